Background: an optimization exercise with open tools, aiming at small area. Do not read the settings as production practice. Only simulation tests tie the RTL to the original design; equivalence was not proved. Order is by start time. A run may have started before the one above it ended, and the first run may already hold edits. Some runs may be left out. An edit can pass the tests and still lose a function that they never use. No driver is modelled on the clock port, so clocking that relies on it looks cheaper here than on a real chip. Power figures rest on the tool's default switching activity, not on a simulated workload.

==> flow/design.v <==
`timescale 1ns / 1ns
module VendMachine(
    input wire clk, rst, btnU, btnL, btnR, btnD, btnC,
    input wire [3:1] sw,
    output reg [3:0] an,
    output reg [0:7] seg,
    output wire [15:0] led
    );
    localparam IDLE = 2'd0, COIN = 2'd1, VEND = 2'd2, REFUND = 2'd3;
    reg [6:0] c;
    always @(posedge clk)
        if (rst || c == 7'd99) c <= 0;
        else c <= c + 1'b1;
    wire tick1 = (c == 7'd0);
    wire tick2 = (c == 7'd0) || (c == 7'd50);
    reg [1:0] mod4;
    always @(posedge clk)
        if (rst) mod4 <= 0;
        else if (c[1:0] == 2'd1) mod4 <= mod4 + 1'b1;
    reg [3:0] b1;
    reg [2:0] e1, ev;
    wire [3:0] btn = {btnD, btnR, btnL, btnC};
    wire [3:0] rise = btn & ~b1;
    always @(posedge clk)
        if (rst) begin
            b1 <= 0; e1 <= 0; ev <= 0;
        end else begin
            b1 <= btn;
            e1 <= {rise[0], rise[1] ? 2'd1 : rise[2] ? 2'd2 : rise[3] ? 2'd3 : 2'd0};
            ev <= e1;
        end
    reg [1:0] st;
    reg k;               
    reg [3:0] timer;
    reg [4:0] r;         
    reg [4:0] M;         
    reg [1:0] P;         
    reg [2:0] swr;
    reg p;               
    wire [4:0] inc = (P == 2'd1) ? 5'd2 : (P == 2'd2) ? 5'd5 : (P == 2'd3) ? 5'd10 : 5'd0;
    wire [4:0] price = swr[0] ? 5'd3 : swr[1] ? 5'd7 : 5'd11;
    wire vend_end = (st == VEND) && tick1 && (r == 5'd1);
    wire [4:0] money = M + (vend_end ? -price : inc);
    wire ge3 = money[4] | money[3] | money[2] | (money[1] & money[0]);
    wire ge7 = money[4] | money[3] | (money[2] & money[1] & money[0]);
    wire ge11 = money[4] | (money[3] & (money[2] | (money[1] & money[0])));
    wire reached = swr[0] ? ge3 : swr[1] ? ge7 : ge11;
    wire t10 = timer[3] & timer[1];                  
    wire tlt2 = ~|timer[3:1];
    wire t2 = (timer == 4'd2);
    wire swany = |sw;
    reg [1:0] st_n;
    reg [3:0] timer_n;
    reg [4:0] r_n, M_n;
    reg [1:0] P_n;
    reg p_n;
    always @(*) begin
        st_n = st; timer_n = timer; r_n = 5'd21; M_n = money; P_n = 0; p_n = p;
        case (st)
            IDLE: begin
                M_n = 0;
                p_n = p ^ (tick2 | swany);
                if (swany) st_n = COIN;
            end
            COIN: begin
                p_n = ~p;
                if (reached) begin
                    st_n = VEND; timer_n = 0;
                end else if (ev[2]) begin
                    st_n = REFUND; timer_n = 0;
                end else if (ev[1:0] != 0) begin
                    P_n = ev[1:0]; timer_n = 0;
                end
                if (tick1 && !t10) timer_n = timer + 1'b1;
                if (t10) begin
                    st_n = REFUND; timer_n = 0;
                end
            end
            VEND: begin
                r_n = tick1 ? r - 1'b1 : r;
                if (vend_end) st_n = REFUND;
            end
            REFUND: begin
                r_n = r;
                p_n = 0;
                if (tick1 && tlt2) timer_n = timer + 1'b1;
                if (t2 && !swany) st_n = IDLE;
            end
        endcase
    end
    always @(posedge clk)
        if (rst) begin
            st <= IDLE; k <= 0; timer <= 0; r <= 5'd21; M <= 0; P <= 0; p <= 0;
        end else begin
            st <= st_n; k <= (st_n != st); timer <= timer_n; r <= r_n; M <= M_n; P <= P_n; p <= p_n;
        end
    always @(posedge clk) if (st == IDLE) swr <= sw;
    wire L = (st == COIN) || (st == VEND && k) || (st == REFUND && r != 0);
    wire full = (st == IDLE) || (st == COIN && k);
    wire [2:0] base = {3{p}} & (full ? 3'b111 : swr);
    wire vr = (st == VEND) || (st == REFUND);
    wire bl = (r == 5'd21) ? p : (r == 5'd19);
    wire [2:0] sel = swr[0] ? 3'b001 : swr[1] ? 3'b010 : 3'b100;
    wire [2:0] sv = {3{vr}} & sel;
    wire [2:0] l3 = (sv & {3{bl}}) | (~sv & base);
    assign led = {{12{L}}, l3, L};
    reg dash, cnt, usr;
    always @(*) begin
        dash = 0; cnt = 0; usr = 0;
        case (st)
            IDLE:   begin dash = k; cnt = ~k; end
            COIN:   cnt = k;
            VEND:   begin cnt = (r != 5'd21); usr = cnt; end
            REFUND: if (k && r == 0) begin cnt = 1; usr = 1; end
                    else dash = ~k;
        endcase
    end
    wire [4:0] v = usr ? r : M;
    reg [1:0] tens;
    reg [3:0] ones;
    always @(*) begin
        case (v)
            5'd10: {tens, ones} = cnt ? {2'd0, 4'd1} : {2'd1, 4'd0};
            5'd11: {tens, ones} = {2'd1, 4'd1};
            5'd12: {tens, ones} = {2'd1, 4'd2};
            5'd13: {tens, ones} = {2'd1, 4'd3};
            5'd14: {tens, ones} = {2'd1, 4'd4};
            5'd15: {tens, ones} = {2'd1, 4'd5};
            5'd16: {tens, ones} = {2'd1, 4'd6};
            5'd17: {tens, ones} = {2'd1, 4'd7};
            5'd18: {tens, ones} = {2'd1, 4'd8};
            5'd19: {tens, ones} = {2'd1, 4'd9};
            5'd20: {tens, ones} = {2'd2, 4'd0};
            default: {tens, ones} = {2'd0, v[3:0]};
        endcase
    end
    reg [3:0] dig;
    always @(*) begin
        case (mod4)
            2'd3: begin an = 4'b0111; dig = dash ? 4'hA : 4'hF; end
            2'd2: begin an = 4'b1011; dig = (tens == 0 && !cnt) ? 4'hF : {2'b00, tens}; end
            2'd1: begin an = 4'b1101; dig = ones; end
            default: begin an = 4'b1110; dig = 4'h0; end
        endcase
        case (dig)
            4'd0: seg = 8'b0000_0011;
            4'd1: seg = 8'b1001_1111;
            4'd2: seg = 8'b0010_0101;
            4'd3: seg = 8'b0000_1101;
            4'd4: seg = 8'b1001_1001;
            4'd5: seg = 8'b0100_1001;
            4'd6: seg = 8'b0100_0001;
            4'd7: seg = 8'b0001_1111;
            4'd8: seg = 8'b0000_0001;
            4'd9: seg = 8'b0000_1001;
            4'hA: seg = 8'b1111_1101;
            default: seg = 8'b1111_1111;
        endcase
        if (mod4 == 2'd1) seg[7] = 1'b0;
    end
endmodule
==> flow/run.sh <==
#!/bin/bash
# synth_recipe.tcl (not shown) runs the flow's synth.tcl, then flattens the netlist and writes it again
# the make line also repeats each setting of config.mk as NAME=value (left out here)
make -C /OpenROAD-flow-scripts/flow DESIGN_CONFIG=/design/flow/config.mk WORK_HOME=/design/flow/orfs CLKGATE_MAP_FILE= SYNTH_SCRIPT=/design/flow/synth_recipe.tcl finish
==> flow/config.mk <==
export PLATFORM = sky130hd
export DESIGN_NAME = VendMachine
export DESIGN_NICKNAME = VendMachine
export VERILOG_FILES = /design/flow/design.v
export SDC_FILE = /design/flow/constraint.sdc
export NUM_CORES = 4
export LEC_CHECK = 0
export CAP_MARGIN = 20
export CORE_MARGIN = 2
export CORE_UTILIZATION = 40
export SLEW_MARGIN = 20
==> flow/constraint.sdc <==
create_clock -name core_clock -period 20.0 [get_ports {clk}]
set_input_delay 4.0000 -clock core_clock [delete_from_list [all_inputs] [get_ports {clk}]]
set_output_delay 4.0000 -clock core_clock [all_outputs]
set_load 0.01 [all_outputs]
==> flow_metrics.py, run 1 <==
metrics = {
    "cells_and_area": {
        "layout_common_cells": "39 x dfxtp_1, 36 x clkdlybuf4s50_1, 33 x nor2_1, 32 x nand2_1, 28 x inv_1",
        "area_growth_pct": 12.97,
        "multiInputGateArea_um2": 1991,
        "antenna_cells": 0,
        "final_nets": 437,
        "final_core_util": 0.4622,
        "drive_gt1_frac": 0.07731,
        "mostFrequentLayoutCell": "dfxtp_1",
        "seq_area_um2": 870.8,
        "fillers": 801,
    },
    "yosys": {
        "synth_cell_types": 73,
        "yosys.area.top_type_share": 0.2482,
        "synthMuxAreaShare": 0.006364,
        "synth-simple-area-share": 0.2530,
        "synth_area_leaders": "dfxtp_1 25%, ha_1 10%, nor2_1 3.9%",
        "synth_top_family_by_area": "simple AND/OR/NAND/NOR gates",
        "synth_area_per_cell_um2": 8.170,
        "synthAdderAreaFrac": 0.1098,
        "netlist_area_um2": 3146,
        "yosys.area_share.xor_xnor": 0.03580,
        "synth_edf_count": 3,
        "synth_ff_type": "dfxtp_1",
        "async_reset_ff_frac": 0,
        "yosysSeqAreaShare": 0.2768,
        "synth_top_cell_by_area": "dfxtp_1",
        "ys_warn_count": 1,
        "syn_inst": 385,
        "ys_seq_elements": 42,
        "synth_compound_area_frac": 0.2279,
    },
    "clocking": {
        "root_buffer": "clkbuf_8",
        "clock_path_buffers": 2,
        "clkSlewWorstSetupHoldPaths_ns": 0.08,
        "clock-sinks": 42,
        "cts_resized": 0,
        "numCtsBuffers": 5,
        "cts_tree": "done",
        "clock_latency_ns": 0.30,
        "cts_hold_buf": 0,
        "post-cts-setup-buffers": 0,
        "h-tree-depth": 2,
    },
    "critical_path": {
        "r2r-end": "timer[2]",
        "crit_chain": "inv_1 > ha_1 > a311o_1 > nand2_1 > a21oi_1 > o311ai_1 > a211oi_1 > a31oi_1 > ha_1 > nor3_1 > and3_1 > a221oi_1 > clkdlybuf4s50_1",
        "ff2ff_path_depth": 13,
        "r2r_slack_ns": 16.29,
        "critPathLaunchType": "register",
        "path_max_fanout": 12,
        "cp_slowest_cell": "clkdlybuf4s50_1",
        "cp-startpoint": "r[1]",
        "crit_family": "compound AO/OA/AOI/OAI gates",
        "timing_worst_setup_path_type": "reg -> out",
        "crit_path_end": "seg[5]",
        "worstPathArrival_ns": 4.26,
        "cp.depth": 13,
        "crit_path_frequent_cell": "ha_1",
        "required_ns": 16.00,
        "endpoint_kind": "primary output",
        "rr_startpoint": "st[1]",
        "critPathBufInv": 2,
        "cpPeakStageDelay_ns": 0.58,
    },
    "sta": {
        "grt_setup_unrepaired": "false",
        "max_clock_freq_mhz": 121.0,
        "finalSetupTns_ns": 0,
        "skew_ns": 0.01096,
        "setup_viol": 0,
        "slew_viol_final": 0,
        "fin_crit_sh": 0.4131,
        "finalHoldViolCount": 0,
        "period_minus_slack_ns": 8.262,
        "max_slew_margin": 0.4033,
        "tightest_slew_ns": 0.8910,
    },
    "routing": {
        "vias": 2752,
        "wl_mm": 6.868,
        "drc": 0,
        "first_iter_violations": 120,
        "antenna_left": 0,
        "wl_per_cell_um": 13.65,
        "vias_per_cell": 5.471,
        "dr.pass1.iters": 5,
    },
    "floorplan": {
        "io_pins": 38,
        "fp-row-count": 32,
        "coreArea_um2": 7687,
        "die_w_um": 92.68,
        "initial_core_util": 0.4092,
        "design.die.area_um2": 8590,
        "die_y_um": 92.68,
    },
    "hold_path": {
        "hp-class": "reg -> reg",
    },
    "power_and_ir_drop": {
        "ir_drop_v": 0.00003201,
        "p_leak_nw": 1.394,
        "cellPowerDensity_nw_per_um2": 52.72,
    },
    "global_route": {
        "antenna_found_initial": 0,
        "track_usage": 0.1674,
        "grt_pass1_vias": 2539,
        "grt_start_max_net_pins": 22,
        "grt_overflow": 0,
        "grt_first_pass_wirelength_mm": 11.76,
    },
    "status": {
        "outcome": "finished clean",
    },
    "placement": {
        "port_buffers": 36,
        "hpwl_mm": 5.178,
        "gp_congestion": 0.8186,
    },
    "run": {
        "maxCapViolations": 0,
    },
}
kinds of logic after synthesis:
logic type / after synthesis
AND/OR/NAND/NOR: 148
AO/OA/AOI/OAI: 97
buffers and inverters: 57
flip-flops: 42
adder cells (fa/ha/maj): 27
XOR/XNOR: 12
multiplexers: 2
per-layer routing:
metal | track usage | part of all wire | vias to the layer above
met3 | 0.02197 | 0.036 | 9
met2 | 0.2743 | 0.47 | 43
met1 | 0.2250 | 0.48 | 1319
li1 | - | - | 1381
met4 | 0.06250 | 0.015 | 0
met5 | 0 | 0 | -
sequential cells by signal (all words and copies together), names as in the netlist:
| register | cells |
|---|---|
| timer | 4 |
| mod4 | 2 |
| k | 1 |
| b1 | 4 |
| ev | 3 |
| e1 | 3 |
| M | 5 |
| c | 7 |
| p | 1 |
| r | 5 |
| st | 2 |
| swr | 3 |
| P | 2 |
worst min-delay path by stage:
stage                      from     to  slack (ns)  cells past startpoint
after global routing      b1[0]  e1[2]        0.40                      1
after CTS                 b1[0]  e1[2]        0.39                      1
after detailed placement  b1[0]  e1[2]        0.38                      1
final                     b1[0]  e1[2]        0.39                      1
after global placement    b1[0]  e1[2]        0.37                      1
after floorplan           b1[0]  e1[2]        0.37                      1
stage by stage:
step | instances | total power [mW] | cell area (um2) | setup WS [ns] | hold WS, ns
2_1_floorplan | 385 | 0.1198 | 3146 | 13.09 | 0.3674
3_3_place_gp | 495 | 0.1317 | 3462 | 12.11 | 0.3714
3_5_place_dp | 495 | 0.1321 | 3462 | 12.14 | 0.3764
4_1_cts | 503 | 0.1893 | 3553 | 11.77 | 0.3884
5_1_grt | 503 | 0.1971 | 3553 | 11.42 | 0.4012
6_report | 503 | 0.1873 | 3553 | 11.74 | 0.3859
synthesized netlist by cell type, types with 3 or more instances:
library cell / number
buf_4: 16
a21oi_1: 24
or3b_2: 3
inv_1: 28
a31o_2: 4
nand2b_1: 7
ha_1: 26
edfxtp_1: 3
or3_1: 4
nor2b_1: 15
o211ai_1: 3
and2_1: 3
nor3_1: 16
nand2_1: 32
clkbuf_1: 10
nand3_1: 10
dfxtp_1: 39
o31ai_1: 3
a211oi_1: 3
nand4_1: 5
and3_1: 5
xnor2_1: 9
nor2_1: 33
o21ai_0: 15
o221ai_1: 3
a31oi_1: 8
cell type report:
| class | count | share of cell area |
|---|---|---|
| sequential | 42 | 0.2451 |
| timing repair buffer | 37 | 0.1035 |
| clock inverter | 1 | 0.001408 |
| tap | 102 | 0.03592 |
| inverter | 28 | 0.02958 |
| multi-input combinational | 286 | 0.5602 |
| clock buffer | 7 | 0.02430 |
report_power, final:
part / total, mW / switching, mW / internal [mW]
clock network: 0.0573 / 0.0295 / 0.0279
logic: 0.0373 / 0.0195 / 0.0178
registers: 0.0927 / 0.00445 / 0.0883
==> inputs of run 2 (changes only) <==
--- a/flow/config.mk
+++ b/flow/config.mk
@@ -6,4 +6,5 @@
 export NUM_CORES = 4
 export LEC_CHECK = 0
+export ABC_AREA = 1
 export CAP_MARGIN = 20
 export CORE_MARGIN = 2
==> run 2 against run 1 <==
First-iteration DRC count decreased by 13%. Highest routed layer unchanged. Via count shrank 1.1%. Clock skew grew 0.00082 ns. Hold slack better by 0.0058 ns. Synthesized area up 0.20%. Non-clock buffer count fell by 1. Sequential share of layout area down 0.38 points. Fmax is 7.1% higher.
==> flow_metrics.py, run 2 <==
metrics = {
    "global_route": {
        "grt_first_pass_wirelength_mm": 10.48,
        "grt_overflow": 0,
        "track_usage": 0.1483,
        "antenna_found_initial": 0,
        "grt_start_max_net_pins": 17,
        "grt_pass1_vias": 2455,
    },
    "run": {
        "maxCapViolations": 0,
    },
    "clocking": {
        "clock_path_buffers": 2,
        "cts_tree": "done",
        "cts_hold_buf": 0,
        "clkSlewWorstSetupHoldPaths_ns": 0.08,
        "root_buffer": "clkbuf_8",
        "clock-sinks": 42,
        "h-tree-depth": 2,
        "post-cts-setup-buffers": 0,
        "numCtsBuffers": 5,
        "clock_latency_ns": 0.29,
        "cts_resized": 0,
    },
    "floorplan": {
        "io_pins": 38,
        "design.die.area_um2": 8605,
        "die_w_um": 92.77,
        "fp-row-count": 32,
        "coreArea_um2": 7687,
        "initial_core_util": 0.4100,
        "die_y_um": 92.77,
    },
    "yosys": {
        "synth_top_family_by_area": "simple AND/OR/NAND/NOR gates",
        "ys_seq_elements": 42,
        "synth-simple-area-share": 0.3732,
        "yosysSeqAreaShare": 0.2763,
        "synthMuxAreaShare": 0,
        "synth_cell_types": 39,
        "synth_common_cells": "81 x nand2_1, 73 x inv_1, 49 x nor2_1",
        "synth_ff_type": "dfxtp_1",
        "synthAdderAreaFrac": 0.1096,
        "synth_area_leaders": "dfxtp_1 25%, ha_1 10%, nand2_1 9.6%",
        "ys_warn_count": 1,
        "synth.most_common_cell": "nand2_1",
        "async_reset_ff_frac": 0,
        "yosys.area.top_type_share": 0.2477,
        "synth_top_cell_by_area": "dfxtp_1",
        "synth_compound_area_frac": 0.09250,
        "synth_edf_count": 3,
        "synth_area_per_cell_um2": 6.988,
        "yosys.area_share.xor_xnor": 0.01389,
        "netlist_area_um2": 3152,
        "syn_inst": 451,
    },
    "cells_and_area": {
        "drive_gt1_frac": 0.1148,
        "reg_top3": "c: 7 flops, M: 5 flops, r: 5 flops",
        "area_growth_pct": 14.53,
        "finalNonFillerCells": 581,
        "antenna_cells": 0,
        "largest_reg_flops": 7,
        "regMostFlops": "c",
        "final_core_util": 0.4696,
        "mostFrequentLayoutCell": "nand2_1",
        "final_nets": 515,
        "layout_common_cells": "81 x nand2_1, 73 x inv_1, 49 x nor2_1, 39 x dfxtp_1, 38 x nand3_1",
    },
    "sta": {
        "finalHoldViolCount": 0,
        "fin_crit_sh": 0.3857,
        "skew_ns": 0.01178,
        "setup_viol": 0,
        "period_minus_slack_ns": 7.715,
        "slew_viol_final": 0,
        "tightest_slew_ns": 0.9206,
        "max_clock_freq_mhz": 129.6,
        "grt_setup_unrepaired": "false",
        "max_slew_margin": 0.3834,
        "finalSetupTns_ns": 0,
    },
    "power_and_ir_drop": {
        "cellPowerDensity_nw_per_um2": 60.33,
        "power_mw": 0.2178,
        "ir_drop_v": 0.00004035,
        "p_comb_frac": 0.309,
        "seq_power_share": 0.441,
        "switching_share": 0.3363,
        "p_leak_nw": 1.713,
        "p_clk_frac": 0.250,
        "p_switching_mw": 0.07325,
        "p_int_mw": 0.1445,
    },
    "routing": {
        "dr.pass1.iters": 5,
        "wl_per_cell_um": 10.72,
        "vias_per_cell": 4.685,
        "wl_mm": 6.230,
        "antenna_left": 0,
        "vias": 2722,
        "first_iter_violations": 104,
        "drc": 0,
    },
    "critical_path": {
        "cp-startpoint": "r[0]",
        "path_max_fanout": 10,
        "timing_worst_setup_path_type": "reg -> out",
        "critPathLaunchType": "register",
        "r2r_slack_ns": 16.45,
        "endpoint_kind": "primary output",
        "required_ns": 16.00,
        "rr_startpoint": "st[1]",
        "worstPathArrival_ns": 3.71,
    },
    "placement": {
        "port_buffers": 36,
        "hpwl_mm": 4.992,
        "gp_congestion": 0.8472,
        "dp.cells": 573,
    },
    "hold_path": {
        "hp-class": "reg -> reg",
        "hp-start": "b1[0]",
    },
    "status": {
        "outcome": "finished clean",
    },
}
run 2: power by group through the flow:
stage	registers [mW]	clock network (mW)	logic [mW]
2_1_floorplan	0.0954	0	0.0504
3_3_place_gp	0.0979	0	0.0670
3_5_place_dp	0.0980	0	0.0678
4_1_cts	0.0961	0.0561	0.0680
5_1_grt	0.0969	0.0601	0.0754
6_report	0.0961	0.0544	0.0673
run 2: path summary, 6_finish.rpt:
kind / depth (start not counted) / to
max reg2reg: 19 / timer[1]
max: 21 / seg[4]
min: 1 / e1[2]
min reg2reg: 1 / e1[2]
run 2: stage by stage:
stage / hold WS [ns] / setup WS (ns) / instance area [um2]
global route: 0.4135 / 11.89 / 3610
floorplan: 0.3743 / 13.48 / 3152
global placement: 0.3781 / 12.66 / 3516
CTS: 0.3935 / 12.25 / 3602
finish: 0.3917 / 12.29 / 3610
detailed placement: 0.3811 / 12.59 / 3516
run 2: routing by layer:
layer  global-route usage  share of wire
met5                    0              0
met1               0.1936           0.49
met4              0.04044         0.0048
met3              0.02685          0.031
met2               0.2506           0.48
run 2: cell families after synthesis:
| kind of cell | after synthesis |
|---|---|
| simple gates | 228 |
| compound gates | 53 |
| fa+ha+maj | 27 |
| xor+xnor | 5 |
| flops | 42 |
| buf+inv | 96 |
run 2: area by class of cell:
cell class	instances	area, um2
Clock buffer	6	72.57
Multi-Input combinational cell	313	1864
Timing Repair Buffer	36	360.3
Tap cell	102	127.6
Sequential cell	42	870.8
Inverter	80	300.3
Clock inverter	2	13.76
Fill cell	823	4078
run 2: critical path: stages, from the launching register on:
cell and delay [ns]:
dfxtp_1 0.34, inv_1 0.17, ha_1 0.17, inv_1 0.04, nor2_1 0.20, nand3_4 0.17, nand2_4 0.12, nand2_1 0.06
nand2_1 0.13, nand3_2 0.11, nand2_2 0.08, inv_2 0.06, nand3_2 0.08, a21oi_1 0.08, o21ai_1 0.39, inv_1 0.15
ha_1 0.21, nand3b_1 0.15, nand2_1 0.06, nand2_1 0.05, nand2_1 0.07, clkdlybuf4s50_1 0.53
==> inputs of run 3 (changes only) <==
==> flow/flow/run.sh (new file) <==
#!/bin/bash
# Standard ORFS layout; port buffers use the smallest buffer cell.
set -euo pipefail
bash standard.sh finish 'BUFFER_PORTS_ARGS=-buffer_cell sky130_fd_sc_hd__buf_1' > make_finish.log 2>&1
==> flow/standard.sh (new file) <==
#!/bin/bash
# synth_recipe.tcl (not shown) runs the flow's synth.tcl, then flattens the netlist and writes it again
# the make line also repeats each setting of config.mk as NAME=value (left out here)
make -C /OpenROAD-flow-scripts/flow DESIGN_CONFIG=/design/flow/config.mk WORK_HOME=/design/flow/orfs CLKGATE_MAP_FILE= SYNTH_SCRIPT=/design/flow/synth_recipe.tcl "${@:-finish}"
--- a/flow/config.mk
+++ b/flow/config.mk
@@ -6,5 +6,4 @@
 export NUM_CORES = 4
 export LEC_CHECK = 0
-export ABC_AREA = 1
 export CAP_MARGIN = 20
 export CORE_MARGIN = 2
removed: flow/run.sh
==> run 3 against run 2 <==
Still clean on timing, DRC and antenna. Total power is 19% lower. Synthesized cell count shrank 15%. Register-to-register slack got worse by 0.18 ns. Sequential share of layout area rose by 2.1 points. Final cell count down 13%. Clock power down 3.7%. Die area down 0.18%.
==> flow_metrics.py, run 3 <==
metrics = {
    "status": {
        "outcome": "finished clean",
    },
    "clocking": {
        "cts_hold_buf": 0,
        "clkSlewWorstSetupHoldPaths_ns": 0.08,
        "clock_path_buffers": 2,
        "numCtsBuffers": 5,
        "cts_tree": "done",
        "clock-sinks": 42,
        "root_buffer": "clkbuf_8",
        "cts_resized": 0,
        "post-cts-setup-buffers": 0,
        "h-tree-depth": 2,
        "clock_latency_ns": 0.29,
    },
    "critical_path": {
        "r2r_slack_ns": 16.27,
        "r2r-end": "timer[2]",
        "critPathLaunchType": "register",
        "worstPathArrival_ns": 3.85,
        "endpoint_kind": "primary output",
        "required_ns": 16.00,
        "rr_startpoint": "st[1]",
        "path_max_fanout": 12,
        "timing_worst_setup_path_type": "reg -> out",
        "ff2ff_path_depth": 13,
    },
    "yosys": {
        "synth_area_per_cell_um2": 8.170,
        "async_reset_ff_frac": 0,
        "synth_ff_type": "dfxtp_1",
        "ys_warn_count": 1,
        "synth_edf_count": 3,
        "synth_top_cell_by_area": "dfxtp_1",
        "yosys.area.top_type_share": 0.2482,
        "synth_common_cells": "39 x dfxtp_1, 33 x nor2_1, 32 x nand2_1",
        "netlist_area_um2": 3146,
        "synth.most_common_cell": "dfxtp_1",
        "yosysSeqAreaShare": 0.2768,
        "synth_area_leaders": "dfxtp_1 25%, ha_1 10%, nor2_1 3.9%",
        "synthMuxAreaShare": 0.006364,
        "synth-simple-area-share": 0.2530,
        "ys_seq_elements": 42,
        "synth_compound_area_frac": 0.2279,
        "synthAdderAreaFrac": 0.1098,
        "yosys.area_share.xor_xnor": 0.03580,
        "syn_inst": 385,
        "synth_top_family_by_area": "simple AND/OR/NAND/NOR gates",
        "synth_cell_types": 73,
    },
    "cells_and_area": {
        "regMostFlops": "c",
        "antenna_cells": 0,
        "fillers": 816,
        "multiInputGateArea_um2": 1991,
        "largest_reg_flops": 7,
        "layout_common_cells": "39 x dfxtp_1, 36 x buf_1, 33 x nor2_1, 32 x nand2_1, 28 x inv_1",
        "mostFrequentLayoutCell": "dfxtp_1",
        "seq_area_um2": 870.8,
        "drive_gt1_frac": 0.07481,
        "final_core_util": 0.4316,
        "reg_top3": "c: 7 flops, M: 5 flops, r: 5 flops",
        "area_growth_pct": 5.489,
        "final_nets": 437,
    },
    "placement": {
        "gp_congestion": 0.8749,
        "hpwl_mm": 5.045,
        "dp_slack_ns": 12.50,
        "port_buffers": 36,
    },
    "sta": {
        "period_minus_slack_ns": 7.853,
        "finalSetupTns_ns": 0,
        "tightest_slew_ns": 0.8591,
        "max_slew_margin": 0.4246,
        "fin_crit_sh": 0.3927,
        "max_clock_freq_mhz": 127.3,
        "setup_viol": 0,
        "grt_setup_unrepaired": "false",
        "slew_viol_final": 0,
        "fin_ws_ns": 12.15,
        "finalHoldViolCount": 0,
        "skew_ns": 0.008402,
    },
    "routing": {
        "drc": 0,
        "vias_per_cell": 5.366,
        "wl_per_cell_um": 13.29,
        "antenna_left": 0,
        "top_layer": "met4",
        "vias": 2699,
        "wl_met3_um": 229,
        "dr.pass1.iters": 4,
        "wl_mm": 6.685,
        "first_iter_violations": 151,
        "wl_met1_mm": 3.199,
        "met2RoutedLength_mm": 3.203,
    },
    "global_route": {
        "grt_overflow": 0,
        "grt_pass1_vias": 2429,
        "grt_first_pass_wirelength_mm": 11.31,
        "grt_start_max_net_pins": 22,
        "antenna_found_initial": 0,
        "track_usage": 0.1614,
    },
    "floorplan": {
        "fp-row-count": 32,
        "design.die.area_um2": 8590,
        "die_y_um": 92.68,
        "die_w_um": 92.68,
        "io_pins": 38,
        "initial_core_util": 0.4092,
        "coreArea_um2": 7687,
    },
    "power_and_ir_drop": {
        "cellPowerDensity_nw_per_um2": 53.08,
        "p_leak_nw": 1.293,
        "ir_drop_v": 0.00003749,
    },
    "hold_path": {
        "holdPathEnd": "e1[2]",
        "hp-start": "b1[0]",
        "hold_depth": 1,
        "hp-class": "reg -> reg",
    },
    "run": {
        "maxCapViolations": 0,
    },
}
-- run 3: changes by cell type after synthesis, sizes merged, moves of 7 or more --
cell | before | now
nor3 | 5 | 17
nand2b | 0 | 7
nand2 | 100 | 33
nor2 | 62 | 34
nor2b | 0 | 16
inv | 77 | 28
xnor2 | 3 | 10
clkbuf | 1 | 10
o21ai | 23 | 16
nand3 | 44 | 11
-- run 3: routing by layer --
layer	vias up	GRT usage
met5	-	0
met4	0	0.03676
met3	5	0.02685
met2	50	0.2664
met1	1251	0.2215
li1	1393	-
-- run 3: stage by stage --
| step | cells | hold slack [ns] | instance area [um2] | power, mW |
|---|---|---|---|---|
| after floorplan | 385 | 0.3674 | 3146 | 0.1198 |
| after global placement | 495 | 0.3742 | 3237 | 0.1254 |
| after detailed placement | 495 | 0.3820 | 3237 | 0.1259 |
| after CTS | 503 | 0.3925 | 3318 | 0.1787 |
| after global routing | 503 | 0.4092 | 3318 | 0.1877 |
| final | 503 | 0.3920 | 3318 | 0.1761 |
-- run 3: worst max-delay path by stage --
stage,start,to,slack [ns],depth (start not counted)
floorplan,r[1],seg[5],13.09,13
global placement,r[1],seg[5],12.56,13
global route,r[1],seg[5],11.87,13
detailed placement,r[1],seg[5],12.50,13
finish,r[1],seg[5],12.15,13
CTS,r[1],seg[5],12.18,13
-- run 3: critical path: stages, from the launching register on --
cell      delay, ns
dfxtp_1        0.59
inv_1          0.20
ha_1           0.30
a311o_1        0.43
nand2_1        0.21
a21oi_1        0.12
o311ai_1       0.40
a211oi_1       0.16
a31oi_1        0.26
ha_1           0.23
nor3_1         0.08
and3_1         0.19
a221oi_1       0.20
buf_1          0.19
-- run 3: power breakdown --
group | total [mW] | internal, mW | switching (mW)
Clock | 0.0524 | 0.0240 | 0.0284
Sequential | 0.0927 | 0.0883 | 0.00442
Combinational | 0.0310 | 0.0117 | 0.0193
Total | 0.176 | 0.124 | 0.0522
-- run 3: area by class of cell --
class	count	share of cell area
Sequential cell	42	0.2624
Tap cell	102	0.03846
Timing Repair Buffer	37	0.04299
Multi-Input combinational cell	286	0.5999
Clock buffer	6	0.02187
Inverter	28	0.03167
Clock inverter	2	0.002640
-- run 3: cells by family (layout without fill, tap and decap cells) --
family,Yosys count,after routing
compound gates,97,97
xor+xnor,12,12
fa+ha+maj,27,27
buf+inv,57,73
flops,42,42
mux,2,2
simple gates,148,148
==> inputs of run 4 (changes only) <==
==> flow/flow/run.sh (replaced) <==
#!/bin/bash
# Standard ORFS layout without adder-cell extraction, with yosys/abc buffers
# removed at floorplan; port buffers use the smallest buffer cell.
set -euo pipefail
bash standard.sh finish ADDER_MAP_FILE= REMOVE_ABC_BUFFERS=1 'BUFFER_PORTS_ARGS=-buffer_cell sky130_fd_sc_hd__buf_1' > make_finish.log 2>&1
==> run 4 against run 3 <==
Non-clock buffer count unchanged. Die area down 2.4%. Via count up 7.8%. Synthesized area down 2.5%. Hold slack worse by 0.0027 ns. Count of clock-buffer cells in the layout down 1. Register-to-register slack better by 0.10 ns. Final cell count up 1.4%. Sequential power up 1%. Flip-flop and latch count unchanged. First-iteration DRC count down 19%. Largest cell class unchanged. Largest power group unchanged.
==> flow_metrics.py, run 4 <==
metrics = {
    "cells_and_area": {
        "final_area_um2": 3228,
        "final_nets": 420,
        "drive_gt1_frac": 0.06326,
        "area_growth_pct": 5.306,
        "mostFrequentLayoutCell": "nand2_1",
        "largest_reg_flops": 7,
        "regMostFlops": "c",
        "finalNonFillerCells": 510,
        "reg_top3": "c: 7 flops, M: 5 flops, r: 5 flops",
        "final_core_util": 0.4403,
        "fillers": 734,
        "antenna_cells": 0,
        "layout_common_cells": "43 x nand2_1, 42 x nor2_1, 39 x dfxtp_1, 36 x buf_1, 19 x o21ai_0",
    },
    "sta": {
        "period_minus_slack_ns": 7.825,
        "fin_crit_sh": 0.3912,
        "max_slew_margin": 0.4306,
        "holdWs_ns": 0.3894,
        "finalSetupTns_ns": 0,
        "max_clock_freq_mhz": 127.8,
        "skew_ns": 0.006162,
        "slew_viol_final": 0,
        "fin_ws_ns": 12.18,
        "tightest_slew_ns": 0.8502,
        "finalHoldViolCount": 0,
        "setup_viol": 0,
        "grt_setup_unrepaired": "false",
    },
    "clocking": {
        "clock_path_buffers": 2,
        "clkSlewWorstSetupHoldPaths_ns": 0.09,
        "cts_hold_buf": 0,
        "root_buffer": "clkbuf_8",
        "cts_resized": 0,
        "clock-sinks": 42,
        "numCtsBuffers": 5,
        "post-cts-setup-buffers": 0,
        "cts_tree": "done",
        "clock_latency_ns": 0.30,
        "h-tree-depth": 2,
    },
    "global_route": {
        "grt_start_max_net_pins": 27,
        "met1_usage": 0.2295,
        "busiest_layer": "met2",
        "grt.met2_usage": 0.2714,
        "track_usage": 0.1663,
        "grt_pass1_vias": 2549,
        "antenna_found_initial": 0,
        "grt_overflow": 0,
        "use_met3": 0.02324,
        "grt_first_pass_wirelength_mm": 11.77,
    },
    "yosys": {
        "synth_cell_types": 71,
        "ys_warn_count": 1,
        "netlist_area_um2": 3065,
        "synth_edf_count": 3,
        "synth_area_leaders": "dfxtp_1 25%, nand2_1 5.3%, nor2_1 5.1%",
        "syn_inst": 404,
        "synth_top_cell_by_area": "dfxtp_1",
        "synth_area_per_cell_um2": 7.588,
        "synth_ff_type": "dfxtp_1",
        "yosys.area.top_type_share": 0.2547,
        "ys_seq_elements": 42,
        "synth.most_common_cell": "nand2_1",
        "synth_common_cells": "43 x nand2_1, 42 x nor2_1, 39 x dfxtp_1",
        "yosysSeqAreaShare": 0.2841,
        "async_reset_ff_frac": 0,
    },
    "power_and_ir_drop": {
        "power_mw": 0.1873,
        "p_switching_mw": 0.05940,
        "cellPowerDensity_nw_per_um2": 58.02,
        "ir_drop_v": 0.00003942,
        "switching_share": 0.3171,
        "seq_power_share": 0.502,
        "p_clk_frac": 0.321,
        "p_comb_frac": 0.177,
        "p_int_mw": 0.1279,
        "p_leak_nw": 1.190,
    },
    "critical_path": {
        "critPathLaunchType": "register",
        "worstPathArrival_ns": 3.82,
        "endpoint_kind": "primary output",
        "timing_worst_setup_path_type": "reg -> out",
        "required_ns": 16.00,
        "path_max_fanout": 19,
    },
    "placement": {
        "dpl_cell_area_um2": 3131,
        "dp_slack_ns": 12.57,
        "gp_congestion": 0.8392,
        "port_buffers": 36,
        "dp.cells": 502,
        "hpwl_mm": 5.127,
    },
    "routing": {
        "drc": 0,
        "vias_per_cell": 5.704,
        "wl_per_cell_um": 13.35,
        "dr.pass1.iters": 4,
        "antenna_left": 0,
        "wl_mm": 6.808,
        "vias": 2909,
        "first_iter_violations": 122,
    },
    "floorplan": {
        "die_y_um": 91.54,
        "fp-row-count": 31,
        "die_w_um": 91.54,
        "io_pins": 38,
        "design.die.area_um2": 8380,
        "coreArea_um2": 7331,
        "initial_core_util": 0.4182,
    },
    "run": {
        "maxCapViolations": 0,
    },
    "hold_path": {
        "hp-class": "reg -> reg",
    },
    "status": {
        "outcome": "finished clean",
    },
}
-- run 4: cell count changes after synthesis, moves of 5 or more --
cell,delta
nand2_1,+11
inv_1,-16
nor3_1,-5
a211oi_1,+6
nor2_1,+9
a21oi_1,-6
ha_1,-26
clkbuf_1,+11
-- run 4: critical path, stage by stage, from the launching register on --
cell	delay [ns]
dfxtp_1	0.72
nand4bb_1	0.26
o21ai_0	0.55
a21bo_2	0.28
a22oi_1	0.13
o2111a_1	0.31
o41ai_1	0.53
nand2_1	0.22
xor2_1	0.21
a21bo_2	0.22
buf_1	0.12
-- run 4: final timing paths --
check | start | end | slack, ns | cells after the start
worst min-delay path | b1[0] | e1[2] | 0.39 | 1
worst min register to register | b1[0] | e1[2] | 0.39 | 1
worst max-delay path | st[1] | seg[1] | 12.18 | 10
worst max register to register | st[1] | timer[0] | 16.37 | 8
-- run 4: cell families (layout without fill, tap and decap cells) --
logic type                after synthesis  count (layout)  synth area share
and+or+nand+nor                       185             185            0.3220
muxes                                   2               2          0.008162
buffers and inverters                  50              57           0.08041
DFF                                    42              42            0.2841
xor gates and xnor gates               17              17           0.04857
AOI/OAI and AO/OA                     108             108            0.2567
-- run 4: final cells by class --
type | instances | area [um2] | area share
Timing Repair Buffer | 37 | 142.6 | 0.04419
Tap cell | 99 | 123.9 | 0.03837
Inverter | 12 | 45.04 | 0.01395
Clock buffer | 5 | 68.82 | 0.02132
Multi-Input combinational cell | 312 | 1948 | 0.6035
Clock inverter | 3 | 28.78 | 0.008915
Sequential cell | 42 | 870.8 | 0.2698
-- run 4: routing by layer --
layer	up-vias	part of all wire
li1	1466	-
met1	1368	0.48
met2	71	0.48
met3	4	0.037
met4	0	0.0043
met5	-	0
-- run 4: power by group through the flow --
stage          logic [mW]  clock network [mW]  registers [mW]
2_1_floorplan      0.0243                   0          0.0942
3_3_place_gp       0.0331                   0          0.0957
3_5_place_dp       0.0333                   0          0.0959
4_1_cts            0.0335              0.0614          0.0939
5_1_grt            0.0368              0.0646          0.0949
6_report           0.0332              0.0602          0.0940
==> inputs of run 5 (changes only) <==
--- a/flow/config.mk
+++ b/flow/config.mk
@@ -6,4 +6,5 @@
 export NUM_CORES = 4
 export LEC_CHECK = 0
+export ABC_AREA = 1
 export CAP_MARGIN = 20
 export CORE_MARGIN = 2
==> run 5 against run 4 <==
Non-clock buffer count stayed put. Synthesized area is 9.7% lower. Highest routed layer unchanged. Utilization is 0.21 points higher. Final cell count is 2.9% higher. Total power is 2.2% higher. Global-route usage hardly changed. Fmax is 11% higher. Synthesized cell count is 3.7% higher. Sequential power is 2% lower. Critical endpoint is now seg[2]. Register-to-register slack better by 0.98 ns. Clock power is 8.8% higher.
==> flow_metrics.py, run 5 <==
metrics = {
    "status": {
        "outcome": "finished clean",
    },
    "clocking": {
        "clkSlewWorstSetupHoldPaths_ns": 0.08,
        "clock_latency_ns": 0.30,
        "cts_hold_buf": 0,
        "h-tree-depth": 2,
        "numCtsBuffers": 5,
        "clock_path_buffers": 2,
        "post-cts-setup-buffers": 0,
        "cts_tree": "done",
        "cts_resized": 0,
        "clock-sinks": 42,
        "root_buffer": "clkbuf_8",
    },
    "cells_and_area": {
        "regMostFlops": "c",
        "fillers": 739,
        "area_growth_pct": 7.953,
        "multiInputGateArea_um2": 1519,
        "mostFrequentLayoutCell": "nand2_1",
        "antenna_cells": 0,
        "reg_top3": "c: 7 flops, M: 5 flops, r: 5 flops",
        "final_nets": 454,
        "drive_gt1_frac": 0.1326,
        "seq_area_um2": 870.8,
        "layout_common_cells": "85 x nand2_1, 58 x nor2_1, 58 x inv_1, 39 x dfxtp_1, 36 x buf_1",
        "finalNonFillerCells": 525,
        "largest_reg_flops": 7,
    },
    "floorplan": {
        "io_pins": 38,
        "coreArea_um2": 6756,
        "initial_core_util": 0.4098,
        "fp-row-count": 30,
        "die_y_um": 87.20,
        "die_w_um": 87.20,
        "design.die.area_um2": 7604,
    },
    "yosys": {
        "syn_inst": 419,
        "netlist_area_um2": 2769,
        "synth_area_leaders": "dfxtp_1 28%, nand2_1 12%, inv_1 7.9%",
        "synth_top_cell_by_area": "dfxtp_1",
        "synth_cell_types": 45,
        "async_reset_ff_frac": 0,
        "synth_common_cells": "85 x nand2_1, 58 x inv_1, 58 x nor2_1",
        "yosysSeqAreaShare": 0.3145,
        "synth.most_common_cell": "nand2_1",
        "ys_seq_elements": 42,
        "yosys.area.top_type_share": 0.2820,
        "ys_warn_count": 1,
        "synth_ff_type": "dfxtp_1",
        "synth_edf_count": 3,
        "synth_area_per_cell_um2": 6.608,
    },
    "sta": {
        "setup_viol": 0,
        "holdWs_ns": 0.3953,
        "max_clock_freq_mhz": 141.3,
        "finalSetupTns_ns": 0,
        "slew_viol_final": 0,
        "tightest_slew_ns": 0.7792,
        "fin_crit_sh": 0.3539,
        "max_slew_margin": 0.4805,
        "period_minus_slack_ns": 7.078,
        "skew_ns": 0.01102,
        "grt_setup_unrepaired": "false",
        "finalHoldViolCount": 0,
    },
    "power_and_ir_drop": {
        "p_int_mw": 0.1321,
        "seq_power_share": 0.483,
        "power_mw": 0.1914,
        "p_switching_mw": 0.05928,
        "p_leak_nw": 1.333,
        "p_comb_frac": 0.175,
        "ir_drop_v": 0.00004908,
        "switching_share": 0.3097,
        "cellPowerDensity_nw_per_um2": 64.04,
        "p_clk_frac": 0.342,
    },
    "routing": {
        "wl_met1_mm": 2.866,
        "met2RoutedLength_mm": 2.737,
        "dr.pass1.iters": 4,
        "antenna_left": 0,
        "vias_per_cell": 4.895,
        "wl_per_cell_um": 11.28,
        "wl_met3_um": 278,
        "first_iter_violations": 113,
        "drc": 0,
        "vias": 2570,
        "wl_mm": 5.923,
        "top_layer": "met4",
    },
    "critical_path": {
        "critPathLaunchType": "register",
        "crit_family": "simple AND/OR/NAND/NOR gates",
        "required_ns": 16.00,
        "crit_path_frequent_cell": "nand2_1",
        "timing_worst_setup_path_type": "reg -> out",
        "r2r-end": "timer[3]",
        "rr_startpoint": "st[1]",
        "path_max_fanout": 11,
        "ff2ff_path_depth": 18,
        "critPathBufInv": 3,
        "r2r_slack_ns": 17.35,
        "cpPeakStageDelay_ns": 0.60,
        "worstPathArrival_ns": 3.08,
        "crit_chain": "nand2_2 > nor2_1 > nand2_1 > nand2_2 > nand2_1 > o21a_1 > inv_1 > nand3_2 > nand2_4 > nor2_8 > inv_2 > nand2_1 > nand3_2 > nand3_4 > or2_1 > a21oi_1 > buf_1",
        "endpoint_kind": "primary output",
        "cp_slowest_cell": "dfxtp_1",
    },
    "hold_path": {
        "hp-start": "b1[0]",
        "hold_depth": 1,
        "hp-class": "reg -> reg",
        "holdPathEnd": "e1[2]",
    },
    "global_route": {
        "grt_pass1_vias": 2364,
        "antenna_found_initial": 0,
        "grt_start_max_net_pins": 23,
        "track_usage": 0.1661,
        "grt_overflow": 0,
        "grt_first_pass_wirelength_mm": 10.27,
    },
    "placement": {
        "port_buffers": 36,
        "dp.cells": 517,
        "hpwl_mm": 4.669,
        "gp_congestion": 0.8511,
    },
    "run": {
        "maxCapViolations": 0,
    },
}
==> run 5: metal layers <==
metal,up-vias,global-route usage
met5,-,0
met1,1130,0.2214
li1,1374,-
met4,0,0.03357
met2,61,0.2831
met3,5,0.02844
==> run 5: worst max-delay path by stage <==
stage               start     end  cells past startpoint  slack (ns)
floorplan           st[0]  led[0]                      2       13.30
global placement    st[0]  seg[3]                     19       13.29
detailed placement  st[0]  seg[2]                     17       13.24
CTS                 st[0]  seg[2]                     17       12.90
global route        st[0]  seg[0]                     19       12.53
finish              st[0]  seg[2]                     17       12.92
==> run 5: worst register-to-register path, stage by stage (launching register included) <==
cell and delay [ns]:
dfxtp_1 0.53, inv_2 0.17, nor2_8 0.16, nand3_2 0.19, nand2_2 0.17, nand3_2 0.15, nand2_1 0.12, nand2_1 0.06
nand2_1 0.11, nand2_1 0.08, nor2_1 0.10, nand2_1 0.07, nand3_2 0.10, nand4_2 0.11, nand2_2 0.15, nand2_2 0.09
nand3_1 0.10, nand2_1 0.05, nor2_1 0.09
==> run 5: logic make-up (layout without fill, tap and decap cells) <==
kind of cell	count (synthesis)	after routing	synth area share
XOR/XNOR	2	2	0.006327
buffers and inverters	84	110	0.1369
flip-flops	42	42	0.3145
AO/OA/AOI/OAI	52	52	0.1139
AND/OR/NAND/NOR	239	239	0.4284
==> run 5: cell type report <==
class | instances | share of cell area
flip-flops and latches | 42 | 0.2913
repair buffers | 37 | 0.04772
inverters | 65 | 0.08162
well taps | 80 | 0.03349
clock inverters | 2 | 0.006279
clock buffers | 6 | 0.03139
multi-input cells | 293 | 0.5082
==> run 5: power by group through the flow <==
| stage | clock network [mW] | logic (mW) | registers [mW] |
|---|---|---|---|
| finish | 0.0655 | 0.0336 | 0.0924 |
| floorplan | 0 | 0.0232 | 0.0933 |
| CTS | 0.0673 | 0.0338 | 0.0924 |
| global placement | 0 | 0.0332 | 0.0941 |
| detailed placement | 0 | 0.0337 | 0.0943 |
| global route | 0.0708 | 0.0384 | 0.0930 |
==> run 5: metrics by stage <==
| step | utilization | setup WS [ns] | cell area [um2] |
|---|---|---|---|
| finish | 0.4424 | 12.92 | 2989 |
| global route | 0.4424 | 12.53 | 2989 |
| CTS | 0.4424 | 12.90 | 2989 |
| detailed placement | 0.4257 | 13.24 | 2877 |
| global placement | 0.4257 | 13.29 | 2877 |
| floorplan | - | 13.30 | 2634 |
==> inputs of run 6 (changes only) <==
==> flow/flow/run.sh (replaced) <==
#!/bin/bash
# Standard ORFS layout (standard.sh) with:
#  - synthesis: the standard flow's script, ABC area mapping with flow/area.script,
#    no adder-cell extraction;
#  - yosys/abc buffers removed at floorplan;
#  - port buffers of the smallest buffer cell.
set -euo pipefail
W=$(pwd)
export FLOW_SYNTH_TCL=$W/synth_recipe.tcl
export MY_ABC=$W/flow/area.script
bash standard.sh finish SYNTH_SCRIPT=$W/flow/synth_wrap.tcl ADDER_MAP_FILE= REMOVE_ABC_BUFFERS=1 \
  'BUFFER_PORTS_ARGS=-buffer_cell sky130_fd_sc_hd__buf_1' > make_finish.log 2>&1
==> flow/flow/area.script (new file) <==
strash
dch -f
map -a
mfs2
strash
dch -f
map -a
mfs2
strash
dch -f
map -a
topo
dnsize -c
==> flow/flow/synth_wrap.tcl (new file) <==
# Runs the standard flow's synthesis script unchanged, except that the ABC area script
# used for technology mapping is replaced by flow/area.script (several rounds
# of choice-based area mapping with don't-care resubstitution). Only the
# combinational mapping changes; registers come out as in the standard run.
proc abc {args} {
  set i [lsearch -exact $args -script]
  if {$i >= 0 && [string match *abc_area* [lindex $args [expr {$i + 1}]]]} {
    lset args [expr {$i + 1}] $::env(MY_ABC)
  }
  yosys abc {*}$args
}
source $::env(FLOW_SYNTH_TCL)
==> run 6 against run 5 <==
Count of clock-buffer cells in the layout is the same. Sequential power decreased by 0.4%. Final cell count is 13% lower. Routed wire length shrank 17%. Still clean on timing, DRC and antenna. Synthesized cell count is 15% lower.
==> flow_metrics.py, run 6 <==
metrics = {
    "placement": {
        "gp_congestion": 0.8139,
        "dp.cells": 450,
        "port_buffers": 36,
        "hpwl_mm": 3.858,
    },
    "global_route": {
        "grt_first_pass_wirelength_mm": 8.045,
        "grt_start_max_net_pins": 20,
        "track_usage": 0.1585,
        "grt_pass1_vias": 1881,
        "grt_overflow": 0,
        "antenna_found_initial": 0,
    },
    "sta": {
        "finalSetupTns_ns": 0,
        "tightest_slew_ns": 0.7513,
        "holdWs_ns": 0.3910,
        "max_clock_freq_mhz": 120.4,
        "period_minus_slack_ns": 8.305,
        "finalHoldViolCount": 0,
        "fin_crit_sh": 0.4153,
        "skew_ns": 0.005051,
        "grt_setup_unrepaired": "false",
        "setup_viol": 0,
        "max_slew_margin": 0.4953,
        "slew_viol_final": 0,
    },
    "critical_path": {
        "cp_slowest_cell": "dfxtp_1",
        "crit_chain": "clkinv_1 > nor2_1 > a32o_1 > nand2_1 > o21ai_0 > clkinv_1 > nor2_1 > clkinv_1 > o21ai_0 > nor2_1 > nand3_1 > nor2_1 > a21oi_1 > o21ai_0 > nor2_1 > clkinv_1 > nand2_1 > o21ai_0 > buf_1",
        "path_max_fanout": 11,
        "ff2ff_path_depth": 16,
        "cp-startpoint": "st[1]",
        "timing_worst_setup_path_type": "reg -> out",
        "rr_startpoint": "st[1]",
        "r2r_slack_ns": 15.50,
        "required_ns": 16.00,
        "r2r-end": "timer[0]",
        "crit_path_frequent_cell": "nor2_1",
        "worstPathArrival_ns": 4.31,
        "cpPeakStageDelay_ns": 0.50,
        "endpoint_kind": "primary output",
        "critPathLaunchType": "register",
    },
    "clocking": {
        "clock_latency_ns": 0.29,
        "clock-sinks": 42,
        "cts_tree": "done",
        "cts_hold_buf": 0,
        "cts_resized": 0,
        "numCtsBuffers": 5,
        "h-tree-depth": 2,
        "clkSlewWorstSetupHoldPaths_ns": 0.08,
        "clock_path_buffers": 2,
        "root_buffer": "clkbuf_8",
        "post-cts-setup-buffers": 0,
    },
    "yosys": {
        "async_reset_ff_frac": 0,
        "yosys.area.top_type_share": 0.3378,
        "synth_edf_count": 3,
        "ys_warn_count": 1,
        "yosysSeqAreaShare": 0.3768,
        "synth_cell_types": 27,
        "syn_inst": 355,
        "ys_seq_elements": 42,
        "synth.most_common_cell": "nor2_1",
        "netlist_area_um2": 2311,
        "synth_area_leaders": "dfxtp_1 34%, nor2_1 12%, clkinv_1 9.4%",
        "synth_area_per_cell_um2": 6.510,
        "synth_ff_type": "dfxtp_1",
        "synth_top_cell_by_area": "dfxtp_1",
        "synth_common_cells": "73 x nor2_1, 58 x clkinv_1, 57 x nand2_1",
    },
    "cells_and_area": {
        "mostFrequentLayoutCell": "nor2_1",
        "final_nets": 395,
        "largest_reg_flops": 7,
        "antenna_cells": 0,
        "layout_common_cells": "73 x nor2_1, 58 x clkinv_1, 57 x nand2_1, 39 x dfxtp_1, 36 x buf_1",
        "area_growth_pct": 9.421,
        "drive_gt1_frac": 0.02591,
        "regMostFlops": "c",
        "reg_top3": "c: 7 flops, M: 5 flops, r: 5 flops",
        "finalNonFillerCells": 458,
    },
    "floorplan": {
        "design.die.area_um2": 6402,
        "initial_core_util": 0.4171,
        "die_y_um": 80.01,
        "coreArea_um2": 5540,
        "die_w_um": 80.01,
        "io_pins": 38,
        "fp-row-count": 27,
    },
    "run": {
        "maxCapViolations": 0,
    },
    "routing": {
        "wl_mm": 4.887,
        "dr.pass1.iters": 5,
        "vias": 2228,
        "antenna_left": 0,
        "vias_per_cell": 4.865,
        "drc": 0,
        "wl_per_cell_um": 10.67,
        "first_iter_violations": 123,
    },
    "hold_path": {
        "holdPathEnd": "e1[2]",
        "hp-start": "b1[0]",
        "hold_depth": 1,
        "hp-class": "reg -> reg",
    },
    "power_and_ir_drop": {
        "cellPowerDensity_nw_per_um2": 69.24,
        "ir_drop_v": 0.00004497,
        "power_mw": 0.1751,
        "p_leak_nw": 0.9156,
    },
    "status": {
        "outcome": "finished clean",
    },
}
[run 6: cell count changes after synthesis, sizes merged, moves of 2 or more]
| cell | change |
|---|---|
| inv | -64 |
| clkinv | +57 |
| nand2 | -44 |
| nand3 | -26 |
| o21ai | +13 |
| a21oi | +3 |
| clkbuf | -3 |
| nor2 | +3 |
| xnor2 | +3 |
| buf | -2 |
| nand3b | -2 |
| nand4 | -2 |
| or2 | -2 |
[run 6: metal layers]
| metal | vias up | share of wire | wire length (um) | GRT usage |
|---|---|---|---|---|
| li1 | 1207 | - | - | - |
| met4 | 0 | 0.0088 | 43 | 0.03898 |
| met5 | - | 0 | 0 | 0 |
| met3 | 5 | 0.053 | 258 | 0.04299 |
| met1 | 955 | 0.48 | 2338 | 0.2034 |
| met2 | 61 | 0.46 | 2246 | 0.2633 |
[run 6: cell families (layout without fill, tap and decap cells)]
logic type      Yosys count  count (layout)  synth area share
xor+xnor                  6               6           0.02274
fa+ha+maj                 1               1          0.004332
compound gates           70              70            0.1684
flops                    42              42            0.3768
simple gates            164             164            0.2897
buf+inv                  72             103            0.1381
[run 6: power by group]
| part | leakage, nW | internal, mW | switching (mW) |
|---|---|---|---|
| Clock | 0.0452 | 0.0246 | 0.0295 |
| Sequential | 0.349 | 0.0886 | 0.00333 |
| Combinational | 0.522 | 0.00928 | 0.0197 |
| Total | 0.916 | 0.123 | 0.0525 |
[run 6: worst max path at each step]
| stage | end | depth (start not counted) | slack [ns] |
|---|---|---|---|
| final | seg[6] | 19 | 11.69 |
| after global routing | seg[1] | 19 | 11.11 |
| after CTS | seg[6] | 19 | 11.68 |
| after detailed placement | seg[6] | 19 | 12.04 |
| after global placement | seg[6] | 19 | 12.01 |
| after floorplan | seg[6] | 16 | 12.95 |
[run 6: metrics by stage]
stage               cell area (um2)    util  setup WS [ns]
global route                   2529  0.4564          11.11
floorplan                      2210       -          12.95
finish                         2529  0.4564          11.69
global placement               2442  0.4408          12.01
detailed placement             2442  0.4408          12.04
CTS                            2529  0.4564          11.68
[run 6: cell type report]
type	instances	area, um2
Clock buffer	6	72.57
Sequential cell	42	870.8
Clock inverter	2	13.76
Multi-Input combinational cell	241	1121
Tap cell	72	90.09
Fill cell	607	3012
Timing Repair Buffer	37	142.6
Inverter	58	217.7
[run 6: critical path: cells and delay by family, from the launching register on]
kind / cells / cell delay [ns]
simple gates: 8 / 1.33
flops: 1 / 0.50
compound gates: 6 / 1.36
buf+inv: 5 / 0.83
==> inputs of run 7 (changes only) <==
==> flow/flow/area.script (replaced) <==
strash
dch -f
map -a
mfs2
strash
dch -f
map -a
mfs2
strash
dch -f
map -a
mfs2
strash
dch -f
map -a
mfs2
strash
dch -f
map -a
mfs2
strash
dch -f
amap
topo
dnsize -c
==> run 7 against run 6 <==
Non-clock buffer count unchanged. Critical path depth down 1. Via count down 5.1%. Synthesized cell count down 10%. Largest cell class unchanged. Highest routed layer unchanged.
==> flow_metrics.py, run 7 <==
metrics = {
    "critical_path": {
        "worstPathArrival_ns": 4.59,
        "crit_family": "simple AND/OR/NAND/NOR gates",
        "critPathBufInv": 5,
        "cpPeakStageDelay_ns": 0.56,
        "crit_path_frequent_cell": "clkinv_1",
        "critPathLaunchType": "register",
        "required_ns": 16.00,
        "crit_chain": "clkinv_1 > nor4_1 > nor2_1 > a21oi_1 > clkinv_1 > o22ai_1 > clkinv_1 > nor4_1 > nor4_1 > nand3_1 > nand2_1 > nor3_1 > clkinv_1 > o21ai_0 > nor2_1 > a21oi_1 > or2_0 > buf_1",
        "cp_slowest_cell": "nor4_1",
        "path_max_fanout": 6,
        "endpoint_kind": "primary output",
        "timing_worst_setup_path_type": "reg -> out",
    },
    "yosys": {
        "ys_seq_elements": 42,
        "async_reset_ff_frac": 0,
        "synth_top_cell_by_area": "dfxtp_1",
        "synth.most_common_cell": "nor2_1",
        "syn_inst": 318,
        "ys_warn_count": 1,
        "synth_edf_count": 3,
        "synth_area_per_cell_um2": 6.996,
        "synth_ff_type": "dfxtp_1",
        "synth_common_cells": "73 x nor2_1, 48 x clkinv_1, 39 x dfxtp_1",
        "netlist_area_um2": 2225,
        "synth_cell_types": 33,
        "yosys.area.top_type_share": 0.3510,
        "synth_area_leaders": "dfxtp_1 35%, nor2_1 12%, clkinv_1 8.1%",
        "yosysSeqAreaShare": 0.3915,
    },
    "status": {
        "outcome": "finished clean",
    },
    "cells_and_area": {
        "layout_common_cells": "73 x nor2_1, 48 x clkinv_1, 39 x dfxtp_1, 36 x buf_1, 24 x nand2_1",
        "final_area_um2": 2494,
        "reg_top3": "c: 7 flops, M: 5 flops, r: 5 flops",
        "final_nets": 358,
        "mostFrequentLayoutCell": "nor2_1",
        "drive_gt1_frac": 0.02579,
        "largest_reg_flops": 7,
        "area_growth_pct": 12.09,
        "regMostFlops": "c",
        "antenna_cells": 0,
    },
    "hold_path": {
        "hp-class": "reg -> reg",
    },
    "clocking": {
        "cts_resized": 0,
        "cts_hold_buf": 0,
        "numCtsBuffers": 5,
        "post-cts-setup-buffers": 0,
        "h-tree-depth": 2,
        "clock_latency_ns": 0.29,
        "clock_path_buffers": 2,
        "cts_tree": "done",
        "clock-sinks": 42,
        "clkSlewWorstSetupHoldPaths_ns": 0.08,
        "root_buffer": "clkbuf_8",
    },
    "routing": {
        "wl_per_cell_um": 10.91,
        "first_iter_violations": 71,
        "antenna_left": 0,
        "wl_mm": 4.592,
        "dr.pass1.iters": 4,
        "vias": 2115,
        "drc": 0,
        "vias_per_cell": 5.024,
    },
    "sta": {
        "fin_crit_sh": 0.4293,
        "slew_viol_final": 0,
        "grt_setup_unrepaired": "false",
        "finalSetupTns_ns": 0,
        "finalHoldViolCount": 0,
        "holdWs_ns": 0.3902,
        "max_clock_freq_mhz": 116.5,
        "period_minus_slack_ns": 8.586,
        "setup_viol": 0,
        "skew_ns": 0.005030,
        "tightest_slew_ns": 0.7961,
        "fin_ws_ns": 11.41,
        "max_slew_margin": 0.4693,
    },
    "floorplan": {
        "die_w_um": 78.58,
        "design.die.area_um2": 6174,
        "coreArea_um2": 5439,
        "die_y_um": 78.58,
        "io_pins": 38,
        "initial_core_util": 0.4090,
        "fp-row-count": 27,
    },
    "global_route": {
        "grt_start_max_net_pins": 20,
        "grt_first_pass_wirelength_mm": 8.079,
        "grt_pass1_vias": 1885,
        "track_usage": 0.1615,
        "antenna_found_initial": 0,
        "grt_overflow": 0,
    },
    "placement": {
        "port_buffers": 36,
        "hpwl_mm": 3.679,
        "gp_congestion": 0.8136,
        "dpl_cell_area_um2": 2356,
        "dp_slack_ns": 11.75,
    },
    "power_and_ir_drop": {
        "cellPowerDensity_nw_per_um2": 79.69,
        "ir_drop_v": 0.00005284,
        "p_leak_nw": 0.8480,
    },
    "run": {
        "maxCapViolations": 0,
    },
}
[run 7: path summary, 6_finish.rpt]
kind,startpoint,to,slack (ns),depth (start not counted)
setup / recovery,r[4],seg[3],11.41,18
hold / removal,b1[0],e1[2],0.39,1
setup reg to reg,st[1],timer[1],15.37,20
hold reg to reg,b1[0],e1[2],0.39,1
[run 7: per-layer routing]
layer	global-route usage	routed length, um	up-vias
li1	-	-	1143
met1	0.2076	2252	926
met2	0.2684	2080	40
met3	0.02874	195	6
met4	0.06140	63	0
met5	0	0	-
[run 7: layout make-up]
| cell class | instances | area, um2 |
|---|---|---|
| Inverter | 48 | 180.2 |
| Sequential cell | 42 | 870.8 |
| Fill cell | 573 | 2945 |
| Timing Repair Buffer | 37 | 142.6 |
| Clock inverter | 1 | 30.03 |
| Tap cell | 72 | 90.09 |
| Multi-Input combinational cell | 214 | 1072 |
| Clock buffer | 7 | 107.6 |
[run 7: power by group]
| part | switching (mW) | internal, mW | total, mW |
|---|---|---|---|
| combinational | 0.0199 | 0.0102 | 0.0301 |
| sequential | 0.00282 | 0.0887 | 0.0915 |
| clock | 0.0289 | 0.0482 | 0.0771 |
| total | 0.0516 | 0.147 | 0.199 |
[run 7: cell families after synthesis]
group / synth area share
AOI/OAI and AO/OA: 0.1974
DFF: 0.3915
buffers and inverters: 0.1265
and+or+nand+nor: 0.2846
[run 7: metrics by stage]
| stage | std cells | utilization | power (mW) |
|---|---|---|---|
| floorplan | 304 | - | 0.1137 |
| global placement | 413 | 0.4332 | 0.1233 |
| detailed placement | 413 | 0.4332 | 0.1237 |
| CTS | 421 | 0.4585 | 0.2011 |
| global route | 421 | 0.4585 | 0.2097 |
| finish | 421 | 0.4585 | 0.1987 |
[run 7: worst reg2reg max path, cell delays in order (launching register included)]
cell and delay (ns):
dfxtp_1 0.52, clkinv_1 0.30, nor2_1 0.25, clkinv_1 0.11, nor3_1 0.17, nand4_1 0.25, o21ai_0 0.24, clkinv_1 0.15
o22ai_1 0.22, nand2_1 0.10, clkinv_1 0.09, o21ai_0 0.12, o21ai_0 0.30, a21boi_0 0.22, o21ai_0 0.09, nor3_1 0.34
nand2b_1 0.11, o21ai_0 0.29, nor2b_1 0.22, o21ai_0 0.22, a211oi_1 0.24
==> inputs of run 8 (changes only) <==
==> flow/flow/area.script (replaced) <==
strash
dch -f
amap
mfs2 -a -e -L 50 -W 6 -M 1000
strash
dch -f
amap
mfs2 -a -e -L 50 -W 6 -M 1000
strash
dch -f
amap
mfs2 -a -e -L 50 -W 6 -M 1000
strash
dch -f
amap
mfs2 -a -e -L 50 -W 6 -M 1000
strash
dch -f
amap
mfs2 -a -e -L 50 -W 6 -M 1000
strash
dch -f
amap
topo
dnsize -c
--- a/flow/config.mk
+++ b/flow/config.mk
@@ -10,3 +10,4 @@
 export CORE_MARGIN = 2
 export CORE_UTILIZATION = 40
+export CTS_BUF_LIST = sky130_fd_sc_hd__clkbuf_2 sky130_fd_sc_hd__clkbuf_4 sky130_fd_sc_hd__clkbuf_8
 export SLEW_MARGIN = 20
==> run 8 against run 7 <==
Register-to-register slack worse by 0.35 ns. Fmax is 4.4% higher. Global-route usage is 0.13 points lower. Clock power is 25% lower. Synthesized cell count is 2.5% lower. First-iteration DRC count is 38% higher. Clock skew is 0.0034 ns higher. Hold slack worse by 0.0074 ns. Largest cell class unchanged. Non-clock buffer count is 1 lower. Sequential power is 1% lower. Routed wire length is 2.7% lower.
==> flow_metrics.py, run 8 <==
metrics = {
    "cells_and_area": {
        "largest_reg_flops": 7,
        "mostFrequentLayoutCell": "nor2_1",
        "area_growth_pct": 9.857,
        "regMostFlops": "c",
        "final_nets": 349,
        "antenna_cells": 0,
        "finalNonFillerCells": 410,
        "layout_common_cells": "73 x nor2_1, 43 x clkinv_1, 39 x dfxtp_1, 36 x buf_1, 26 x nand2_1",
        "drive_gt1_frac": 0.02353,
        "reg_top3": "c: 7 flops, M: 5 flops, r: 5 flops",
    },
    "power_and_ir_drop": {
        "power_mw": 0.1679,
        "ir_drop_v": 0.00005182,
        "p_comb_frac": 0.119,
        "p_switching_mw": 0.04794,
        "seq_power_share": 0.538,
        "p_leak_nw": 0.7862,
        "p_int_mw": 0.1200,
        "switching_share": 0.2855,
        "cellPowerDensity_nw_per_um2": 70.02,
        "p_clk_frac": 0.343,
    },
    "routing": {
        "dr.pass1.iters": 4,
        "vias_per_cell": 5.044,
        "first_iter_violations": 98,
        "vias": 2068,
        "wl_per_cell_um": 10.90,
        "met2RoutedLength_mm": 2.102,
        "top_layer": "met4",
        "antenna_left": 0,
        "wl_mm": 4.468,
        "drc": 0,
        "wl_met1_mm": 2.193,
        "wl_met3_um": 146,
    },
    "critical_path": {
        "endpoint_kind": "primary output",
        "worstPathArrival_ns": 4.22,
        "required_ns": 16.00,
        "path_max_fanout": 6,
        "critPathLaunchType": "register",
        "timing_worst_setup_path_type": "reg -> out",
    },
    "clocking": {
        "clock_path_buffers": 2,
        "clkSlewWorstSetupHoldPaths_ns": 0.09,
        "numCtsBuffers": 5,
        "root_buffer": "clkbuf_8",
        "cts_resized": 0,
        "clock-sinks": 42,
        "h-tree-depth": 2,
        "cts_tree": "done",
        "clock_latency_ns": 0.30,
        "cts_hold_buf": 0,
        "post-cts-setup-buffers": 0,
    },
    "global_route": {
        "grt_start_max_net_pins": 17,
        "grt_pass1_vias": 1882,
        "grt_overflow": 0,
        "grt_first_pass_wirelength_mm": 7.997,
        "antenna_found_initial": 0,
        "track_usage": 0.1603,
    },
    "sta": {
        "max_clock_freq_mhz": 121.6,
        "slew_viol_final": 0,
        "finalHoldViolCount": 0,
        "fin_crit_sh": 0.4112,
        "finalSetupTns_ns": 0,
        "skew_ns": 0.008439,
        "setup_viol": 0,
        "tightest_slew_ns": 0.7629,
        "grt_setup_unrepaired": "false",
        "max_slew_margin": 0.4914,
        "period_minus_slack_ns": 8.223,
    },
    "placement": {
        "gp_congestion": 0.8392,
        "dp.cells": 402,
        "port_buffers": 36,
        "hpwl_mm": 3.522,
    },
    "floorplan": {
        "coreArea_um2": 5172,
        "die_y_um": 77.88,
        "initial_core_util": 0.4221,
        "fp-row-count": 26,
        "die_w_um": 77.88,
        "io_pins": 38,
        "design.die.area_um2": 6065,
    },
    "yosys": {
        "synth_area_per_cell_um2": 7.043,
        "yosysSeqAreaShare": 0.3989,
        "synth_cell_types": 30,
        "synth_common_cells": "73 x nor2_1, 43 x clkinv_1, 39 x dfxtp_1",
        "synth.most_common_cell": "nor2_1",
        "synth_ff_type": "dfxtp_1",
        "synth_top_cell_by_area": "dfxtp_1",
        "async_reset_ff_frac": 0,
        "ys_warn_count": 1,
        "ys_seq_elements": 42,
        "synth_area_leaders": "dfxtp_1 36%, nor2_1 13%, clkinv_1 7.4%",
        "yosys.area.top_type_share": 0.3576,
        "syn_inst": 310,
        "synth_edf_count": 3,
        "netlist_area_um2": 2183,
    },
    "hold_path": {
        "hp-class": "reg -> reg",
    },
    "run": {
        "maxCapViolations": 0,
    },
    "status": {
        "outcome": "finished clean",
    },
}
-- run 8: final timing paths --
check	start	to	slack (ns)	depth (start not counted)
min reg2reg	b1[0]	e1[2]	0.38	1
max	r[2]	seg[5]	11.78	17
max reg2reg	st[1]	timer[3]	15.02	24
min	b1[0]	e1[2]	0.38	1
-- run 8: stage by stage --
| stage | utilization | worst slack (ns) | hold WS (ns) | cell area (um2) |
|---|---|---|---|---|
| floorplan | - | 12.60 | 0.3734 | 2082 |
| global placement | 0.4456 | 12.09 | 0.3764 | 2305 |
| detailed placement | 0.4456 | 12.14 | 0.3808 | 2305 |
| CTS | 0.4637 | 11.79 | 0.3838 | 2399 |
| global route | 0.4637 | 11.09 | 0.4192 | 2399 |
| finish | 0.4637 | 11.78 | 0.3828 | 2399 |
-- run 8: critical path, stage by stage, from the launching register on --
cell and delay, ns:
dfxtp_1 0.36, clkinv_1 0.16, nor4_1 0.34, nor2_1 0.09, a21oi_1 0.38, clkinv_1 0.27, o22ai_1 0.31, nand2_1 0.12
nor4_1 0.49, a21oi_1 0.10, o21ai_0 0.23, o21ai_0 0.16, nor2_1 0.23, clkinv_1 0.13, nand2_1 0.10, o21ai_0 0.11
o21ai_0 0.17, buf_1 0.17
-- run 8: cell type report --
type                            instances  area, um2
Multi-Input combinational cell        211       1050
Fill cell                             545       2774
Clock inverter                          3      25.02
Tap cell                               70      87.58
Sequential cell                        42      870.8
Timing Repair Buffer                   36      135.1
Inverter                               43      161.4
Clock buffer                            5      68.82
-- run 8: power groups by stage --
stage	sequential, mW	clock [mW]	combinational [mW]
3_5_place_dp	0.0924	0	0.0201
4_1_cts	0.0904	0.0594	0.0202
3_3_place_gp	0.0923	0	0.0200
2_1_floorplan	0.0916	0	0.0137
5_1_grt	0.0909	0.0623	0.0229
6_report	0.0904	0.0575	0.0200
-- run 8: logic make-up after synthesis --
group | after synthesis | synth area share
buf+inv | 57 | 0.1203
flops | 42 | 0.3989
simple gates | 141 | 0.2860
compound gates | 70 | 0.1948
-- run 8: routing by layer --
layer	global-route usage	up-vias
li1	-	1103
met4	0.05000	0
met1	0.2042	923
met3	0.02907	3
met5	0	-
met2	0.2733	39
==> inputs of run 9 (changes only) <==
--- a/flow/config.mk
+++ b/flow/config.mk
@@ -10,4 +10,3 @@
 export CORE_MARGIN = 2
 export CORE_UTILIZATION = 40
-export CTS_BUF_LIST = sky130_fd_sc_hd__clkbuf_2 sky130_fd_sc_hd__clkbuf_4 sky130_fd_sc_hd__clkbuf_8
 export SLEW_MARGIN = 20
==> run 9 against run 8 <==
Clock skew unchanged. Fmax unchanged. Final cell count unchanged. Cell area unchanged. Register-to-register slack about the same. Clock power about the same. Synthesized area unchanged. Count of clock-buffer cells in the layout unchanged. Routed wire length unchanged. Synthesized cell count unchanged. Critical endpoint unchanged. Largest cell class unchanged.
==> flow_metrics.py, run 9 <==
metrics = {
    "floorplan": {
        "die_w_um": 77.88,
        "fp-row-count": 26,
        "initial_core_util": 0.4221,
        "io_pins": 38,
        "coreArea_um2": 5172,
        "design.die.area_um2": 6065,
        "die_y_um": 77.88,
    },
    "yosys": {
        "syn_inst": 310,
        "synth_common_cells": "73 x nor2_1, 43 x clkinv_1, 39 x dfxtp_1",
        "synth.most_common_cell": "nor2_1",
        "async_reset_ff_frac": 0,
        "netlist_area_um2": 2183,
        "synth_area_per_cell_um2": 7.043,
        "synth_edf_count": 3,
        "ys_warn_count": 1,
        "synth_cell_types": 30,
        "yosys.area.top_type_share": 0.3576,
        "ys_seq_elements": 42,
        "synth_area_leaders": "dfxtp_1 36%, nor2_1 13%, clkinv_1 7.4%",
        "synth_ff_type": "dfxtp_1",
        "yosysSeqAreaShare": 0.3989,
        "synth_top_cell_by_area": "dfxtp_1",
    },
    "run": {
        "maxCapViolations": 0,
    },
    "sta": {
        "finalSetupTns_ns": 0,
        "slew_viol_final": 0,
        "tightest_slew_ns": 0.7629,
        "max_clock_freq_mhz": 121.6,
        "setup_viol": 0,
        "grt_setup_unrepaired": "false",
        "finalHoldViolCount": 0,
        "max_slew_margin": 0.4914,
        "period_minus_slack_ns": 8.223,
        "skew_ns": 0.008439,
        "fin_crit_sh": 0.4112,
    },
    "clocking": {
        "h-tree-depth": 2,
        "clock_latency_ns": 0.30,
        "cts_tree": "done",
        "root_buffer": "clkbuf_8",
        "clock_path_buffers": 2,
        "clock-sinks": 42,
        "cts_resized": 0,
        "cts_hold_buf": 0,
        "post-cts-setup-buffers": 0,
        "clkSlewWorstSetupHoldPaths_ns": 0.09,
        "numCtsBuffers": 5,
    },
    "global_route": {
        "grt.met2_usage": 0.2733,
        "grt_start_max_net_pins": 17,
        "antenna_found_initial": 0,
        "met1_usage": 0.2042,
        "use_met3": 0.02907,
        "grt_pass1_vias": 1882,
        "busiest_layer": "met2",
        "track_usage": 0.1603,
        "grt_first_pass_wirelength_mm": 7.997,
        "grt_overflow": 0,
    },
    "power_and_ir_drop": {
        "cellPowerDensity_nw_per_um2": 70.02,
        "switching_share": 0.2855,
        "ir_drop_v": 0.00005182,
        "power_mw": 0.1679,
        "p_clk_frac": 0.343,
        "p_leak_nw": 0.7862,
        "seq_power_share": 0.538,
        "p_comb_frac": 0.119,
        "p_int_mw": 0.1200,
        "p_switching_mw": 0.04794,
    },
    "critical_path": {
        "path_max_fanout": 6,
        "endpoint_kind": "primary output",
        "critPathLaunchType": "register",
        "r2r_slack_ns": 15.02,
        "rr_startpoint": "st[1]",
        "ff2ff_path_depth": 24,
        "required_ns": 16.00,
        "worstPathArrival_ns": 4.22,
        "timing_worst_setup_path_type": "reg -> out",
        "r2r-end": "timer[3]",
    },
    "hold_path": {
        "holdPathEnd": "e1[2]",
        "hp-class": "reg -> reg",
        "hp-start": "b1[0]",
        "hold_depth": 1,
    },
    "cells_and_area": {
        "largest_reg_flops": 7,
        "reg_top3": "c: 7 flops, M: 5 flops, r: 5 flops",
        "drive_gt1_frac": 0.02353,
        "final_nets": 349,
        "regMostFlops": "c",
        "mostFrequentLayoutCell": "nor2_1",
        "layout_common_cells": "73 x nor2_1, 43 x clkinv_1, 39 x dfxtp_1, 36 x buf_1, 26 x nand2_1",
        "area_growth_pct": 9.857,
        "antenna_cells": 0,
    },
    "routing": {
        "wl_per_cell_um": 10.90,
        "wl_mm": 4.468,
        "first_iter_violations": 98,
        "drc": 0,
        "antenna_left": 0,
        "dr.pass1.iters": 4,
        "vias_per_cell": 5.044,
        "vias": 2068,
    },
    "placement": {
        "hpwl_mm": 3.522,
        "gp_congestion": 0.8392,
        "port_buffers": 36,
    },
    "status": {
        "outcome": "finished clean",
    },
}
run 9: cells by family after synthesis:
| logic type | after synthesis | synth area share |
|---|---|---|
| AO/OA/AOI/OAI | 70 | 0.1948 |
| buffers and inverters | 57 | 0.1203 |
| flip-flops | 42 | 0.3989 |
| AND/OR/NAND/NOR | 141 | 0.2860 |
run 9: layer usage:
metal  share of wire  vias to the layer above
met5               0                        -
met4          0.0056                        0
met3           0.033                        3
met2            0.47                       39
met1            0.49                      923
li1                -                     1103
run 9: worst max-delay path, cell delays in order, from the launching register on:
cell      delay [ns]
dfxtp_1         0.36
clkinv_1        0.16
nor4_1          0.34
nor2_1          0.09
a21oi_1         0.38
clkinv_1        0.27
o22ai_1         0.31
nand2_1         0.12
nor4_1          0.49
a21oi_1         0.10
o21ai_0         0.23
o21ai_0         0.16
nor2_1          0.23
clkinv_1        0.13
nand2_1         0.10
o21ai_0         0.11
o21ai_0         0.17
buf_1           0.17
run 9: how the worst max path moves through the flow:
| stage | startpoint | endpoint | slack, ns | cells after the start |
|---|---|---|---|---|
| finish | r[2] | seg[5] | 11.78 | 17 |
| global route | r[2] | seg[5] | 11.09 | 17 |
| global placement | r[2] | seg[5] | 12.09 | 17 |
| floorplan | r[1] | seg[5] | 12.60 | 17 |
| CTS | r[2] | seg[5] | 11.79 | 17 |
| detailed placement | r[2] | seg[5] | 12.14 | 17 |
run 9: metrics by stage:
stage	setup slack, ns	instance area [um2]	instances	hold slack [ns]	utilization
3_5_place_dp	12.14	2305	402	0.3808	0.4456
3_3_place_gp	12.09	2305	402	0.3764	0.4456
2_1_floorplan	12.60	2082	296	0.3734	-
4_1_cts	11.79	2399	410	0.3838	0.4637
6_report	11.78	2399	410	0.3828	0.4637
5_1_grt	11.09	2399	410	0.4192	0.4637
run 9: power by group through the flow:
stage               clock network (mW)  logic, mW  registers, mW
floorplan                            0     0.0137         0.0916
global placement                     0     0.0200         0.0923
detailed placement                   0     0.0201         0.0924
CTS                             0.0594     0.0202         0.0904
global route                    0.0623     0.0229         0.0909
finish                          0.0575     0.0200         0.0904
run 9: layout make-up:
| cell class | instances | area [um2] |
|---|---|---|
| Clock buffer | 5 | 68.82 |
| Inverter | 43 | 161.4 |
| Clock inverter | 3 | 25.02 |
| Tap cell | 70 | 87.58 |
| Multi-Input combinational cell | 211 | 1050 |
| Timing Repair Buffer | 36 | 135.1 |
| Fill cell | 545 | 2774 |
| Sequential cell | 42 | 870.8 |
==> inputs of run 10 (changes only) <==
--- a/flow/design.v
+++ b/flow/design.v
@@ -7,5 +7,5 @@
     output wire [15:0] led
     );
-    localparam IDLE = 2'd0, COIN = 2'd1, VEND = 2'd2, REFUND = 2'd3;
+    localparam IDLE = 2'd2, COIN = 2'd3, VEND = 2'd0, REFUND = 2'd1;
     reg [6:0] c;
     always @(posedge clk)
==> flow/flow/area.script (replaced) <==
strash
dch -f
amap
mfs2 -e -L 20 -W 4
strash
dch -f
amap
mfs2 -e -L 20 -W 4
strash
dch -f
amap
mfs2 -e -L 20 -W 4
strash
dch -f
amap
mfs2 -e -L 20 -W 4
strash
dch -f
amap
mfs2 -e -L 20 -W 4
strash
dch -f
amap
topo
dnsize -c
==> run 10 against run 9 <==
Final cell count is 2.2% lower. Critical path type unchanged. Hold slack better by 0.0064 ns. Sequential share of layout area increased by 0.31 points. Fmax is 5.0% lower. Register-to-register slack worse by 0.08 ns. Clock skew rose by 0.0049 ns.
==> flow_metrics.py, run 10 <==
metrics = {
    "yosys": {
        "ys_seq_elements": 42,
        "async_reset_ff_frac": 0,
        "synth_cell_types": 34,
        "syn_inst": 300,
        "synth.most_common_cell": "nor2_1",
        "synth_top_cell_by_area": "dfxtp_1",
        "ys_warn_count": 1,
        "synth_ff_type": "dfxtp_1",
        "yosysSeqAreaShare": 0.4018,
        "netlist_area_um2": 2167,
        "synth_area_leaders": "dfxtp_1 36%, nor2_1 11%, clkinv_1 7.1%",
        "synth_common_cells": "65 x nor2_1, 41 x clkinv_1, 39 x dfxtp_1",
        "synth_area_per_cell_um2": 7.224,
        "synth_edf_count": 3,
        "yosys.area.top_type_share": 0.3603,
    },
    "clocking": {
        "clkSlewWorstSetupHoldPaths_ns": 0.08,
        "cts_tree": "done",
        "cts_resized": 0,
        "h-tree-depth": 2,
        "clock-sinks": 42,
        "cts_hold_buf": 0,
        "numCtsBuffers": 5,
        "post-cts-setup-buffers": 0,
        "root_buffer": "clkbuf_8",
        "clock_path_buffers": 2,
        "clock_latency_ns": 0.29,
    },
    "sta": {
        "fin_crit_sh": 0.4326,
        "period_minus_slack_ns": 8.652,
        "skew_ns": 0.01329,
        "finalSetupTns_ns": 0,
        "max_slew_margin": 0.5136,
        "slew_viol_final": 0,
        "max_clock_freq_mhz": 115.6,
        "grt_setup_unrepaired": "false",
        "fin_ws_ns": 11.35,
        "setup_viol": 0,
        "tightest_slew_ns": 0.7230,
        "finalHoldViolCount": 0,
    },
    "status": {
        "outcome": "finished clean",
    },
    "placement": {
        "dp_slack_ns": 11.83,
        "hpwl_mm": 3.468,
        "gp_congestion": 0.8174,
        "port_buffers": 36,
        "dp.cells": 393,
    },
    "routing": {
        "vias": 2019,
        "wl_mm": 4.451,
        "wl_per_cell_um": 11.10,
        "drc": 0,
        "first_iter_violations": 102,
        "dr.pass1.iters": 4,
        "vias_per_cell": 5.035,
        "antenna_left": 0,
    },
    "cells_and_area": {
        "regMostFlops": "c",
        "mostFrequentLayoutCell": "nor2_1",
        "layout_common_cells": "65 x nor2_1, 41 x clkinv_1, 39 x dfxtp_1, 36 x buf_1, 23 x nand2_1",
        "final_nets": 340,
        "reg_top3": "c: 7 flops, M: 5 flops, r: 5 flops",
        "area_growth_pct": 9.757,
        "finalNonFillerCells": 401,
        "drive_gt1_frac": 0.02417,
        "antenna_cells": 0,
        "largest_reg_flops": 7,
    },
    "critical_path": {
        "cp_slowest_cell": "a21oi_1",
        "critPathBufInv": 5,
        "critPathLaunchType": "register",
        "worstPathArrival_ns": 4.65,
        "crit_path_frequent_cell": "clkinv_1",
        "required_ns": 16.00,
        "crit_chain": "clkinv_1 > or2_0 > nor4_1 > nor2_1 > a21oi_1 > clkinv_1 > o22ai_1 > clkinv_1 > or2_0 > o22ai_1 > clkinv_1 > nand2_1 > o31ai_1 > nand2_1 > nor3_1 > a31oi_1 > o21ai_0 > nor2_1 > nor2_1 > a21oi_1 > or2_0 > buf_1",
        "endpoint_kind": "primary output",
        "crit_family": "simple AND/OR/NAND/NOR gates",
        "timing_worst_setup_path_type": "reg -> out",
        "cpPeakStageDelay_ns": 0.38,
        "path_max_fanout": 6,
    },
    "hold_path": {
        "hp-class": "reg -> reg",
    },
    "power_and_ir_drop": {
        "ir_drop_v": 0.00004915,
        "cellPowerDensity_nw_per_um2": 79.28,
        "p_leak_nw": 0.8209,
    },
    "floorplan": {
        "die_w_um": 77.61,
        "initial_core_util": 0.4190,
        "fp-row-count": 26,
        "coreArea_um2": 5172,
        "design.die.area_um2": 6023,
        "die_y_um": 77.61,
        "io_pins": 38,
    },
    "global_route": {
        "grt_start_max_net_pins": 18,
        "grt_pass1_vias": 1779,
        "grt_overflow": 0,
        "track_usage": 0.1569,
        "antenna_found_initial": 0,
        "grt_first_pass_wirelength_mm": 7.693,
    },
    "run": {
        "maxCapViolations": 0,
    },
}
## run 10: cell count changes after synthesis, moves of 4 or more
cell / change
o22ai_1: -4
nor2b_1: -4
or2_0: +4
nor2_1: -8
## run 10: cell families (layout without fill, tap and decap cells)
logic type             Yosys count  count (layout)  synth area share
AO/OA/AOI/OAI                   70              70            0.2032
buffers and inverters           55              86            0.1178
flip-flops                      42              42            0.4018
AND/OR/NAND/NOR                133             133            0.2771
## run 10: per-layer routing
metal | vias up | wire (um) | share of wire | GRT usage
li1 | 1077 | - | - | -
met1 | 884 | 2231 | 0.50 | 0.2084
met2 | 54 | 1969 | 0.44 | 0.2474
met3 | 4 | 211 | 0.047 | 0.03488
met4 | 0 | 40 | 0.0090 | 0.06071
met5 | - | 0 | 0 | 0
## run 10: per-stage QoR
stage / utilization / instance area [um2] / hold WS [ns] / power (mW)
finish: 0.4598 / 2379 / 0.3892 / 0.1886
global route: 0.4598 / 2379 / 0.3987 / 0.2005
CTS: 0.4598 / 2379 / 0.3927 / 0.1904
detailed placement: 0.4439 / 2296 / 0.3810 / 0.1378
global placement: 0.4439 / 2296 / 0.3786 / 0.1374
floorplan: - / 2066 / 0.3734 / 0.1238
## run 10: final timing paths
| kind | start | end | slack [ns] | depth (start not counted) |
|---|---|---|---|---|
| worst max-delay path | r[0] | seg[4] | 11.35 | 22 |
| worst min-delay path | b1[0] | e1[2] | 0.39 | 1 |
| worst max register to register | c[2] | timer[0] | 14.94 | 21 |
| worst min register to register | b1[0] | e1[2] | 0.39 | 1 |
## run 10: layout make-up
cell class / count / area, um2
clock inverter: 2 / 10.01
clock buffer: 6 / 72.57
multi-input combinational: 203 / 1041
tap: 70 / 87.58
sequential: 42 / 870.8
inverter: 41 / 153.9
timing repair buffer: 37 / 142.6
fill: 526 / 2794
## run 10: where the power goes
group	switching (mW)	total (mW)	internal (mW)
clock network	0.0286	0.0528	0.0242
registers	0.00546	0.0957	0.0902
logic	0.0264	0.0401	0.0137
==> inputs of run 11 (changes only) <==
--- a/flow/design.v
+++ b/flow/design.v
@@ -7,5 +7,5 @@
     output wire [15:0] led
     );
-    localparam IDLE = 2'd2, COIN = 2'd3, VEND = 2'd0, REFUND = 2'd1;
+    localparam IDLE = 2'd0, COIN = 2'd1, VEND = 2'd2, REFUND = 2'd3;
     reg [6:0] c;
     always @(posedge clk)
@@ -17,5 +17,5 @@
     always @(posedge clk)
         if (rst) mod4 <= 0;
-        else if (c[1:0] == 2'd1) mod4 <= mod4 + 1'b1;
+        else if (c[1:0] == 2'd1) mod4 <= {mod4[0], ~mod4[1]};
     reg [3:0] b1;
     reg [2:0] e1, ev;
@@ -138,7 +138,7 @@
     always @(*) begin
         case (mod4)
-            2'd3: begin an = 4'b0111; dig = dash ? 4'hA : 4'hF; end
-            2'd2: begin an = 4'b1011; dig = (tens == 0 && !cnt) ? 4'hF : {2'b00, tens}; end
-            2'd1: begin an = 4'b1101; dig = ones; end
+            2'b10: begin an = 4'b0111; dig = dash ? 4'hA : 4'hF; end
+            2'b11: begin an = 4'b1011; dig = (tens == 0 && !cnt) ? 4'hF : {2'b00, tens}; end
+            2'b01: begin an = 4'b1101; dig = ones; end
             default: begin an = 4'b1110; dig = 4'h0; end
         endcase
==> flow/run.sh (new file) <==
#!/bin/bash
# synth_recipe.tcl (not shown) runs the flow's synth.tcl, then flattens the netlist and writes it again
# the make line also repeats each setting of config.mk as NAME=value (left out here)
make -C /OpenROAD-flow-scripts/flow DESIGN_CONFIG=/design/flow/config.mk WORK_HOME=/design/flow/orfs CLKGATE_MAP_FILE= SYNTH_SCRIPT=/design/flow/synth_recipe.tcl finish
--- a/flow/config.mk
+++ b/flow/config.mk
@@ -6,5 +6,4 @@
 export NUM_CORES = 4
 export LEC_CHECK = 0
-export ABC_AREA = 1
 export CAP_MARGIN = 20
 export CORE_MARGIN = 2
removed: flow/flow/run.sh
removed: flow/flow/area.script
removed: flow/flow/synth_wrap.tcl
removed: flow/standard.sh
==> run 11 against run 10 <==
Utilization grew 1.4 points. Critical path depth shrank 10. Synthesized area grew 36%. Synthesized cell count grew 20%. Fmax grew 9.0%. Flip-flop and latch count is the same. Clock skew shrank 0.0054 ns. Critical path type unchanged.
==> flow_metrics.py, run 11 <==
metrics = {
    "critical_path": {
        "timing_worst_setup_path_type": "reg -> out",
        "worstPathArrival_ns": 3.94,
        "required_ns": 16.00,
        "critPathLaunchType": "register",
        "path_max_fanout": 9,
        "endpoint_kind": "primary output",
        "r2r_slack_ns": 15.87,
    },
    "placement": {
        "dp.cells": 471,
        "hpwl_mm": 4.642,
        "gp_congestion": 0.8778,
        "port_buffers": 36,
    },
    "power_and_ir_drop": {
        "ir_drop_v": 0.00005374,
        "p_leak_nw": 1.301,
        "cellPowerDensity_nw_per_um2": 58.64,
    },
    "clocking": {
        "post-cts-setup-buffers": 0,
        "numCtsBuffers": 5,
        "clock_latency_ns": 0.29,
        "root_buffer": "clkbuf_8",
        "cts_hold_buf": 0,
        "h-tree-depth": 2,
        "clkSlewWorstSetupHoldPaths_ns": 0.08,
        "cts_resized": 0,
        "cts_tree": "done",
        "clock-sinks": 42,
        "clock_path_buffers": 2,
    },
    "run": {
        "maxCapViolations": 0,
    },
    "cells_and_area": {
        "fillers": 699,
        "drive_gt1_frac": 0.06842,
        "mostFrequentLayoutCell": "nor2_1",
        "area_growth_pct": 15.63,
        "layout_common_cells": "40 x nor2_1, 39 x dfxtp_1, 36 x clkdlybuf4s50_1, 23 x inv_1, 23 x nand2_1",
        "regMostFlops": "c",
        "final_nets": 410,
        "antenna_cells": 0,
        "seq_area_um2": 870.8,
        "reg_top3": "c: 7 flops, M: 5 flops, r: 5 flops",
        "finalNonFillerCells": 479,
        "multiInputGateArea_um2": 1832,
        "largest_reg_flops": 7,
    },
    "yosys": {
        "synth_top_cell_by_area": "dfxtp_1",
        "async_reset_ff_frac": 0,
        "synth_cell_types": 61,
        "syn_inst": 359,
        "synth_ff_type": "dfxtp_1",
        "synth_common_cells": "40 x nor2_1, 39 x dfxtp_1, 23 x inv_1, 23 x nand2_1",
        "ys_seq_elements": 42,
        "synth_area_per_cell_um2": 8.183,
        "yosysSeqAreaShare": 0.2964,
        "ys_warn_count": 1,
        "netlist_area_um2": 2938,
        "synth_area_leaders": "dfxtp_1 27%, ha_1 8.5%, nor2_1 5.1%",
        "yosys.area.top_type_share": 0.2658,
        "synth_edf_count": 3,
        "synth.most_common_cell": "nor2_1",
    },
    "sta": {
        "tightest_slew_ns": 0.8937,
        "period_minus_slack_ns": 7.941,
        "slew_viol_final": 0,
        "max_clock_freq_mhz": 125.9,
        "setup_viol": 0,
        "skew_ns": 0.007934,
        "finalHoldViolCount": 0,
        "grt_setup_unrepaired": "false",
        "fin_crit_sh": 0.3971,
        "finalSetupTns_ns": 0,
        "max_slew_margin": 0.4014,
    },
    "global_route": {
        "grt_overflow": 0,
        "track_usage": 0.1509,
        "grt_pass1_vias": 2238,
        "grt_start_max_net_pins": 25,
        "antenna_found_initial": 0,
        "grt_first_pass_wirelength_mm": 10.36,
    },
    "floorplan": {
        "fp-row-count": 31,
        "die_y_um": 89.70,
        "design.die.area_um2": 8046,
        "die_w_um": 89.70,
        "initial_core_util": 0.4094,
        "io_pins": 38,
        "coreArea_um2": 7176,
    },
    "routing": {
        "dr.pass1.iters": 4,
        "first_iter_violations": 112,
        "vias": 2481,
        "vias_per_cell": 5.180,
        "antenna_left": 0,
        "drc": 0,
        "wl_per_cell_um": 12.68,
        "wl_mm": 6.075,
    },
    "hold_path": {
        "hp-class": "reg -> reg",
    },
    "status": {
        "outcome": "finished clean",
    },
}
==> run 11: worst paths after layout <==
kind	start	end	depth (start not counted)
setup / recovery	r[1]	seg[2]	12
setup reg to reg	st[1]	timer[2]	13
hold reg to reg	b1[0]	e1[2]	1
hold / removal	b1[0]	e1[2]	1
==> run 11: cell type report <==
cell class                 count  area share
clock buffer                   5     0.02026
clock inverter                 3     0.01289
inverter                      24     0.02652
multi-input combinational    269      0.5392
sequential                    42      0.2564
tap                           99     0.03646
timing repair buffer          37      0.1083
==> run 11: through the flow <==
stage / hold WS, ns / total power, mW / utilization / setup WS, ns / cell area (um2)
floorplan: 0.3674 / 0.1197 / - / 13.19 / 2938
CTS: 0.3840 / 0.2017 / 0.4734 / 12.05 / 3397
global route: 0.4011 / 0.2081 / 0.4734 / 11.83 / 3397
finish: 0.3839 / 0.1992 / 0.4734 / 12.06 / 3397
global placement: 0.3730 / 0.1326 / 0.4577 / 12.41 / 3284
detailed placement: 0.3711 / 0.1332 / 0.4577 / 12.39 / 3284
==> run 11: layer usage <==
metal  GRT usage  part of all wire  vias to the layer above
met3     0.02682             0.029                        2
met2      0.2462              0.46                       39
met1      0.2095              0.50                     1145
li1            -                 -                     1295
met4     0.03333            0.0053                        0
met5           0                 0                        -
==> run 11: cell families after synthesis <==
group                    count (synthesis)  synth area share
flip-flops                              42            0.2964
buffers and inverters                   48           0.08007
AND/OR/NAND/NOR                        142            0.2666
adder cells (fa/ha/maj)                 21           0.09199
AO/OA/AOI/OAI                           85            0.1989
multiplexers                             8           0.02726
XOR/XNOR                                13           0.03876
==> run 11: worst max-delay path: stages (launching register included) <==
cell	delay (ns)
dfxtp_1	0.40
inv_1	0.20
ha_1	0.19
nor4b_4	0.31
o22ai_2	0.16
a21oi_2	0.26
a21boi_0	0.13
o311ai_0	0.44
a21o_1	0.28
ha_1	0.16
or3b_2	0.43
a21oi_1	0.15
clkdlybuf4s50_1	0.55
==> run 11: power by group <==
group / switching, mW / internal [mW]
Clock: 0.0307 / 0.0374
Combinational: 0.0194 / 0.0195
Sequential: 0.00407 / 0.0881
==> inputs of run 12 (changes only) <==
--- a/flow/design.v
+++ b/flow/design.v
@@ -7,5 +7,5 @@
     output wire [15:0] led
     );
-    localparam IDLE = 2'd0, COIN = 2'd1, VEND = 2'd2, REFUND = 2'd3;
+    localparam IDLE = 2'd2, COIN = 2'd3, VEND = 2'd0, REFUND = 2'd1;
     reg [6:0] c;
     always @(posedge clk)
@@ -17,5 +17,5 @@
     always @(posedge clk)
         if (rst) mod4 <= 0;
-        else if (c[1:0] == 2'd1) mod4 <= {mod4[0], ~mod4[1]};
+        else if (c[1:0] == 2'd1) mod4 <= mod4 + 1'b1;
     reg [3:0] b1;
     reg [2:0] e1, ev;
@@ -138,7 +138,7 @@
     always @(*) begin
         case (mod4)
-            2'b10: begin an = 4'b0111; dig = dash ? 4'hA : 4'hF; end
-            2'b11: begin an = 4'b1011; dig = (tens == 0 && !cnt) ? 4'hF : {2'b00, tens}; end
-            2'b01: begin an = 4'b1101; dig = ones; end
+            2'd3: begin an = 4'b0111; dig = dash ? 4'hA : 4'hF; end
+            2'd2: begin an = 4'b1011; dig = (tens == 0 && !cnt) ? 4'hF : {2'b00, tens}; end
+            2'd1: begin an = 4'b1101; dig = ones; end
             default: begin an = 4'b1110; dig = 4'h0; end
         endcase
==> flow/flow/run.sh (new file) <==
#!/bin/bash
# Standard ORFS layout (standard.sh) with:
#  - synthesis: the standard flow's script, ABC area mapping with flow/area.script,
#    no adder-cell extraction;
#  - yosys/abc buffers removed at floorplan;
#  - port buffers of the smallest buffer cell.
set -euo pipefail
W=$(pwd)
export FLOW_SYNTH_TCL=$W/synth_recipe.tcl
export MY_ABC=$W/flow/area.script
bash standard.sh finish SYNTH_SCRIPT=$W/flow/synth_wrap.tcl ADDER_MAP_FILE= REMOVE_ABC_BUFFERS=1 \
  'BUFFER_PORTS_ARGS=-buffer_cell sky130_fd_sc_hd__buf_1' > make_finish.log 2>&1
==> flow/flow/area.script (new file) <==
strash
dch -f
amap
mfs2 -e -L 20 -W 4
strash
dch -f
amap
mfs2 -e -L 20 -W 4
strash
dch -f
amap
mfs2 -e -L 20 -W 4
strash
dch -f
amap
mfs2 -e -L 20 -W 4
strash
dch -f
amap
mfs2 -e -L 20 -W 4
strash
strash
dch -f
amap
mfs3 -a -e
topo
dnsize -c
==> flow/flow/synth_wrap.tcl (new file) <==
# Runs the standard flow's synthesis script unchanged, except that the ABC area script
# used for technology mapping is replaced by flow/area.script (several rounds
# of choice-based area mapping with don't-care resubstitution). Only the
# combinational mapping changes; registers come out as in the standard run.
proc abc {args} {
  set i [lsearch -exact $args -script]
  if {$i >= 0 && [string match *abc_area* [lindex $args [expr {$i + 1}]]]} {
    lset args [expr {$i + 1}] $::env(MY_ABC)
  }
  yosys abc {*}$args
}
source $::env(FLOW_SYNTH_TCL)
==> flow/standard.sh (new file) <==
#!/bin/bash
# synth_recipe.tcl (not shown) runs the flow's synth.tcl, then flattens the netlist and writes it again
# the make line also repeats each setting of config.mk as NAME=value (left out here)
make -C /OpenROAD-flow-scripts/flow DESIGN_CONFIG=/design/flow/config.mk WORK_HOME=/design/flow/orfs CLKGATE_MAP_FILE= SYNTH_SCRIPT=/design/flow/synth_recipe.tcl "${@:-finish}"
--- a/flow/config.mk
+++ b/flow/config.mk
@@ -6,4 +6,5 @@
 export NUM_CORES = 4
 export LEC_CHECK = 0
+export ABC_AREA = 1
 export CAP_MARGIN = 20
 export CORE_MARGIN = 2
removed: flow/run.sh
==> run 12 against run 11 <==
Global-route usage hardly changed. Worst setup slack worse by 0.52 ns. Sequential share of layout area is 10 points higher. Flip-flop and latch count stayed put. First-iteration DRC count is 38% lower. Cell area is 29% lower. Sequential power is 3.3% higher. Register-to-register slack worse by 0.65 ns.
==> flow_metrics.py, run 12 <==
metrics = {
    "cells_and_area": {
        "area_growth_pct": 12.38,
        "drive_gt1_frac": 0.02848,
        "layout_common_cells": "51 x nor2_1, 39 x dfxtp_1, 36 x buf_1, 27 x clkinv_1, 22 x nand2_1",
        "antenna_cells": 0,
        "mostFrequentLayoutCell": "nor2_1",
        "final_nets": 325,
        "largest_reg_flops": 7,
        "reg_top3": "c: 7 flops, M: 5 flops, r: 5 flops",
        "final_area_um2": 2420,
        "final_core_util": 0.4708,
        "fillers": 550,
        "finalNonFillerCells": 386,
        "regMostFlops": "c",
    },
    "power_and_ir_drop": {
        "cellPowerDensity_nw_per_um2": 86.90,
        "switching_share": 0.2806,
        "seq_power_share": 0.452,
        "p_int_mw": 0.1513,
        "ir_drop_v": 0.00005064,
        "p_leak_nw": 0.8273,
        "p_switching_mw": 0.05901,
        "p_clk_frac": 0.370,
        "p_comb_frac": 0.178,
        "power_mw": 0.2103,
    },
    "sta": {
        "fin_ws_ns": 11.54,
        "max_clock_freq_mhz": 118.2,
        "grt_setup_unrepaired": "false",
        "tightest_slew_ns": 0.7655,
        "skew_ns": 0.004587,
        "max_slew_margin": 0.4850,
        "finalHoldViolCount": 0,
        "period_minus_slack_ns": 8.463,
        "setup_viol": 0,
        "fin_crit_sh": 0.4231,
        "holdWs_ns": 0.3886,
        "slew_viol_final": 0,
        "finalSetupTns_ns": 0,
    },
    "critical_path": {
        "r2r_slack_ns": 15.22,
        "cpPeakStageDelay_ns": 0.40,
        "worstPathArrival_ns": 4.46,
        "ff2ff_path_depth": 23,
        "rr_startpoint": "c[2]",
        "path_max_fanout": 6,
        "r2r-end": "timer[3]",
        "critPathLaunchType": "register",
        "cp-startpoint": "r[0]",
        "timing_worst_setup_path_type": "reg -> out",
        "crit_chain": "clkinv_1 > or2_0 > nor4_1 > nor2_1 > a21oi_1 > clkinv_1 > o22ai_1 > clkinv_1 > o22ai_1 > nand2b_1 > o31ai_1 > nand2_1 > nor3_1 > a31oi_1 > o21ai_0 > nor2_1 > nor2_1 > a21oi_1 > or2_0 > buf_1",
        "endpoint_kind": "primary output",
        "crit_family": "simple AND/OR/NAND/NOR gates",
        "cp_slowest_cell": "nor4_1",
        "required_ns": 16.00,
        "critPathBufInv": 4,
    },
    "routing": {
        "antenna_left": 0,
        "wl_per_cell_um": 11.13,
        "dr.pass1.iters": 4,
        "first_iter_violations": 69,
        "wl_mm": 4.296,
        "vias": 1926,
        "drc": 0,
        "vias_per_cell": 4.990,
    },
    "yosys": {
        "syn_inst": 285,
        "synth_top_cell_by_area": "dfxtp_1",
        "yosys.area_share.xor_xnor": 0,
        "synth_edf_count": 3,
        "synthMuxAreaShare": 0,
        "yosysSeqAreaShare": 0.4044,
        "ys_seq_elements": 42,
        "synth_common_cells": "51 x nor2_1, 39 x dfxtp_1, 27 x clkinv_1",
        "synth_top_family_by_area": "simple AND/OR/NAND/NOR gates",
        "synth_cell_types": 37,
        "netlist_area_um2": 2153,
        "synthAdderAreaFrac": 0,
        "yosys.area.top_type_share": 0.3626,
        "ys_warn_count": 1,
        "synth_ff_type": "dfxtp_1",
        "async_reset_ff_frac": 0,
        "synth_area_per_cell_um2": 7.555,
        "synth_area_leaders": "dfxtp_1 36%, nor2_1 8.9%, o21ai_0 4.9%",
        "synth.most_common_cell": "nor2_1",
        "synth-simple-area-share": 0.2923,
        "synth_compound_area_frac": 0.2092,
    },
    "status": {
        "outcome": "finished clean",
    },
    "clocking": {
        "clock_path_buffers": 2,
        "clock_latency_ns": 0.29,
        "root_buffer": "clkbuf_8",
        "cts_resized": 0,
        "cts_tree": "done",
        "post-cts-setup-buffers": 0,
        "cts_hold_buf": 0,
        "clock-sinks": 42,
        "h-tree-depth": 2,
        "clkSlewWorstSetupHoldPaths_ns": 0.08,
        "numCtsBuffers": 5,
    },
    "floorplan": {
        "io_pins": 38,
        "fp-row-count": 26,
        "initial_core_util": 0.4189,
        "die_y_um": 77.37,
        "design.die.area_um2": 5986,
        "coreArea_um2": 5140,
        "die_w_um": 77.37,
    },
    "placement": {
        "port_buffers": 36,
        "hpwl_mm": 3.273,
        "gp_congestion": 0.7998,
        "dp_slack_ns": 11.90,
        "dpl_cell_area_um2": 2282,
        "dp.cells": 378,
    },
    "global_route": {
        "track_usage": 0.1508,
        "grt_overflow": 0,
        "grt_pass1_vias": 1616,
        "grt_first_pass_wirelength_mm": 7.279,
        "grt_start_max_net_pins": 21,
        "antenna_found_initial": 0,
    },
    "hold_path": {
        "hp-class": "reg -> reg",
        "holdPathEnd": "e1[2]",
        "hp-start": "b1[0]",
        "hold_depth": 1,
    },
    "run": {
        "maxCapViolations": 0,
    },
}
run 12: cell types whose count changed after synthesis, sizes merged, moves of 6 or more:
cell / before / now
clkinv: 0 / 27
inv: 24 / 0
ha: 20 / 0
nor2: 40 / 51
or2: 2 / 12
nand3: 11 / 2
xor2: 9 / 0
clkbuf: 8 / 0
mux2i: 8 / 0
a21oi: 22 / 15
o22ai: 1 / 8
nand3b: 6 / 0
run 12: worst reg2reg max path, stage by stage (launching register included):
cell      delay (ns)
dfxtp_1         0.32
or2_0           0.24
nor2_1          0.13
nand2_1         0.18
nor4_1          0.63
clkinv_1        0.31
o21ai_0         0.22
clkinv_1        0.15
o22ai_1         0.21
nand2_1         0.13
nor2_1          0.12
nor2_1          0.07
o21ai_0         0.30
o32ai_1         0.15
a21oi_1         0.14
nand2_1         0.11
or3_1           0.38
nor2_1          0.20
a41oi_1         0.19
nand2_1         0.15
nor2_1          0.07
and2_0          0.17
nor2_1          0.09
nor2_1          0.04
run 12: how the worst max path moves through the flow:
stage / slack, ns / end / cells after the start
6_report: 11.54 / seg[3] / 20
3_5_place_dp: 11.90 / seg[4] / 20
4_1_cts: 11.55 / seg[3] / 20
3_3_place_gp: 11.91 / seg[3] / 20
2_1_floorplan: 12.41 / seg[3] / 19
5_1_grt: 10.92 / seg[3] / 20
run 12: kinds of logic after synthesis:
family / Yosys count
simple gates: 131
compound gates: 71
flops: 42
buf+inv: 41
run 12: power groups by stage:
stage	clock (mW)	sequential, mW	combinational [mW]
5_1_grt	0.0836	0.0961	0.0420
2_1_floorplan	0	0.0956	0.0257
4_1_cts	0.0790	0.0951	0.0377
3_3_place_gp	0	0.0971	0.0375
3_5_place_dp	0	0.0970	0.0375
6_report	0.0778	0.0951	0.0374
run 12: final cells by class:
cell class | instances | area (um2) | share of cell area
multi-input cells | 202 | 1080 | 0.4462
flip-flops and latches | 42 | 870.8 | 0.3599
repair buffers | 37 | 142.6 | 0.05895
clock buffers | 7 | 107.6 | 0.04447
inverters | 27 | 101.3 | 0.04188
well taps | 70 | 87.58 | 0.03619
clock inverters | 1 | 30.03 | 0.01241
run 12: routing by layer:
layer  up-vias  global-route usage  wire length [um]
li1       1047                   -                 -
met2        34              0.2339              1902
met1       838              0.2077              2171
met4         0             0.04821                51
met5         -                   0                 0
met3         7             0.03488               171
==> inputs of run 13 (changes only) <==
==> flow/flow/run.sh (replaced) <==
#!/bin/bash
# Standard ORFS layout (standard.sh) with:
#  - synthesis: the standard flow's script, with ABC area mapping done by flow/area.script
#    (rounds of choice-based area mapping and don't-care optimisation), and
#    no adder-cell extraction; if ABC fails on that script, the synthesis is
#    rerun with flow/area_fallback.script;
#  - yosys/abc buffers removed at floorplan;
#  - port buffers of the smallest buffer cell;
#  - clock tree synthesis as standard, without dummy balancing loads.
# Each step's full output goes to a log file in this folder.
set -euo pipefail
W=$(pwd)
export FLOW_SYNTH_TCL=$W/synth_recipe.tcl
KNOBS=(SYNTH_SCRIPT=$W/flow/synth_wrap.tcl ADDER_MAP_FILE= REMOVE_ABC_BUFFERS=1
       'BUFFER_PORTS_ARGS=-buffer_cell sky130_fd_sc_hd__buf_1'
       'CTS_ARGS=-sink_clustering_enable -repair_clock_nets -dont_use_dummy_load')
export MY_ABC=$W/flow/area.script
if ! bash standard.sh synth "${KNOBS[@]}" > make_synth.log 2>&1; then
  rm -rf orfs
  export MY_ABC=$W/flow/area_fallback.script
  bash standard.sh synth "${KNOBS[@]}" > make_synth_fallback.log 2>&1
fi
bash standard.sh finish "${KNOBS[@]}" > make_finish.log 2>&1
==> flow/flow/area.script (replaced) <==
bogus_command
==> flow/flow/area_fallback.script (new file) <==
strash
dch -f
amap
mfs2 -e -L 20 -W 4
strash
dch -f
amap
mfs2 -e -L 20 -W 4
strash
dch -f
amap
mfs2 -e -L 20 -W 4
strash
dch -f
amap
mfs2 -e -L 20 -W 4
strash
dch -f
amap
mfs2 -e -L 20 -W 4
strash
dch -f
amap
topo
dnsize -c
==> run 13 against run 12 <==
Hold slack improved by 0.00061 ns. Synthesized area is 0.64% higher. Register-to-register slack lost 0.27 ns. Critical path depth grew 2. Non-clock buffer count is the same. Flip-flop and latch count did not move. Critical path type unchanged. Highest routed layer unchanged.
==> flow_metrics.py, run 13 <==
metrics = {
    "critical_path": {
        "endpoint_kind": "primary output",
        "required_ns": 16.00,
        "critPathBufInv": 5,
        "worstPathArrival_ns": 4.64,
        "cpPeakStageDelay_ns": 0.38,
        "cp_slowest_cell": "a21oi_1",
        "path_max_fanout": 6,
        "crit_path_frequent_cell": "clkinv_1",
        "timing_worst_setup_path_type": "reg -> out",
        "crit_chain": "clkinv_1 > or2_0 > nor4_1 > nor2_1 > a21oi_1 > clkinv_1 > o22ai_1 > clkinv_1 > or2_0 > o22ai_1 > clkinv_1 > nand2_1 > o31ai_1 > nand2_1 > nor3_1 > a31oi_1 > o21ai_0 > nor2_1 > nor2_1 > a21oi_1 > or2_0 > buf_1",
        "critPathLaunchType": "register",
        "crit_family": "simple AND/OR/NAND/NOR gates",
    },
    "global_route": {
        "track_usage": 0.1559,
        "grt_overflow": 0,
        "grt.met2_usage": 0.2431,
        "grt_start_max_net_pins": 18,
        "use_met3": 0.03488,
        "busiest_layer": "met2",
        "grt_pass1_vias": 1762,
        "grt_first_pass_wirelength_mm": 7.652,
        "antenna_found_initial": 0,
        "met1_usage": 0.2091,
    },
    "sta": {
        "fin_crit_sh": 0.4320,
        "finalHoldViolCount": 0,
        "holdWs_ns": 0.3892,
        "setup_viol": 0,
        "grt_setup_unrepaired": "false",
        "max_clock_freq_mhz": 115.7,
        "period_minus_slack_ns": 8.641,
        "tightest_slew_ns": 0.7129,
        "skew_ns": 0.01583,
        "finalSetupTns_ns": 0,
        "max_slew_margin": 0.5204,
        "slew_viol_final": 0,
    },
    "hold_path": {
        "hp-class": "reg -> reg",
    },
    "placement": {
        "dpl_cell_area_um2": 2296,
        "port_buffers": 36,
        "gp_congestion": 0.8174,
        "hpwl_mm": 3.468,
    },
    "routing": {
        "antenna_left": 0,
        "wl_per_cell_um": 11.14,
        "drc": 0,
        "wl_mm": 4.433,
        "dr.pass1.iters": 4,
        "vias_per_cell": 5.053,
        "vias": 2011,
        "first_iter_violations": 125,
    },
    "cells_and_area": {
        "final_nets": 340,
        "regMostFlops": "c",
        "largest_reg_flops": 7,
        "mostFrequentLayoutCell": "nor2_1",
        "reg_top3": "c: 7 flops, M: 5 flops, r: 5 flops",
        "antenna_cells": 0,
        "final_area_um2": 2365,
        "area_growth_pct": 9.123,
        "drive_gt1_frac": 0.01829,
        "fillers": 526,
        "layout_common_cells": "65 x nor2_1, 41 x clkinv_1, 39 x dfxtp_1, 36 x buf_1, 23 x nand2_1",
    },
    "run": {
        "maxCapViolations": 0,
    },
    "floorplan": {
        "design.die.area_um2": 6023,
        "coreArea_um2": 5172,
        "io_pins": 38,
        "die_w_um": 77.61,
        "fp-row-count": 26,
        "initial_core_util": 0.4190,
        "die_y_um": 77.61,
    },
    "yosys": {
        "yosys.area.top_type_share": 0.3603,
        "synth_common_cells": "65 x nor2_1, 41 x clkinv_1, 39 x dfxtp_1",
        "synth_ff_type": "dfxtp_1",
        "syn_inst": 300,
        "synth_cell_types": 34,
        "synth_top_cell_by_area": "dfxtp_1",
        "synth_edf_count": 3,
        "netlist_area_um2": 2167,
        "async_reset_ff_frac": 0,
        "ys_warn_count": 1,
        "yosysSeqAreaShare": 0.4018,
        "synth_area_leaders": "dfxtp_1 36%, nor2_1 11%, clkinv_1 7.1%",
        "ys_seq_elements": 42,
        "synth.most_common_cell": "nor2_1",
        "synth_area_per_cell_um2": 7.224,
    },
    "clocking": {
        "cts_tree": "done",
        "cts_hold_buf": 0,
        "clock_path_buffers": 2,
        "clock_latency_ns": 0.29,
        "clock-sinks": 42,
        "numCtsBuffers": 5,
        "root_buffer": "clkbuf_8",
        "h-tree-depth": 2,
        "clkSlewWorstSetupHoldPaths_ns": 0.08,
        "cts_resized": 0,
        "post-cts-setup-buffers": 0,
    },
    "power_and_ir_drop": {
        "p_switching_mw": 0.05800,
        "p_clk_frac": 0.263,
        "cellPowerDensity_nw_per_um2": 77.99,
        "seq_power_share": 0.519,
        "p_int_mw": 0.1264,
        "p_leak_nw": 0.8119,
        "p_comb_frac": 0.218,
        "ir_drop_v": 0.00004363,
        "switching_share": 0.3145,
    },
    "status": {
        "outcome": "finished clean",
    },
}
## run 13: cell types whose count changed in the layout (fill, tap and decap cells not counted), moves of 2 or more
cell and change:
clkinv_1 +14, nor2_1 +14, nor2b_1 -10, nand2b_1 -5, and2_0 -3, nor3_1 +3, nand4_1 +2, o22ai_1 +2
## run 13: per-layer routing
| metal | wire [um] | share of wire |
|---|---|---|
| met5 | 0 | 0 |
| met3 | 182 | 0.041 |
| met1 | 2244 | 0.51 |
| met2 | 1966 | 0.44 |
| met4 | 40 | 0.0090 |
## run 13: worst paths after layout
path              cells past startpoint  endpoint  slack [ns]  start
hold reg to reg                       1     e1[2]        0.39  b1[0]
setup reg to reg                     21  timer[0]       14.95   c[2]
setup / recovery                     22    seg[4]       11.36   r[0]
hold / removal                        1     e1[2]        0.39  b1[0]
## run 13: cells by family after synthesis
kind of cell | share of synthesized area
AOI/OAI and AO/OA | 0.2032
buffers and inverters | 0.1178
DFF | 0.4018
and+or+nand+nor | 0.2771
## run 13: worst reg2reg max path, delay by kind of cell, from the launching register on
family,cells,cell delay (ns)
compound gates,7,1.41
flops,1,0.32
buf+inv,2,0.49
simple gates,12,2.76
## run 13: final cells by class
class	instances	area [um2]	share of cell area
multi-input combinational	203	1041	0.4402
inverter	41	153.9	0.06508
tap	70	87.58	0.03704
sequential	42	870.8	0.3683
timing repair buffer	37	142.6	0.06032
clock buffer	5	68.82	0.02910
## run 13: through the flow
| step | total power, mW | cells | util | worst slack, ns |
|---|---|---|---|---|
| after detailed placement | 0.1378 | 393 | 0.4439 | 11.83 |
| after floorplan | 0.1238 | 286 | - | 12.26 |
| after global placement | 0.1374 | 393 | 0.4439 | 11.84 |
| final | 0.1844 | 398 | 0.4572 | 11.36 |
| after global routing | 0.1960 | 398 | 0.4572 | 10.79 |
| after CTS | 0.1865 | 398 | 0.4572 | 11.48 |
## run 13: power by group through the flow
stage	clock network (mW)	logic [mW]	registers [mW]
4_1_cts	0.0505	0.0403	0.0956
3_3_place_gp	0	0.0399	0.0975
3_5_place_dp	0	0.0402	0.0976
5_1_grt	0.0531	0.0462	0.0966
2_1_floorplan	0	0.0279	0.0960
6_report	0.0485	0.0402	0.0957
==> inputs of run 14 (changes only) <==
==> flow/flow/area.script (replaced) <==
strash
dch -f
amap
mfs2 -e -L 20 -W 4
strash
dch -f
amap
mfs2 -e -L 20 -W 4
strash
dch -f
amap
mfs2 -e -L 20 -W 4
strash
dch -f
amap
mfs2 -e -L 20 -W 4
strash
dch -f
amap
mfs2 -e -L 20 -W 4
strash
strash
dch -f
amap
mfs3 -a -e
topo
dnsize -c
==> run 14 against run 13 <==
Still clean on timing, DRC and antenna. Combinational power fell by 6.7%. Synthesized cell count fell by 5.0%. Sequential power fell by 0.5%. Worst setup slack improved by 0.17 ns. Utilization barely moved. Clock power barely moved. Final cell count fell by 3.8%. Total power fell by 1.9%. Non-clock buffer count did not move. Cell area fell by 0.58%. Critical path depth fell by 2. Largest cell class unchanged.
==> flow_metrics.py, run 14 <==
metrics = {
    "floorplan": {
        "die_w_um": 77.37,
        "die_y_um": 77.37,
        "coreArea_um2": 5140,
        "initial_core_util": 0.4189,
        "design.die.area_um2": 5986,
        "io_pins": 38,
        "fp-row-count": 26,
    },
    "critical_path": {
        "critPathLaunchType": "register",
        "crit_chain": "clkinv_1 > or2_0 > nor4_1 > nor2_1 > a21oi_1 > clkinv_1 > o22ai_1 > clkinv_1 > o22ai_1 > nand2b_1 > o31ai_1 > nand2_1 > nor3_1 > a31oi_1 > o21ai_0 > nor2_1 > nor2_1 > a21oi_1 > or2_0 > buf_1",
        "endpoint_kind": "primary output",
        "crit_family": "simple AND/OR/NAND/NOR gates",
        "r2r_slack_ns": 15.23,
        "path_max_fanout": 6,
        "critPathBufInv": 4,
        "cp_slowest_cell": "nor4_1",
        "timing_worst_setup_path_type": "reg -> out",
        "worstPathArrival_ns": 4.47,
        "required_ns": 16.00,
        "cpPeakStageDelay_ns": 0.40,
    },
    "cells_and_area": {
        "regMostFlops": "c",
        "mostFrequentLayoutCell": "nor2_1",
        "antenna_cells": 0,
        "reg_top3": "c: 7 flops, M: 5 flops, r: 5 flops",
        "area_growth_pct": 9.180,
        "final_nets": 325,
        "drive_gt1_frac": 0.01917,
        "fillers": 556,
        "layout_common_cells": "51 x nor2_1, 39 x dfxtp_1, 36 x buf_1, 27 x clkinv_1, 22 x nand2_1",
        "largest_reg_flops": 7,
    },
    "clocking": {
        "post-cts-setup-buffers": 0,
        "cts_tree": "done",
        "clock_path_buffers": 2,
        "clock-sinks": 42,
        "cts_resized": 0,
        "root_buffer": "clkbuf_8",
        "h-tree-depth": 2,
        "numCtsBuffers": 5,
        "clock_latency_ns": 0.29,
        "clkSlewWorstSetupHoldPaths_ns": 0.08,
        "cts_hold_buf": 0,
    },
    "routing": {
        "vias_per_cell": 5.037,
        "first_iter_violations": 68,
        "dr.pass1.iters": 4,
        "wl_mm": 4.303,
        "vias": 1929,
        "wl_per_cell_um": 11.23,
        "drc": 0,
        "antenna_left": 0,
    },
    "sta": {
        "period_minus_slack_ns": 8.467,
        "slew_viol_final": 0,
        "setup_viol": 0,
        "finalSetupTns_ns": 0,
        "fin_crit_sh": 0.4234,
        "finalHoldViolCount": 0,
        "skew_ns": 0.009103,
        "max_slew_margin": 0.4835,
        "grt_setup_unrepaired": "false",
        "tightest_slew_ns": 0.7677,
        "max_clock_freq_mhz": 118.1,
    },
    "yosys": {
        "synth_cell_types": 37,
        "synth_area_leaders": "dfxtp_1 36%, nor2_1 8.9%, o21ai_0 4.9%",
        "synth_edf_count": 3,
        "netlist_area_um2": 2153,
        "synth_ff_type": "dfxtp_1",
        "synth_area_per_cell_um2": 7.555,
        "ys_warn_count": 1,
        "syn_inst": 285,
        "yosys.area.top_type_share": 0.3626,
        "yosysSeqAreaShare": 0.4044,
        "async_reset_ff_frac": 0,
        "ys_seq_elements": 42,
        "synth_top_cell_by_area": "dfxtp_1",
        "synth_common_cells": "51 x nor2_1, 39 x dfxtp_1, 27 x clkinv_1",
        "synth.most_common_cell": "nor2_1",
    },
    "power_and_ir_drop": {
        "cellPowerDensity_nw_per_um2": 76.99,
        "seq_power_share": 0.526,
        "p_clk_frac": 0.267,
        "ir_drop_v": 0.00003853,
        "p_int_mw": 0.1256,
        "p_switching_mw": 0.05538,
        "power_mw": 0.1810,
        "switching_share": 0.3060,
        "p_comb_frac": 0.207,
        "p_leak_nw": 0.7936,
    },
    "placement": {
        "hpwl_mm": 3.273,
        "gp_congestion": 0.7998,
        "port_buffers": 36,
    },
    "hold_path": {
        "hp-class": "reg -> reg",
    },
    "status": {
        "outcome": "finished clean",
    },
    "global_route": {
        "grt_first_pass_wirelength_mm": 7.258,
        "grt_overflow": 0,
        "track_usage": 0.1503,
        "grt_pass1_vias": 1611,
        "grt_start_max_net_pins": 21,
        "antenna_found_initial": 0,
    },
    "run": {
        "maxCapViolations": 0,
    },
}
-- run 14: cell count changes after synthesis, sizes merged, moves of 2 or more --
cell | before | now
and2 | 0 | 3
nor3 | 10 | 7
nand4 | 2 | 0
nand2b | 0 | 5
nor2 | 65 | 51
nor2b | 5 | 15
o22ai | 10 | 8
clkinv | 41 | 27
-- run 14: metal layers --
| metal | share of wire | GRT usage | routed length (um) | up-vias |
|---|---|---|---|---|
| met4 | 0.012 | 0.04821 | 53 | 0 |
| li1 | - | - | - | 1045 |
| met2 | 0.44 | 0.2330 | 1892 | 38 |
| met5 | 0 | 0 | 0 | - |
| met3 | 0.040 | 0.03488 | 172 | 6 |
| met1 | 0.51 | 0.2070 | 2184 | 840 |
-- run 14: final timing paths --
kind,start,endpoint,cells after the start
worst max-delay path,r[0],seg[3],20
worst min-delay path,b1[0],e1[2],1
worst max register to register,c[2],timer[3],23
worst min register to register,b1[0],e1[2],1
-- run 14: power by group through the flow --
stage	registers (mW)	logic (mW)	clock network, mW
2_1_floorplan	0.0956	0.0257	0
3_3_place_gp	0.0971	0.0375	0
3_5_place_dp	0.0970	0.0375	0
4_1_cts	0.0951	0.0377	0.0498
5_1_grt	0.0961	0.0420	0.0540
6_report	0.0952	0.0375	0.0483
-- run 14: layout make-up --
class                   count  area (um2)  area share
multi-input cells         202        1080      0.4593
flip-flops and latches     42       870.8      0.3704
repair buffers             37       142.6     0.06067
inverters                  27       101.3     0.04311
well taps                  70       87.58     0.03725
clock buffers               5       68.82     0.02927
-- run 14: through the flow --
stage	utilization	hold slack (ns)	cell area [um2]	setup WS, ns	instances
2_1_floorplan	-	0.3714	2052	12.41	271
3_3_place_gp	0.4440	0.3756	2282	11.91	378
3_5_place_dp	0.4440	0.3805	2282	11.90	378
4_1_cts	0.4574	0.3923	2351	11.55	383
5_1_grt	0.4574	0.4117	2351	10.92	383
6_report	0.4574	0.3883	2351	11.53	383
-- run 14: kinds of logic after synthesis --
family,after synthesis,synth area share
AO/OA/AOI/OAI,71,0.2092
buffers and inverters,41,0.09413
flip-flops,42,0.4044
AND/OR/NAND/NOR,131,0.2923
==> inputs of run 15 (changes only) <==
--- a/flow/flow/run.sh
+++ b/flow/flow/run.sh
@@ -7,5 +7,6 @@
 #  - yosys/abc buffers removed at floorplan;
 #  - port buffers of the smallest buffer cell;
-#  - clock tree synthesis as standard, without dummy balancing loads.
+#  - clock tree synthesis as standard, without dummy balancing loads, and
+#    the smallest clock buffer at the root (flow/post_cts.tcl).
 # Each step's full output goes to a log file in this folder.
 set -euo pipefail
@@ -14,5 +15,6 @@
 KNOBS=(SYNTH_SCRIPT=$W/flow/synth_wrap.tcl ADDER_MAP_FILE= REMOVE_ABC_BUFFERS=1
        'BUFFER_PORTS_ARGS=-buffer_cell sky130_fd_sc_hd__buf_1'
-       'CTS_ARGS=-sink_clustering_enable -repair_clock_nets -dont_use_dummy_load')
+       'CTS_ARGS=-sink_clustering_enable -repair_clock_nets -dont_use_dummy_load'
+       POST_CTS_TCL=$W/flow/post_cts.tcl)
 export MY_ABC=$W/flow/area.script
 if ! bash standard.sh synth "${KNOBS[@]}" > make_synth.log 2>&1; then
==> flow/flow/post_cts.tcl (new file) <==
# After clock tree synthesis: the root clock buffer only drives the few leaf
# clock buffers, so give it the smallest clock buffer cell. The leaf buffers
# that drive the flip-flops are left as clock tree synthesis sized them.
foreach inst [get_cells clkbuf_0_*] {
  replace_cell $inst sky130_fd_sc_hd__clkbuf_1
}
estimate_parasitics -placement
report_clock_skew
==> run 15 against run 14 <==
Synthesized area did not move. Critical path depth unchanged. Synthesized cell count unchanged. Fmax shrank 2.5%. Worst setup slack got worse by 0.22 ns. Largest power group unchanged. Highest routed layer unchanged.
==> flow_metrics.py, run 15 <==
metrics = {
    "cells_and_area": {
        "fillers": 557,
        "layout_common_cells": "51 x nor2_1, 39 x dfxtp_1, 36 x buf_1, 27 x clkinv_1, 22 x nand2_1",
        "drive_gt1_frac": 0.01597,
        "multiInputGateArea_um2": 1080,
        "seq_area_um2": 870.8,
        "largest_reg_flops": 7,
        "reg_top3": "c: 7 flops, M: 5 flops, r: 5 flops",
        "antenna_cells": 0,
        "regMostFlops": "c",
        "final_nets": 325,
        "mostFrequentLayoutCell": "nor2_1",
        "area_growth_pct": 8.716,
    },
    "floorplan": {
        "design.die.area_um2": 5986,
        "die_w_um": 77.37,
        "fp-row-count": 26,
        "initial_core_util": 0.4189,
        "io_pins": 38,
        "die_y_um": 77.37,
        "coreArea_um2": 5140,
    },
    "yosys": {
        "synth_common_cells": "51 x nor2_1, 39 x dfxtp_1, 27 x clkinv_1",
        "synth_ff_type": "dfxtp_1",
        "synth_edf_count": 3,
        "synthMuxAreaShare": 0,
        "async_reset_ff_frac": 0,
        "synth_area_per_cell_um2": 7.555,
        "yosys.area.top_type_share": 0.3626,
        "synth_area_leaders": "dfxtp_1 36%, nor2_1 8.9%, o21ai_0 4.9%",
        "ys_seq_elements": 42,
        "ys_warn_count": 1,
        "synth_top_cell_by_area": "dfxtp_1",
        "yosys.area_share.xor_xnor": 0,
        "synth_compound_area_frac": 0.2092,
        "netlist_area_um2": 2153,
        "synthAdderAreaFrac": 0,
        "synth_top_family_by_area": "simple AND/OR/NAND/NOR gates",
        "synth.most_common_cell": "nor2_1",
        "synth_cell_types": 37,
        "synth-simple-area-share": 0.2923,
        "syn_inst": 285,
        "yosysSeqAreaShare": 0.4044,
    },
    "global_route": {
        "grt_pass1_vias": 1610,
        "grt_start_max_net_pins": 21,
        "track_usage": 0.1503,
        "antenna_found_initial": 0,
        "met1_usage": 0.2070,
        "busiest_layer": "met2",
        "grt.met2_usage": 0.2330,
        "use_met3": 0.03488,
        "grt_first_pass_wirelength_mm": 7.265,
        "grt_overflow": 0,
    },
    "critical_path": {
        "crit_family": "simple AND/OR/NAND/NOR gates",
        "endpoint_kind": "primary output",
        "cpPeakStageDelay_ns": 0.40,
        "cp_slowest_cell": "nor4_1",
        "path_max_fanout": 6,
        "crit_chain": "clkinv_1 > or2_0 > nor4_1 > nor2_1 > a21oi_1 > clkinv_1 > o22ai_1 > clkinv_1 > o22ai_1 > nand2b_1 > o31ai_1 > nand2_1 > nor3_1 > a31oi_1 > o21ai_0 > nor2_1 > nor2_1 > a21oi_1 > or2_0 > buf_1",
        "critPathLaunchType": "register",
        "timing_worst_setup_path_type": "reg -> out",
        "required_ns": 16.00,
        "critPathBufInv": 4,
        "worstPathArrival_ns": 4.69,
    },
    "run": {
        "maxCapViolations": 0,
    },
    "sta": {
        "max_slew_margin": 0.4905,
        "period_minus_slack_ns": 8.687,
        "tightest_slew_ns": 0.7573,
        "holdWs_ns": 0.3888,
        "slew_viol_final": 0,
        "skew_ns": 0.009920,
        "finalSetupTns_ns": 0,
        "fin_crit_sh": 0.4343,
        "max_clock_freq_mhz": 115.1,
        "setup_viol": 0,
        "finalHoldViolCount": 0,
        "grt_setup_unrepaired": "false",
    },
    "routing": {
        "first_iter_violations": 68,
        "vias_per_cell": 5.029,
        "wl_per_cell_um": 11.15,
        "antenna_left": 0,
        "vias": 1926,
        "wl_mm": 4.271,
        "drc": 0,
        "dr.pass1.iters": 4,
    },
    "clocking": {
        "clkSlewWorstSetupHoldPaths_ns": 0.08,
        "clock_latency_ns": 0.52,
        "cts_tree": "done",
        "clock-sinks": 42,
    },
    "power_and_ir_drop": {
        "p_leak_nw": 0.7876,
        "ir_drop_v": 0.00003821,
        "cellPowerDensity_nw_per_um2": 75.44,
    },
    "placement": {
        "hpwl_mm": 3.273,
        "gp_congestion": 0.7998,
        "port_buffers": 36,
    },
    "hold_path": {
        "hp-class": "reg -> reg",
    },
    "status": {
        "outcome": "finished clean",
    },
}
run 15: cell types whose count changed in the layout (fill, tap and decap cells not counted):
cell / change
clkbuf_8: -1
clkbuf_1: +1
run 15: power by group:
group          leakage (nW)  total (mW)  switching (mW)  internal (mW)
Combinational         0.409      0.0374          0.0244         0.0131
Sequential            0.349      0.0951         0.00507         0.0901
Clock                0.0299      0.0441          0.0257         0.0183
run 15: cells by family (layout without fill, tap and decap cells):
| kind of cell | Yosys count | count (layout) |
|---|---|---|
| simple gates | 131 | 131 |
| compound gates | 71 | 71 |
| flops | 42 | 42 |
| buf+inv | 41 | 69 |
run 15: path summary, 6_finish.rpt:
path	start	slack (ns)	depth (start not counted)	endpoint
min	b1[0]	0.39	1	e1[2]
max	r[0]	11.31	20	seg[3]
min reg2reg	b1[0]	0.39	1	e1[2]
max reg2reg	c[2]	15.26	23	timer[3]
run 15: routing by layer:
| layer | routed length, um | part of all wire | up-vias |
|---|---|---|---|
| met3 | 192 | 0.045 | 7 |
| met2 | 1883 | 0.44 | 42 |
| met5 | 0 | 0 | - |
| li1 | - | - | 1043 |
| met1 | 2131 | 0.50 | 834 |
| met4 | 62 | 0.015 | 0 |
run 15: per-stage QoR:
stage | utilization | area [um2] | instances | total power [mW] | worst slack, ns
2_1_floorplan | - | 2052 | 271 | 0.1214 | 12.41
3_3_place_gp | 0.4440 | 2282 | 378 | 0.1346 | 11.91
5_1_grt | 0.4555 | 2341 | 383 | 0.1879 | 10.65
6_report | 0.4555 | 2341 | 383 | 0.1766 | 11.31
3_5_place_dp | 0.4440 | 2282 | 378 | 0.1345 | 11.90
run 15: area by class of cell:
| type | count | share of cell area |
|---|---|---|
| inverter | 27 | 0.04329 |
| sequential | 42 | 0.3720 |
| multi-input combinational | 202 | 0.4613 |
| timing repair buffer | 37 | 0.06093 |
| tap | 70 | 0.03741 |
| clock buffer | 5 | 0.02512 |

## static timing again, ports no longer ideal
How much do the figures lean on ideal ports? The routed layouts below were timed once more, with nothing changed but the port constraints.
Step 1 sets driving cells, clkbuf_16 on the clock port and buf_2 on the other inputs (assumed; they add their load-dependent delay and slew).
Step 2 times the ports against the registers' clock, not the clock port: input delays grow and output delays shrink by t, the midpoint of the rising clock arrivals with the driver on.
Three values: no drivers, after step 1, after step 2; two values: the first two.
run	t (ns)	setup slack, ns	worst register clock-pin slew, ns
run 1	0.323	11.738 / 11.709 / 12.031	0.08 / 0.08
run 2	0.315	12.285 / 12.257 / 12.572	0.09 / 0.09
run 3	0.317	12.147 / 12.120 / 12.437	0.08 / 0.08
run 4	0.326	12.175 / 12.146 / 12.472	0.09 / 0.09
run 5	0.325	12.922 / 12.895 / 13.219	0.10 / 0.10
run 6	0.318	11.695 / 11.668 / 11.986	0.08 / 0.08
run 7	0.315	11.414 / 11.387 / 11.701	0.08 / 0.08
run 8	0.320	11.777 / 11.753 / 12.072	0.09 / 0.09
run 9	0.320	11.777 / 11.753 / 12.072	0.09 / 0.09
run 10	0.317	11.348 / 11.319 / 11.635	0.09 / 0.09
run 11	0.318	12.059 / 12.030 / 12.347	0.09 / 0.09
run 12	0.319	11.537 / 11.511 / 11.830	0.08 / 0.08
run 13	0.310	11.359 / 11.330 / 11.640	0.08 / 0.08
run 14	0.310	11.533 / 11.506 / 11.816	0.08 / 0.08
run 15	0.534	11.313 / 11.290 / 11.824	0.08 / 0.08
After both steps every run listed still meets setup and hold.
